From an optimization exercise on the open Yosys and OpenROAD flow, aimed at small area and a short achievable clock period; shortcuts taken in it are not production practice. Where RTL was checked, it was by simulation tests only, not by an equivalence proof against the original. Order is by start time. A run may have started before the one above it ended, and the first run may already hold edits. The series may have gaps, and a smaller design here may also do less where the tests do not look. Function not checked in runs 4 to 9: the RTL went through the layout flow alone. In runs 8 to 14 the design's own scripts or RTL, not TritonCTS, make the clock network. The clock input has no modelled driver; a real chip could not lean on it and would need a root buffer or a full tree.

===== design/flow/run.sh =====
#!/bin/bash
# synth_recipe.tcl (not shown) runs the flow's synth.tcl, then flattens the netlist and writes it again
# the make line also repeats each setting of config.mk as NAME=value (left out here)
make -C /OpenROAD-flow-scripts/flow DESIGN_CONFIG=/design/flow/config.mk WORK_HOME=/design/flow/orfs CLKGATE_MAP_FILE= SYNTH_SCRIPT=/design/flow/synth_recipe.tcl finish

===== design/flow/config.mk =====
export PLATFORM = sky130hd
export DESIGN_NAME = param_measure
export DESIGN_NICKNAME = param_measure
export VERILOG_FILES = /design/flow/design.v
export SDC_FILE = /design/flow/constraint.sdc
export NUM_CORES = 4
export LEC_CHECK = 0
export CAP_MARGIN = 20
export CORE_MARGIN = 2
export CORE_UTILIZATION = 40
export SLEW_MARGIN = 20

===== design/flow/constraint.sdc =====
create_clock -name core_clock -period 250.0 [get_ports {clk}]
set_input_delay 50.0000 -clock core_clock [delete_from_list [all_inputs] [get_ports {clk}]]
set_output_delay 50.0000 -clock core_clock [all_outputs]
set_load 0.01 [all_outputs]

===== design/flow/design.v =====
module pulse_gen(
    input           rst_n,       
    input  [7:0]    trig_level,
    input           ad_clk,      
    input  [7:0]    ad_data,     
    output          ad_pulse     
);
parameter THR_DATA = 3;
reg          pulse;
reg          pulse_delay;
assign ad_pulse = pulse & pulse_delay;
always @ (posedge ad_clk or negedge rst_n)begin
    if(!rst_n)
        pulse <= 1'b0;
    else begin
        if((trig_level >= THR_DATA) && (ad_data < trig_level - THR_DATA))
            pulse <= 1'b0;
        else if(ad_data > trig_level + THR_DATA)
            pulse <= 1'b1;
    end    
end
always @ (posedge ad_clk or negedge rst_n)begin
    if(!rst_n)
        pulse_delay <= 1'b0;
    else
        pulse_delay <= pulse;
end
endmodule 
module cymometer
   #(parameter    CLK_FS = 26'd50_000_000)  
    (    
        input                 clk_fs ,      
        input                 rst_n  ,      
        input                 clk_fx ,      
        output   reg [19:0]   data_fx       
);
localparam   MAX       =  30;               
localparam   GATE_TIME = 16'd2_000;         
reg                gate        ;            
reg                gate_fs     ;            
reg                gate_fs_r   ;            
reg                gate_fs_d0  ;            
reg                gate_fs_d1  ;           
reg                gate_fx_d0  ;            
reg                gate_fx_d1  ;           
reg    [   58:0]   data_fx_t    ;          
reg    [   15:0]   gate_cnt    ;            
reg    [MAX-1:0]   fs_cnt      ;            
reg    [MAX-1:0]   fs_cnt_temp ;            
reg    [MAX-1:0]   fx_cnt      ;            
reg    [MAX-1:0]   fx_cnt_temp ;            
wire               neg_gate_fs;             
wire               neg_gate_fx;             
reg                clk_fx_d    ;            
wire               fx_en       ;            
assign neg_gate_fs = gate_fs_d1 & (~gate_fs_d0);
assign neg_gate_fx = gate_fx_d1 & (~gate_fx_d0);
assign fx_en       = clk_fx & (~clk_fx_d);
always @(posedge clk_fs or negedge rst_n) begin
    if(!rst_n)
        clk_fx_d <= 1'b0;
    else
        clk_fx_d <= clk_fx;
end
always @(posedge clk_fs or negedge rst_n) begin
    if(!rst_n)
        gate_cnt <= 16'd0; 
    else if(!fx_en)
        gate_cnt <= gate_cnt;
    else if(gate_cnt == GATE_TIME + 5'd20)
        gate_cnt <= 16'd0;
    else
        gate_cnt <= gate_cnt + 1'b1;
end
always @(posedge clk_fs or negedge rst_n) begin
    if(!rst_n)
        gate <= 1'b0;
    else if(!fx_en)
        gate <= gate;
    else if(gate_cnt < 4'd10)
        gate <= 1'b0;     
    else if(gate_cnt < GATE_TIME + 4'd10)
        gate <= 1'b1;
    else if(gate_cnt <= GATE_TIME + 5'd20)
        gate <= 1'b0;
    else 
        gate <= 1'b0;
end
always @(posedge clk_fs or negedge rst_n) begin
    if(!rst_n) begin
        gate_fs_r <= 1'b0;
        gate_fs   <= 1'b0;
    end
    else begin
        gate_fs_r <= gate;
        gate_fs   <= gate_fs_r;
    end
end
always @(posedge clk_fs or negedge rst_n) begin
    if(!rst_n) begin
        gate_fx_d0 <= 1'b0;
        gate_fx_d1 <= 1'b0;
    end
    else if(fx_en) begin
        gate_fx_d0 <= gate;
        gate_fx_d1 <= gate_fx_d0;
    end
end
always @(posedge clk_fs or negedge rst_n) begin
    if(!rst_n) begin
        gate_fs_d0 <= 1'b0;
        gate_fs_d1 <= 1'b0;
    end
    else begin
        gate_fs_d0 <= gate_fs;
        gate_fs_d1 <= gate_fs_d0;
    end
end
always @(posedge clk_fs or negedge rst_n) begin
    if(!rst_n) begin
        fx_cnt_temp <= 32'd0;
        fx_cnt <= 32'd0;
    end
    else if(!fx_en) begin
    end
    else if(gate)
        fx_cnt_temp <= fx_cnt_temp + 1'b1;
    else if(neg_gate_fx) begin
        fx_cnt_temp <= 32'd0;
        fx_cnt   <= fx_cnt_temp;
    end
end 
always @(posedge clk_fs or negedge rst_n) begin
    if(!rst_n) begin
        fs_cnt_temp <= 32'd0;
        fs_cnt <= 32'd0;
    end
    else if(gate_fs)
        fs_cnt_temp <= fs_cnt_temp + 1'b1;
    else if(neg_gate_fs) begin
        fs_cnt_temp <= 32'd0;
        fs_cnt <= fs_cnt_temp;
    end
end
always @(posedge clk_fs or negedge rst_n) begin
    if(!rst_n) begin
        data_fx_t <= 1'b0;
    end
    else if(gate_fs == 1'b0)
        data_fx_t <= CLK_FS * fx_cnt ;
end
always @(posedge clk_fs or negedge rst_n) begin
    if(!rst_n) begin
        data_fx <= 20'd0;
    end
    else if(gate_fs == 1'b0)
        data_fx <= data_fx_t / fs_cnt ;
end
endmodule 
module vpp_measure(   
    input               rst_n,       
    input               ad_clk,      
    input      [7:0]    ad_data,     
    input               ad_pulse,    
    output reg [7:0]    ad_vpp,      
    output reg [7:0]    ad_max,      
    output reg [7:0]    ad_min       
);
reg         vpp_flag;                
reg         vpp_flag_d;              
reg [7:0]   ad_data_max;             
reg [7:0]   ad_data_min;             
wire        vpp_flag_pos;            
wire        vpp_flag_neg;            
reg         ad_pulse_d;              
assign vpp_flag_pos = (~vpp_flag_d) & vpp_flag;
assign vpp_flag_neg = vpp_flag_d & (~vpp_flag);
always @(posedge ad_clk or negedge rst_n) begin
    if(!rst_n)
        ad_pulse_d <= 1'b0;
    else
        ad_pulse_d <= ad_pulse;
end
always @(posedge ad_clk or negedge rst_n) begin
    if(!rst_n)
        vpp_flag <= 1'b0; 
    else if(ad_pulse & (~ad_pulse_d))
        vpp_flag <= ~vpp_flag; 
end
always @(posedge ad_clk or negedge rst_n) begin
    if(!rst_n)
        vpp_flag_d <= 1'b0; 
    else 
        vpp_flag_d <= vpp_flag; 
end
always @(posedge ad_clk or negedge rst_n) begin
    if(!rst_n) begin
        ad_data_max <= 8'd0; 
        ad_data_min <= 8'd0;
    end
    else if(vpp_flag_pos)begin       
        ad_data_max <= ad_data; 
        ad_data_min <= ad_data;
    end
    else if(vpp_flag_d) begin   
        if(ad_data > ad_data_max)
            ad_data_max <= ad_data;  
        if(ad_data < ad_data_min)
            ad_data_min <= ad_data;  
    end    
end
always @(posedge ad_clk or negedge rst_n) begin
    if(!rst_n) begin
        ad_vpp <= 8'd0;
        ad_max <= 8'd0;
        ad_min <= 8'd0;
    end
    else if(vpp_flag_neg) begin
        ad_vpp <= ad_data_max - ad_data_min;
        ad_max <= ad_data_max;
        ad_min <= ad_data_min;
    end
end
endmodule 
module param_measure(
    input               clk ,        
    input               rst_n  ,     
    input      [7:0]    trig_level,  
    input      [7:0]    ad_data,     
    output              ad_pulse,    
    output     [19:0]   ad_freq,     
    output     [7:0]    ad_vpp,      
    output     [7:0]    ad_max,      
    output     [7:0]    ad_min       
);
parameter CLK_FS = 26'd50_000_000;   
pulse_gen u_pulse_gen(
    .rst_n          (rst_n),         
    .trig_level     (trig_level),    
    .ad_clk         (clk),           
    .ad_data        (ad_data),       
    .ad_pulse       (ad_pulse)       
    );
cymometer #(
    .CLK_FS         (CLK_FS)         
) u_cymometer(
    .clk_fs         (clk),
    .rst_n          (rst_n),
    .clk_fx         (ad_pulse),      
    .data_fx        (ad_freq)        
    );
vpp_measure u_vpp_measure(
    .rst_n          (rst_n),
    .ad_clk         (clk),
    .ad_data        (ad_data),
    .ad_pulse       (ad_pulse),
    .ad_vpp         (ad_vpp),
    .ad_max         (ad_max),
    .ad_min         (ad_min)
    );
endmodule 

==> run notes, run 1 <==
The number of slew-limit violations in the final report is 0. The worst clock skew is 0.0597 ns. The share of the Yosys chip area taken by registers is 0.0615. The maximum number of buffers from clock root to sink came out at 3.

The post-synthesis to final-layout area growth came out at 7.68%. The maximum number of pins on one net before global-route repair came out at 91. The layout has 26800 filler cells. The startpoint identified for the worst hold timing path is u_cymometer.gate_fs_r. The floorplan step defined a core boundary enclosing 260000 um2. In this run the mean area of a mapped cell was 7.42 um2.

The end of the worst register-to-register path is u_cymometer.data_fx[0]. In this run the worst setup path terminates at u_cymometer.data_fx[0]. The total number of vias is 108000.

STA classifies the critical path endpoint as a register. Summing all placed instances gives a cell area of 109000 um2. Yosys mapped a number of flops with a built-in enable equal to 0. Hold is met by 0.353 ns. STA puts the critical path data required time at 250.50 ns. TritonCTS built the clock tree. On the worst path, the slowest cell contributes a delay of 0.80 ns.

The die covers 265000 um2. In this run the worst hold path is classified as reg2reg. For this run, design rule violations remaining after detail routing come to 0. The library cell used most frequently in the layout, excluding fill and tap cells, is ha_1. The number of nets at the end of the flow is 15900.

The total area of multi-input combinational cells is 95100 um2. For flop-to-flop paths, the worst setup slack is 14.45 ns. The post-synthesis cell count came out at 14100. The first detailed-routing pass took 9 iterations. The origin of the critical flop-to-flop path is u_cymometer.fs_cnt[0]. The later-pin clock latency in the skew report came out at 0.67 ns.

The die outline width came out at 515 um. Together, buffers and inverters on the worst path number 37. The layout cell share with drive strength beyond 1 came out at 0.0973. The clock period minus worst slack is 235.55 ns.

The upper clock frequency limit came out at 4.25 MHz. Dividing the detail-routed wire length by the instance count gives 21.5 um. The first-pass GRT wire length is 578 mm. The finished cells cover 113000 um2. The cell count of the worst reg-to-reg path is 1118. The measured slew at the worst slew-check pin came out at 1.22 ns. The die is 515 um tall.

For hold timing, the worst endpoint is u_cymometer.gate_fs. Broken down by cell family, the worst path's largest delay share belongs to compound AO/OA/AOI/OAI gates. The weighted congestion at the end of routability-driven global placement came out at 1.01. The initial antenna violation count is 9. The top fanout value on the critical path came out at 68.

The number of buffers added on ports came out at 62. The start-to-end type of the worst setup path is reg2reg. The final count of hold timing violations is 0. The top-level port count came out at 63. Tracing the worst setup path back leads to its startpoint at u_cymometer.fs_cnt[0].

The number of antenna-violating nets in the routed design is 0. Setup violations remaining at the end of the flow were counted as 0. Clock tree synthesis found a total of 257 sinks. The run finished with no timing, DRC or antenna violations. Wires add up to 375 mm.

The count of standard-cell rows came out at 187. The critical path runs through a total of 818 cells. The number of global-route vias before repair is 99200. The sum of net half-perimeters after detailed placement came out at 300 mm. The global-route congestion overflow total came out at 0. The area taken by flip-flops and latches came out at 6430 um2. The overall global routing resource usage is 0.271.

STA puts the critical path data arrival time at 236.06 ns. After the first detailed-routing iteration, the DRC count stood at 10100. In this design, the critical path's most frequently occurring cell is o21a_1. The unique cell type count in the Yosys netlist came out at 153.

Clock-pin slew was measured on the worst setup and hold paths at 0.07 ns. The final clock period utilization by the worst path is 0.942. The area of the mapped netlist is 105000 um2. The detailed-route vias per instance came out at 6.17.

For this design, the slowest cell found on the critical path is o21ai_0. In the layout the commonest cells are ha_1, nor2_1, nand2_1. The worst hold path cell count is 0.

The number of synthesized register bits came out at 257. Clock tree synthesis selected as its root buffer the cell clkbuf_16. Headroom to the max-slew limit came out at 0.180. The initial cell density of the core came out at 0.403. The proportion of register bits with asynchronous set or reset after synthesis is 1.00.

The number of warning messages in the yosys log is 3. STA classifies the critical path startpoint as a register. The level count of the clock H-tree came out at 2. For this run, the leading register cell type out of synthesis is dfrtp_1. Max-cap violations in this run came to 0. The total CTS buffers came out at 36.
## per-stage QoR
stage	TNS [ns]	utilization	worst slack, ns	instances
floorplan	0	-	3.81	14100
global placement	-0.203	0.421	-0.203	17300
detailed placement	-2.40	0.421	-2.35	17300
CTS	0	0.426	0.114	17400
global route	-0.513	0.433	-0.513	17500
finish	0	0.433	14.45	17500
## synthesized netlist by cell type, types with 38 or more instances
cell,count,area share
nor2_1,1320,0.047
nor4_1,95,0.0057
or3_1,110,0.0066
o2111ai_1,43,0.0036
a311oi_1,41,0.0034
inv_1,656,0.024
o21a_1,651,0.047
a211oi_1,102,0.0073
clkbuf_1,290,0.010
or2_2,186,0.011
a21o_1,442,0.032
nor3_1,702,0.034
a211o_1,52,0.0044
o21ai_0,679,0.033
a21oi_1,1064,0.051
buf_1,58,0.0021
mux2_2,347,0.037
and2_1,161,0.0096
a31oi_1,175,0.010
nand2b_1,153,0.0092
a2111oi_0,38,0.0032
nand4_1,218,0.013
and3_1,142,0.0085
ha_1,1560,0.19
o21bai_1,84,0.0060
xnor2_1,625,0.052
nand2_1,1145,0.041
mux2i_1,90,0.0086
and4_1,62,0.0052
dfrtp_1,257,0.062
xor2_1,301,0.025
or4_1,40,0.0029
buf_4,58,0.0042
a21boi_0,39,0.0028
o21ai_1,47,0.0023
fa_1,270,0.052
o211ai_1,108,0.0078
nor2b_1,150,0.0090
nand3_1,352,0.017
o31ai_1,274,0.020
## flip-flops by register name (all words and copies together), names as in the netlist, 8 cells and up
| signal | count |
|---|---|
| u_cymometer.data_fx | 20 |
| u_cymometer.data_fx_t | 49 |
| u_cymometer.fs_cnt | 30 |
| u_cymometer.fs_cnt_temp | 30 |
| u_cymometer.fx_cnt | 30 |
| u_cymometer.fx_cnt_temp | 30 |
| u_cymometer.gate_cnt | 16 |
| u_vpp_measure.ad_data_max | 8 |
| u_vpp_measure.ad_data_min | 8 |
| u_vpp_measure.ad_max | 8 |
| u_vpp_measure.ad_min | 8 |
| u_vpp_measure.ad_vpp | 8 |
## layout make-up
class,instances,area share
repair buffers,365,0.0273
diodes,2,0.0000445
multi-input cells,12700,0.845
clock inverters,17,0.00187
well taps,3402,0.0378
flip-flops and latches,257,0.0572
clock buffers,46,0.00914
inverters,657,0.0221
## routing by layer
layer / global-route usage / vias to the layer above / share of wire / wire length [um]
li1: - / 52500 / - / -
met1: 0.392 / 51000 / 0.47 / 177000
met2: 0.422 / 3686 / 0.43 / 160000
met3: 0.0279 / 611 / 0.069 / 25900
met4: 0.0747 / 2 / 0.032 / 12000
met5: 0 / - / 0.000048 / 18
## cell families (layout without fill, tap and decap cells)
| kind of cell | after synthesis | after routing | share of synthesized area |
|---|---|---|---|
| fa+ha+maj | 1832 | 1832 | 0.239 |
| mux | 470 | 470 | 0.0497 |
| simple gates | 5101 | 5105 | 0.243 |
| compound gates | 4394 | 4399 | 0.285 |
| buf+inv | 1102 | 1085 | 0.0432 |
| other cells | 1 | 5 | 0.0000359 |
| flops | 257 | 257 | 0.0615 |
| xor+xnor | 936 | 936 | 0.0791 |
## what timing repair did
action	in CTS	in global routing
gates cloned	1	8
hold buffers	0	0
pin swaps	1	44
resized for setup	17	284
endpoints found under the setup margin	2	4
setup buffers	0	71
Power of run 1 is not shown: the default activity estimate is doubtful for this run.
==> run 2: changes to the inputs <==
==> design/flow/design.v (replaced) <==
module pulse_gen(
    input           rst_n,
    input  [7:0]    trig_level,
    input           ad_clk,
    input  [7:0]    ad_data,
    output          ad_pulse,
    output          rise         
);
parameter THR_DATA = 3;
reg          pulse;
reg          pulse_delay;    
reg          ad_pulse_d;     
assign ad_pulse = pulse & pulse_delay;
assign rise     = ad_pulse & ~ad_pulse_d;
wire go_low  = ({1'b0, ad_data} + THR_DATA) < {1'b0, trig_level};
wire go_high = {1'b0, ad_data} > ({1'b0, trig_level} + THR_DATA);
always @ (posedge ad_clk or negedge rst_n)begin
    if(!rst_n)
        pulse <= 1'b0;
    else if(go_low)
        pulse <= 1'b0;
    else if(go_high)
        pulse <= 1'b1;
end
always @ (posedge ad_clk) begin
    pulse_delay <= pulse;
    ad_pulse_d  <= ad_pulse;
end
endmodule
module cymometer
   #(parameter    CLK_FS = 26'd50_000_000)
    (
        input                 clk_fs ,
        input                 rst_n  ,
        input                 fx_en  ,      
        output   reg [19:0]   data_fx
);
localparam   MAX       = 30;
localparam   GATE_TIME = 2000;
localparam   PERIODS   = GATE_TIME + 21;            
localparam   EOFS      = 2048 - PERIODS;             
localparam [63:0] DIVIDEND = CLK_FS * 64'd2000;      
localparam   IOFS      = 64 - 37;                    
reg  [10:0]    ecnt;
wire [11:0]    ecnt_inc = ecnt + fx_en;
wire           start    = fx_en & (ecnt == EOFS + 10);           
wire           stop     = fx_en & (ecnt == EOFS + GATE_TIME + 10);  
always @(posedge clk_fs or negedge rst_n) begin
    if(!rst_n)
        ecnt <= EOFS[10:0];
    else
        ecnt <= ecnt_inc[10:0] | (ecnt_inc[11] ? EOFS[10:0] : 11'd0);
end
reg  [5:0]     icnt;
wire           busy = |icnt;
always @(posedge clk_fs or negedge rst_n) begin
    if(!rst_n)
        icnt <= 6'd0;
    else
        icnt <= (icnt + busy) | (stop ? IOFS[5:0] : 6'd0);
end
reg  [MAX-1:0] fs_cnt;
always @(posedge clk_fs) begin
    if(start)
        fs_cnt <= {MAX{1'b0}};
    else
        fs_cnt <= fs_cnt + !busy;
end
reg  [MAX-1:0] rem;
wire           dbit = DIVIDEND[~icnt];
wire [MAX+1:0] diff = {1'b0, rem, dbit} - {2'b00, fs_cnt};
wire           qbit = ~diff[MAX+1];
always @(posedge clk_fs) begin
    if(busy & qbit)
        rem <= diff[MAX-1:0];
    else
        rem <= {rem[MAX-2:0], dbit};
end
always @(posedge clk_fs or negedge rst_n) begin
    if(!rst_n)
        data_fx <= 20'd0;
    else if(busy)
        data_fx <= {data_fx[18:0], qbit};
end
endmodule
module vpp_measure(
    input               rst_n,
    input               ad_clk,
    input      [7:0]    ad_data,
    input               rise,        
    output     [7:0]    ad_vpp,
    output reg [7:0]    ad_max,
    output reg [7:0]    ad_min
);
reg         vpp_flag;
reg         vpp_flag_d;
reg [7:0]   ad_data_max;
reg [7:0]   ad_data_min;
wire        vpp_flag_pos = (~vpp_flag_d) & vpp_flag;
wire        vpp_flag_neg = vpp_flag_d & (~vpp_flag);
always @(posedge ad_clk or negedge rst_n) begin
    if(!rst_n) begin
        vpp_flag   <= 1'b0;
        vpp_flag_d <= 1'b0;
    end
    else begin
        vpp_flag   <= vpp_flag ^ rise;
        vpp_flag_d <= vpp_flag;
    end
end
always @(posedge ad_clk) begin
    if(vpp_flag_pos || ad_data > ad_data_max)
        ad_data_max <= ad_data;
    if(vpp_flag_pos || ad_data < ad_data_min)
        ad_data_min <= ad_data;
end
always @(posedge ad_clk or negedge rst_n) begin
    if(!rst_n) begin
        ad_max <= 8'd0;
        ad_min <= 8'd0;
    end
    else if(vpp_flag_neg) begin
        ad_max <= ad_data_max;
        ad_min <= ad_data_min;
    end
end
assign ad_vpp = ad_max - ad_min;
endmodule
module param_measure(
    input               clk ,
    input               rst_n  ,
    input      [7:0]    trig_level,
    input      [7:0]    ad_data,
    output              ad_pulse,
    output     [19:0]   ad_freq,
    output     [7:0]    ad_vpp,
    output     [7:0]    ad_max,
    output     [7:0]    ad_min
);
parameter CLK_FS = 26'd50_000_000;
wire rise;
pulse_gen u_pulse_gen(
    .rst_n          (rst_n),
    .trig_level     (trig_level),
    .ad_clk         (clk),
    .ad_data        (ad_data),
    .ad_pulse       (ad_pulse),
    .rise           (rise)
    );
cymometer #(
    .CLK_FS         (CLK_FS)
) u_cymometer(
    .clk_fs         (clk),
    .rst_n          (rst_n),
    .fx_en          (rise),
    .data_fx        (ad_freq)
    );
vpp_measure u_vpp_measure(
    .rst_n          (rst_n),
    .ad_clk         (clk),
    .ad_data        (ad_data),
    .rise           (rise),
    .ad_vpp         (ad_vpp),
    .ad_max         (ad_max),
    .ad_min         (ad_min)
    );
endmodule
==> run 2 against run 1 <==
Net effect: first-iteration DRC count decreased by 97%; via count down 94%; worst hold slack better by 0.033 ns; routed wire length shrank 96%; non-clock buffer count down 298; flip-flop and latch count down 123; critical endpoint is now ad_vpp[7]; largest cell class unchanged; highest routed layer is now met4.
==> run notes, run 2 <==
The maximum number of buffers from clock root to sink came out at 2. The number of post-CTS setup repair buffers is 0. The sink count of the clock tree came out at 134. The height of the die is 148 um. The sum of negative setup slack came out at 0 ns.

Leaving out fill and tap cells, the most frequent cell in the layout is ha_1. The total wirelength of the detailed-routed design came out at 16.7 mm. Setup repair after global routing left no endpoint under its margin.

The first-pass GRT wire length came out at 28.5 mm. The number of global-route vias before repair came out at 5910. The setup path with the least slack is of type reg2out. TritonCTS built the clock tree. The count of standard-cell rows came out at 52. The total CTS buffers came out at 17. The cell count of the worst reg-to-reg path is 15. The worst register-to-register path begins at u_cymometer.icnt[0]. The final count of hold timing violations came out at 0.

The worst setup path is launched from a register. The global-route congestion overflow total came out at 0. The proportion of register bits with asynchronous set or reset after synthesis is 0.418. The total die area came out at 21800 um2. The count of flip-flops with a built-in enable after synthesis came out at 16. The library cells used most frequently in the layout, excluding fill and tap cells, are ha_1, inv_1, nand2_1. The layout cell share with drive strength beyond 1 is 0.112. The violation count after the first detailed-route iteration came out at 278. The arrival time at the worst endpoint is 3.08 ns. The final layout contains 1026 nets. The end point of the critical path is ad_vpp[7]. The filler cell count in the final layout is 1947. Buffers placed on the I/O ports in this run total 62. In this run the remaining antenna-violating nets after routing total 0.

The flow ran to the end and the layout has no timing, DRC or antenna violations. The die outline width is 148 um. Of the post-synthesis cell area, the dominant cell type holds 0.157. Pin placement for this block handled 63 I/O pins.

The overall global routing resource usage is 0.162. The number of synthesized register bits is 134. The dominant synthesized flop cell is dfxtp_1. The region available for standard cell placement spans 20200 um2. The detailed-route vias per instance is 4.97. The first-pass iteration count of the detailed router came out at 6. During synthesis, Yosys emitted a total of 3 warnings. Clock tree synthesis selected as its root buffer the cell clkbuf_16. The critical path launch point is u_vpp_measure.ad_min[1]. The measured slew at the worst slew-check pin came out at 0.832 ns.

The upper clock frequency limit came out at 18.8 MHz. The number of buffers inserted for hold repair after clock tree synthesis is 0. In this run the tightest slew margin relative to its limit is 0.445.

Post-CTS repair changed the size of 0 cells. The antenna diode count came out at 0. The later-pin clock latency in the skew report came out at 0.42 ns. The number of slew-limit violations in the final report is 0. The min-delay analysis places its worst path in the category reg2reg. In the post-synthesis netlist, the cell with the most instances is ha_1. The worst path needs 53.08 ns of the cycle, external delays included. The area of the mapped netlist came out at 8270 um2. For this block, the via count after detailed routing is 6019. Along the worst path, the maximum fanout reaches 4. The per-instance average area after synthesis is 9.51 um2. After clock tree synthesis, the clock-pin slew on the worst setup and hold paths is 0.06 ns. By count the netlist is led by ha_1, inv_1, nand2_1, dfxtp_1, nor2_1. The maximum number of pins on one net before global-route repair is 57. The worst register-to-register path ends at u_cymometer.rem[18]. Dividing the detail-routed wire length by the instance count gives 13.8 um.

The post-synthesis to final-layout area growth came out at 17.2%. The worst reg-to-reg setup slack is 245.83 ns. The total of max-cap violations came out at 0. The required time reported for the critical path endpoint is 200.00 ns. The sum of net half-perimeters after detailed placement came out at 12.6 mm. The number of setup violations in the final report is 0. The worst setup path is captured at an output port. The worst clock skew is 0.0115 ns. By area the synthesized netlist is led by dfrtp_1, dfxtp_1, ha_1. The DRC violation count after routing came out at 0. The level count of the clock H-tree came out at 4. The unique cell type count in the Yosys netlist is 70. The initial antenna violation count came to 0. The largest registers in the layout are u_cymometer.fs_cnt: 30 flops, u_cymometer.rem: 30 flops, u_cymometer.data_fx: 20 flops. The initial cell density of the core came out at 0.409. dfrtp_1 takes more of the synthesized area than any other cell.

The congestion estimate from routability-driven global placement came to 0.803. The final clock period utilization by the worst path came out at 0.212. Of the synthesized area, sequential elements account for 0.378. The post-synthesis cell count is 870.
-- run 2: final cells by class --
type | instances | area [um2] | area share
repair buffers | 67 | 653 | 0.0674
clock buffers | 19 | 454 | 0.0469
flip-flops and latches | 134 | 3130 | 0.323
well taps | 270 | 338 | 0.0349
clock inverters | 13 | 141 | 0.0146
multi-input cells | 630 | 4690 | 0.484
inverters | 77 | 289 | 0.0298
-- run 2: worst min path at each step --
stage                           start                        to  slack [ns]  cells after the start
2_1_floorplan  u_vpp_measure.vpp_flag  u_vpp_measure.vpp_flag_d        0.35                      0
3_3_place_gp   u_vpp_measure.vpp_flag  u_vpp_measure.vpp_flag_d        0.36                      0
3_5_place_dp   u_vpp_measure.vpp_flag  u_vpp_measure.vpp_flag_d        0.37                      0
4_1_cts        u_vpp_measure.vpp_flag  u_vpp_measure.vpp_flag_d        0.39                      0
5_1_grt        u_vpp_measure.vpp_flag  u_vpp_measure.vpp_flag_d        0.40                      0
6_report       u_vpp_measure.vpp_flag  u_vpp_measure.vpp_flag_d        0.39                      0
-- run 2: per-layer routing --
layer	part of all wire	up-vias	global-route usage
li1	-	3137	-
met1	0.49	2790	0.216
met2	0.46	73	0.257
met3	0.027	19	0.0367
met4	0.016	0	0.0624
met5	0	-	0
-- run 2: metrics by stage --
stage          std cells  setup slack (ns)  utilization  cell area [um2]  hold slack [ns]
3_3_place_gp        1178            197.33        0.450             9100            0.358
2_1_floorplan        870            198.11            -             8270            0.354
6_report            1210            196.92        0.479             9690            0.386
3_5_place_dp        1178            197.32        0.450             9100            0.367
5_1_grt             1210            196.63        0.479             9690            0.403
4_1_cts             1210            196.86        0.479             9690            0.386
-- run 2: critical path, stage by stage (launching register included) --
cell and delay [ns]:
dfrtp_1 0.41, inv_1 0.07, ha_1 0.26, nor2b_1 0.12, o21ai_0 0.19, a21boi_0 0.15, o21ai_0 0.16, nand2b_1 0.10
a21o_1 0.20, a21oi_1 0.28, xnor2_1 0.16, clkdlybuf4s50_1 0.55
-- run 2: cell families after synthesis --
kind of cell / share of synthesized area
buffers and inverters: 0.0557
XOR/XNOR: 0.0858
flip-flops: 0.378
adder cells (fa/ha/maj): 0.123
AND/OR/NAND/NOR: 0.150
multiplexers: 0.0764
AO/OA/AOI/OAI: 0.131
Power of run 2 is not shown: the default activity estimate is doubtful for this run.
==> run 3: changes to the inputs <==
--- a/design/flow/design.v
+++ b/design/flow/design.v
@@ -12,8 +12,8 @@
 reg          ad_pulse_d;     
 assign ad_pulse = pulse & pulse_delay;
 assign rise     = ad_pulse & ~ad_pulse_d;
-wire go_low  = ({1'b0, ad_data} + THR_DATA) < {1'b0, trig_level};
-wire go_high = {1'b0, ad_data} > ({1'b0, trig_level} + THR_DATA);
+wire [8:0] bw; wire [7:0] dd; assign bw[0]=1'b0; genvar i; generate for(i=0;i<8;i=i+1) begin: g assign dd[i] = ad_data[i]^trig_level[i]^bw[i]; assign bw[i+1] = (~ad_data[i] & trig_level[i]) | (~ad_data[i] & bw[i]) | (trig_level[i] & bw[i]); end endgenerate wire go_low = bw[8] & ~(&dd[7:2] & |dd[1:0]);
+wire go_high = ~bw[8] & |dd[7:2];
 always @ (posedge ad_clk or negedge rst_n)begin
     if(!rst_n)
         pulse <= 1'b0;
@@ -66,15 +66,25 @@
     else
         fs_cnt <= fs_cnt + !busy;
 end
-reg  [MAX-1:0] rem;
+reg  [MAX-1:0] rem_n;
 wire           dbit = DIVIDEND[~icnt];
-wire [MAX+1:0] diff = {1'b0, rem, dbit} - {2'b00, fs_cnt};
-wire           qbit = ~diff[MAX+1];
+wire [MAX:0]   a_n  = {rem_n, ~dbit};        
+wire [MAX:0]   bw;                           
+wire [MAX-1:0] s_n;                          
+assign bw[0] = 1'b0;
+genvar i;
+generate
+    for (i = 0; i < MAX; i = i + 1) begin : g_sub
+        assign s_n[i]   = a_n[i] ^ fs_cnt[i] ^ bw[i];
+        assign bw[i+1]  = (a_n[i] & fs_cnt[i]) | (a_n[i] & bw[i]) | (fs_cnt[i] & bw[i]);
+    end
+endgenerate
+wire           qbit = ~(a_n[MAX] & bw[MAX]);   
 always @(posedge clk_fs) begin
     if(busy & qbit)
-        rem <= diff[MAX-1:0];
+        rem_n <= s_n;
     else
-        rem <= {rem[MAX-2:0], dbit};
+        rem_n <= a_n[MAX-1:0];
 end
 always @(posedge clk_fs or negedge rst_n) begin
     if(!rst_n)
@@ -108,10 +118,20 @@
         vpp_flag_d <= vpp_flag;
     end
 end
+wire [8:0] cg, cl;
+assign cg[0] = 1'b0;
+assign cl[0] = 1'b0;
+genvar i;
+generate
+    for (i = 0; i < 8; i = i + 1) begin : g_cmp
+        assign cg[i+1] = (ad_data[i] & ~ad_data_max[i]) | (ad_data[i] & cg[i]) | (~ad_data_max[i] & cg[i]);
+        assign cl[i+1] = (~ad_data[i] & ad_data_min[i]) | (~ad_data[i] & cl[i]) | (ad_data_min[i] & cl[i]);
+    end
+endgenerate
 always @(posedge ad_clk) begin
-    if(vpp_flag_pos || ad_data > ad_data_max)
+    if(vpp_flag_pos || cg[8])
         ad_data_max <= ad_data;
-    if(vpp_flag_pos || ad_data < ad_data_min)
+    if(vpp_flag_pos || cl[8])
         ad_data_min <= ad_data;
 end
 always @(posedge ad_clk or negedge rst_n) begin
@@ -124,7 +144,14 @@
         ad_min <= ad_data_min;
     end
 end
-assign ad_vpp = ad_max - ad_min;
+wire [8:0] vb;
+assign vb[0] = 1'b0;
+generate
+    for (i = 0; i < 8; i = i + 1) begin : g_sub
+        assign ad_vpp[i] = ad_max[i] ^ ad_min[i] ^ vb[i];
+        assign vb[i+1]   = (~ad_max[i] & ad_min[i]) | (~ad_max[i] & vb[i]) | (ad_min[i] & vb[i]);
+    end
+endgenerate
 endmodule
 module param_measure(
     input               clk ,
==> design/flow/flow/run.sh (new file) <==
#!/bin/bash
# Own layout flow: the standard synthesis and layout, with
#  - every port buffered with buf_1 instead of the default (larger, slower) cell,
#  - the cells that ABC sized up swapped back to their smallest variant after floorplan
#    (repair_design then sizes up only where slew or load need it).
# Each tool's full output goes to a log of its own in this folder (and ORFS's own logs
# under orfs/logs).
set -euo pipefail
W=$PWD
bash standard.sh synth > "$W/log_synth.txt" 2>&1
bash standard.sh \
  "BUFFER_PORTS_ARGS=-buffer_cell sky130_fd_sc_hd__buf_1" \
  "POST_FLOORPLAN_TCL=$W/flow/downsize.tcl" \
  finish > "$W/log_layout.txt" 2>&1
==> design/flow/flow/downsize.tcl (new file) <==
# Swap every cell for the smallest cell of the same function (same name up to the
# drive-strength suffix), ABC having sized cells for a much faster clock than the
# design needs. repair_design later restores drive where slew or load need it.
set db [ord::get_db]
set dont_use {}
if {[info exists ::env(DONT_USE_CELLS)]} { set dont_use $::env(DONT_USE_CELLS) }
proc is_dont_use {name} {
  foreach pat $::dont_use { if {[string match $pat $name]} { return 1 } }
  return 0
}
array set best {}
foreach lib [$db getLibs] {
  foreach m [$lib getMasters] {
    set n [$m getName]
    if {![regexp {^(sky130_fd_sc_hd__[a-z0-9]+)_([0-9]+)$} $n -> base drive]} { continue }
    if {[is_dont_use $n]} { continue }
    set area [expr {[$m getWidth] * [$m getHeight]}]
    if {![info exists best($base)]} { set best($base) [list $m $area $drive]; continue }
    lassign $best($base) bm ba bd
    if {$area < $ba || ($area == $ba && $drive > $bd)} { set best($base) [list $m $area $drive] }
  }
}
set swapped 0
foreach inst [[ord::get_db_block] getInsts] {
  set m [$inst getMaster]
  set n [$m getName]
  if {![regexp {^(sky130_fd_sc_hd__[a-z0-9]+)_([0-9]+)$} $n -> base drive]} { continue }
  if {![info exists best($base)]} { continue }
  set bm [lindex $best($base) 0]
  if {$bm ne $m && [$bm getName] ne $n} {
    if {[$inst swapMaster $bm]} { incr swapped }
  }
}
puts "downsize: swapped $swapped cells to their smallest variant"
==> design/flow/standard.sh (new file) <==
#!/bin/bash
# synth_recipe.tcl (not shown) runs the flow's synth.tcl, then flattens the netlist and writes it again
# the make line also repeats each setting of config.mk as NAME=value (left out here)
make -C /OpenROAD-flow-scripts/flow DESIGN_CONFIG=/design/flow/config.mk WORK_HOME=/design/flow/orfs CLKGATE_MAP_FILE= SYNTH_SCRIPT=/design/flow/synth_recipe.tcl "${@:-finish}"
--- a/design/flow/config.mk
+++ b/design/flow/config.mk
@@ -8,4 +8,5 @@
 export CAP_MARGIN = 20
 export CORE_MARGIN = 2
 export CORE_UTILIZATION = 40
+export CTS_BUF_LIST = sky130_fd_sc_hd__clkbuf_4
 export SLEW_MARGIN = 20
removed: design/flow/run.sh
==> run 3 against run 2 <==
Net effect: area after synthesis shrank 22%; the run now fails in floorplan (2_1_floorplan); synthesized cell count shrank 40%.
==> run notes, run 3 <==
The run stopped with a tool error. The last stage reached is floorplan (2_1_floorplan). The first error in the log reads "Error: floorplan.tcl, 161 can't read ”::dont_use”: no such variable". The commonest cells after synthesis are dfxtp_1, mux2_2, dfrtp_1, fa_1, inv_1. The most area-hungry cell type in the Yosys netlist is dfrtp_1. Yosys mapped a number of flops with a built-in enable equal to 16. The dominant synthesized flop cell is dfxtp_1. The count of standard-cell rows is 46. The initial cell density of the core is 0.407. The proportion of register bits with asynchronous set or reset after synthesis is 0.418. Measured along the y axis, the die boundary spans 131 um.

The number of warning messages in the yosys log came out at 3. The area of the mapped netlist is 6440 um2. The post-synthesis sequential area ratio is 0.486. The unique cell type count in the Yosys netlist came out at 52. The cell count after synthesis came out at 525. Each instance of the synthesized netlist takes up on average 12.3 um2.

The most common cell in the netlist is dfxtp_1. The die outline width is 131 um. In the post-synthesis netlist, the biggest area contributors are dfrtp_1, dfxtp_1, fa_1.

The number of synthesized register bits is 134. The share of synthesized area in the top cell type comes to 0.202.
## run 3: changes by cell type after synthesis, sizes merged, moves of 9 or more
cell    before  now
ha          80   13
a21oi       50    6
fa           1   42
o21ai       49   10
inv         77   40
xnor2       59   24
nand2       68   34
a21o        25    0
nor2        62   37
mux2        43   60
nor2b       18    4
a31oi       13    1
buf         15    6
clkbuf      14    5
## run 3: cell families after synthesis
family,count (synthesis),synth area share
adders and majority gates,57,0.159
DFF,134,0.486
and+or+nand+nor,150,0.127
xor gates and xnor gates,42,0.0572
AOI/OAI and AO/OA,30,0.0303
buffers and inverters,51,0.0319
muxes,61,0.108
==> run 4: changes to the inputs <==
--- a/design/flow/design.v
+++ b/design/flow/design.v
@@ -59,12 +59,20 @@
     else
         icnt <= (icnt + busy) | (stop ? IOFS[5:0] : 6'd0);
 end
+genvar i;
 reg  [MAX-1:0] fs_cnt;
+wire [MAX:0]   fc;
+assign fc[0] = ~busy;
+generate
+    for (i = 0; i < MAX; i = i + 1) begin : g_inc
+        assign fc[i+1] = fc[i] & fs_cnt[i];
+    end
+endgenerate
 always @(posedge clk_fs) begin
     if(start)
         fs_cnt <= {MAX{1'b0}};
     else
-        fs_cnt <= fs_cnt + !busy;
+        fs_cnt <= fs_cnt ^ fc[MAX-1:0];
 end
 reg  [MAX-1:0] rem_n;
 wire           dbit = DIVIDEND[~icnt];
@@ -72,7 +80,6 @@
 wire [MAX:0]   bw;                           
 wire [MAX-1:0] s_n;                          
 assign bw[0] = 1'b0;
-genvar i;
 generate
     for (i = 0; i < MAX; i = i + 1) begin : g_sub
         assign s_n[i]   = a_n[i] ^ fs_cnt[i] ^ bw[i];
--- a/design/flow/flow/downsize.tcl
+++ b/design/flow/flow/downsize.tcl
@@ -2,8 +2,8 @@
 # drive-strength suffix), ABC having sized cells for a much faster clock than the
 # design needs. repair_design later restores drive where slew or load need it.
 set db [ord::get_db]
-set dont_use {}
-if {[info exists ::env(DONT_USE_CELLS)]} { set dont_use $::env(DONT_USE_CELLS) }
+set ::dont_use {}
+if {[info exists ::env(DONT_USE_CELLS)]} { set ::dont_use $::env(DONT_USE_CELLS) }
 proc is_dont_use {name} {
   foreach pat $::dont_use { if {[string match $pat $name]} { return 1 } }
   return 0
--- a/design/flow/config.mk
+++ b/design/flow/config.mk
@@ -8,5 +8,5 @@
 export CAP_MARGIN = 20
 export CORE_MARGIN = 2
 export CORE_UTILIZATION = 40
-export CTS_BUF_LIST = sky130_fd_sc_hd__clkbuf_4
+export CTS_BUF_LIST = sky130_fd_sc_hd__clkbuf_8
 export SLEW_MARGIN = 20
==> run 4 against run 3 <==
Net effect: now clean on timing, DRC and antenna; area after synthesis is 2.0% lower; synthesized cell count fell by 10%.
==> run notes, run 4 <==
The worst reg-to-reg setup slack is 233.96 ns. The number of antenna-violating nets in the routed design is 0. The total wirelength of the detailed-routed design came out at 10.2 mm.

The final core utilization is 0.463. The first global-routing pass estimated 17.8 mm of wire. For this design, the slowest cell found on the critical path is fa_1. The antenna diode count is 0. By instance count, the leading cell after synthesis is dfxtp_1.

The commonest non-fill, non-tap cell in the layout is dfxtp_1. The area of the mapped netlist is 6310 um2. The cell count of the worst reg-to-reg path is 38.

The start-to-end type of the worst setup path is reg2out. The proportion of netlist area held by the largest area contributor came out at 0.206. The sum of net half-perimeters after detailed placement came out at 7.53 mm.

The largest single stage delay on the critical path is 0.41 ns. The number of setup violations in the final report is 0. Yosys printed 3 warnings. The proportion of register bits with asynchronous set or reset after synthesis is 0.418. The dominant cell type by count on the critical path is fa_1.

The critical path crosses 10 cells after its start point. The classification of the worst-slack hold path is reg2reg. Walking the worst path, the cells encountered are inv_2 -> ha_1 -> fa_1 -> fa_1 -> fa_1 -> fa_1 -> fa_1 -> fa_1 -> xnor2_1 -> buf_1.

The top-level port count came out at 63. The filler cell count in the final layout came out at 1457. In the final layout, the registers with the most flip-flops are u_cymometer.fs_cnt: 30 flops, u_cymometer.rem_n: 30 flops, u_cymometer.data_fx: 20 flops.

The worst clock skew came out at 0.00914 ns. Together, buffers and inverters on the worst path number 2. The number of synthesized register bits is 134. The number of post-CTS setup repair buffers is 0. The post-synthesis cell count is 471. Following the worst setup path forward leads to its endpoint at ad_vpp[7]. In the post-synthesis netlist, the biggest area contributors are dfrtp_1, dfxtp_1, fa_1.

The initial utilization of the core area, before any placement, comes to 0.412. The number of placed cells counting well taps is 734. The level count of the clock H-tree is 4. Among cell families on the critical path, the largest total delay comes from adder cells. The post-synthesis to final-layout area growth came out at 12.3%. The DRC violation count after routing came out at 0. After clock tree synthesis, the clock-pin slew on the worst setup and hold paths is 0.07 ns. The floorplan step set the die width to 130 um. The headroom to the max-slew limit is 0.404.

The upper clock frequency limit is 18.6 MHz. The number of buffers inserted for hold repair after clock tree synthesis is 0. Of the synthesized area, sequential elements account for 0.496. The dominant synthesized flop cell is dfxtp_1. TritonCTS built the clock tree. After detailed routing, the average wire length per cell comes to 13.3 um. The final count of hold timing violations came out at 0.

The sink count of the clock tree came out at 134. From bottom edge to top edge, the die measures 130 um. The number of gates resized after CTS was 0. The top cell types in the final layout, fill and taps aside, are dfxtp_1, buf_1, mux2_2. In this run the critical register-to-register path is launched from u_cymometer.icnt[0].

The total number of vias came out at 3589. The final clock period utilization by the worst path came out at 0.215. The end of the worst register-to-register path is u_cymometer.rem_n[16]. The maximum number of buffers from clock root to sink is 2. Excluding fillers, the count of instances in the completed layout stands at 767.

The tree is rooted in a clkbuf_8. The per-instance average area after synthesis came out at 13.4 um2. Routability-driven placement finished with a final weighted congestion of 0.861. Setup repair after global routing left no endpoint under its margin.

The run finished with no timing, DRC or antenna violations. For the final routed database, the setup TNS stands at 0 ns. After floorplanning, the core was sized to cover 15300 um2. After the first detailed-routing iteration, the DRC count stood at 150. After synthesis, the most frequently instantiated cells are dfxtp_1, dfrtp_1, fa_1, inv_1, ha_1. The number of slew-limit violations in the final report was 0. The initial antenna violation count is 0.

The biggest area contributor in the post-synthesis netlist is dfrtp_1. The unique cell type count in the Yosys netlist is 50. The arrival time at the worst endpoint is 3.76 ns.

The count of flip-flops with a built-in enable after synthesis came out at 16. In the global route stage, overall resource usage came out at 0.136. The number of buffers added on ports is 62. Entering global routing, the biggest net connects 57 pins. The detailed-route vias per instance is 4.68.

The number of nets at the end of the flow is 642. The layout cell share with drive strength beyond 1 came out at 0.243. The first detailed-routing pass took 4 iterations.

Clock latency on the worst-skew pair, taken at its later pin, is 0.43 ns. The kind of end point of the critical path is an output port. The measured slew at the worst slew-check pin is 0.893 ns. The worst setup path is launched from a register. The top fanout value on the critical path is 3. The total of max-cap violations is 0.

The count of standard-cell rows is 45. The required time reported for the critical path endpoint came out at 200.00 ns. The critical path launch point is u_vpp_measure.ad_max[0]. The clock period minus worst slack came out at 53.76 ns. The number of global-route vias before repair is 3759. The tightest hold margin came out at 0.434 ns.

The floorplan step defined a die boundary enclosing 16800 um2. The total CTS buffers is 17. The global-route congestion overflow total is 0.
==> run 4: cell count changes after synthesis, moves of 8 or more <==
cell | before | now
xnor2_1 | 24 | 8
ha_1 | 13 | 39
mux2_2 | 59 | 28
mux2_1 | 1 | 29
nor2_1 | 35 | 1
xor2_1 | 18 | 8
nand2_1 | 34 | 15
and2_1 | 3 | 32
nand3_1 | 15 | 7
==> run 4: how the worst min path moves through the flow <==
| stage | from | end | slack, ns | depth (start not counted) |
|---|---|---|---|---|
| after floorplan | u_pulse_gen.pulse | u_pulse_gen.pulse_delay | 0.38 | 0 |
| after global placement | u_vpp_measure.vpp_flag | u_vpp_measure.vpp_flag_d | 0.41 | 0 |
| after detailed placement | u_vpp_measure.vpp_flag | u_vpp_measure.vpp_flag_d | 0.42 | 0 |
| after CTS | u_vpp_measure.vpp_flag | u_vpp_measure.vpp_flag_d | 0.44 | 0 |
| after global routing | u_vpp_measure.vpp_flag | u_vpp_measure.vpp_flag_d | 0.46 | 0 |
| final | u_vpp_measure.vpp_flag | u_vpp_measure.vpp_flag_d | 0.43 | 0 |
==> run 4: worst reg2reg max path, delay by kind of cell (launching register included) <==
family / cells / cell delay (ns)
AOI/OAI and AO/OA: 2 / 0.54
muxes: 1 / 0.30
and+or+nand+nor: 2 / 0.35
adders and majority gates: 31 / 13.88
buffers and inverters: 2 / 0.39
DFF: 1 / 0.44
==> run 4: cell type report <==
cell class	count	area, um2	share of cell area
multi-input cells	283	2910	0.411
well taps	211	264	0.0373
clock inverters	15	123	0.0173
repair buffers	66	272	0.0383
inverters	41	154	0.0217
flip-flops and latches	134	3130	0.442
clock buffers	17	234	0.0330
==> run 4: through the flow <==
stage	instance area (um2)	worst slack, ns
final	7080	196.24
after detailed placement	6710	196.57
after global routing	7080	196.09
after CTS	7070	196.19
after global placement	6710	196.72
after floorplan	6310	196.84
==> run 4: cell families after synthesis <==
group / share of synthesized area
flops: 0.496
simple gates: 0.0926
buf+inv: 0.0385
mux: 0.102
compound gates: 0.0323
xor+xnor: 0.0222
fa+ha+maj: 0.217
==> run 4: routing by layer <==
layer | global-route usage | part of all wire | vias up
met1 | 0.170 | 0.45 | 1784
met2 | 0.221 | 0.50 | 51
met3 | 0.0380 | 0.036 | 13
li1 | - | - | 1741
met5 | 0 | 0 | -
met4 | 0.0595 | 0.016 | 0
Power of run 4 is not shown: the default activity estimate is doubtful for this run.
==> run 5: changes to the inputs <==
--- a/design/flow/config.mk
+++ b/design/flow/config.mk
@@ -8,5 +8,5 @@
 export CAP_MARGIN = 20
 export CORE_MARGIN = 2
 export CORE_UTILIZATION = 40
-export CTS_BUF_LIST = sky130_fd_sc_hd__clkbuf_8
+export CTS_BUF_LIST = sky130_fd_sc_hd__clkbuf_4 sky130_fd_sc_hd__clkbuf_8 sky130_fd_sc_hd__clkbuf_16
 export SLEW_MARGIN = 20
==> run 5 against run 4 <==
Net effect: worst hold slack worse by 0.00098 ns; design area up 2.9%; sequential share of layout area down 1.2 points; critical path type unchanged; highest routed layer unchanged.
==> run notes, run 5 <==
The run finished with no timing, DRC or antenna violations. After synthesis, the share of flip-flops with an asynchronous set or reset is 0.418. The violation count after the first detailed-route iteration is 124. The library cell used most frequently in the layout, excluding fill and tap cells, is dfxtp_1. The final clock period utilization by the worst path came out at 0.215. Summed over all layers, the routed wires come to 10.2 mm.

The number of setup violations in the final report came out at 0. Of all nets on the critical path, the largest fanout is 3. In the final layout, the registers with the most flip-flops are u_cymometer.fs_cnt: 30 flops, u_cymometer.rem_n: 30 flops, u_cymometer.data_fx: 20 flops.

The initial antenna violation count came out at 0. Counting stages on the worst path, the most repeated cell is fa_1. The compound-gate portion of the synthesized area is 0.0323. Setup slack on the worst reg-to-reg path comes out at 233.99 ns. The clock period minus worst slack is 53.73 ns. The number of post-CTS setup repair buffers is 0. The total of max-cap violations is 0. The number of buffers added on ports came out at 62. The area taken by flip-flops and latches came out at 3130 um2. The die outline width is 130 um. The post-CTS clock slew at the launch and capture registers of the worst setup and hold paths is 0.06 ns. The sum of negative setup slack came out at 0 ns.

Synthesis inferred 134 register bits. The core area came out at 15300 um2. For this run, the number of Yosys warnings is 3. The worst setup slack before clock tree synthesis is 196.57 ns.

The final worst-path setup slack came out at 196.27 ns. Yosys attributes the largest share of cell area to dfrtp_1, dfxtp_1, fa_1. The count of standard-cell rows is 45. Counting the buffers created by CTS gives 17.

The number of buffers inserted for hold repair after clock tree synthesis is 0. Of the total synthesized cell area, the portion taken by XOR and XNOR cells is 0.0222. The critical hold path startpoint is u_pulse_gen.pulse.

The dominant synthesized flop cell is dfxtp_1. Synthesis handed over a netlist of 471 instances. The measured slew at the worst slew-check pin came out at 0.913 ns. The overall global routing resource usage is 0.136.

The path with the worst hold slack has its endpoint at u_pulse_gen.pulse_delay. The per-instance average area after synthesis came out at 13.4 um2. The start-to-end type of the worst setup path is reg2out. The filler cell count in the final layout is 1420.

Entering global routing, the biggest net connects 57 pins. The cell chosen for the clock root is clkbuf_16. The largest stage delay on the critical path is 0.40 ns. The unique cell type count in the Yosys netlist came out at 50. The area of the mapped netlist came out at 6310 um2. The maximum number of buffers from clock root to sink came out at 2. The most common cell in the netlist is dfxtp_1. The detailed-route vias per instance is 4.71. The total area of multi-input combinational cells came out at 2910 um2.

The headroom to the max-slew limit is 0.392. The number of standard cells in the layout, taps in and fillers out came out at 767. Among cell families on the critical path, the largest total delay comes from adder cells. The initial cell density of the core is 0.412. The multiplexer share of the synthesized area came out at 0.102.

The global-route congestion overflow total came out at 0. The number of global-route vias before repair came out at 3766. In this run, post-CTS repair resized a total of 0 instances.

The DRC violation count after routing came out at 0. In this run, synthesis inferred 16 flip-flops with an integrated enable. The TritonCTS clock tree is done. The critical path contains buffers and inverters numbering 2 combined. The worst hold path was traced through 0 stages.

The height of the die came out at 130 um. The largest total area in the synthesized netlist belongs to dfrtp_1. The startpoint identified for the worst register-to-register timing path is u_cymometer.icnt[0]. The total number of vias came out at 3612. The number of nets at the end of the flow came out at 642. The top-level port count is 63. In the layout the commonest cells are dfxtp_1, buf_1, mux2_2.

The total die area came out at 16800 um2. Setup repair after global routing left no endpoint under its margin. The antenna diode count is 0. The first-pass GRT wire length came out at 17.8 mm. The final count of hold timing violations is 0.

On the final layout, the worst clock skew is 0.00694 ns. STA classifies the critical path startpoint as a register. STA puts the critical path data arrival time at 3.73 ns. The level count of the clock H-tree is 4. The proportion of netlist area held by the largest area contributor is 0.206. The weighted congestion at the end of routability-driven global placement came out at 0.861.

The cell count of the worst reg-to-reg path came out at 38. The largest individual stage delay along the critical path comes from the cell fa_1. The later-pin clock latency in the skew report came out at 0.41 ns.

After synthesis, the largest family of logic cells by area is adder cells. The sink count of the clock tree came out at 134. The first-pass iteration count of the detailed router is 4. The sum of net half-perimeters after detailed placement came out at 7.53 mm. The worst register-to-register path ends at u_cymometer.rem_n[16]. The upper clock frequency limit came out at 18.6 MHz. The count of nets left with antenna violations once routing finished came out at 0. The number of slew-limit violations in the final report came out at 0. The commonest cells after synthesis are dfxtp_1, dfrtp_1, fa_1, inv_1, ha_1. Including well taps, the total number of placed cells is 734. The post-synthesis to final-layout area growth came out at 15.5%.

The simple-gate portion of the synthesized area is 0.0926. In the final layout, the share of cells above drive strength 1 is 0.248. The required time reported for the critical path endpoint is 200.00 ns. STA classifies the critical path endpoint as an output port. In the final routed layout, each cell accounts on average for 13.4 um. Of the total synthesized cell area, the portion taken by full adders, half adders and majority gates is 0.217. The tightest min-delay check is of the reg2reg type. The signal on the critical path passes through inv_2 -> ha_1 -> fa_1 -> fa_1 -> fa_1 -> fa_1 -> fa_1 -> fa_1 -> xnor2_1 -> buf_1. The post-synthesis sequential area ratio is 0.496.
## run 5: layout make-up
type	instances	area share
inverter	41	0.0211
multi-input combinational	283	0.399
clock inverter	12	0.0153
tap	211	0.0362
sequential	134	0.429
timing repair buffer	66	0.0373
clock buffer	20	0.0615
## run 5: logic make-up (layout without fill, tap and decap cells)
logic type	Yosys count	after routing
buffers and inverters	54	139
adders and majority gates	85	85
muxes	57	57
and+or+nand+nor	94	94
DFF	134	134
xor gates and xnor gates	16	16
AOI/OAI and AO/OA	31	31
## run 5: worst max path at each step
| stage | to | slack (ns) | depth (start not counted) | startpoint |
|---|---|---|---|---|
| 6_report | ad_vpp[7] | 196.27 | 10 | u_vpp_measure.ad_max[0] |
| 5_1_grt | ad_vpp[7] | 196.13 | 10 | u_vpp_measure.ad_max[0] |
| 4_1_cts | ad_vpp[7] | 196.23 | 10 | u_vpp_measure.ad_max[0] |
| 3_5_place_dp | u_pulse_gen.pulse | 196.57 | 15 | ad_data[0] |
| 3_3_place_gp | u_pulse_gen.pulse | 196.72 | 15 | ad_data[0] |
| 2_1_floorplan | ad_vpp[7] | 196.84 | 9 | u_vpp_measure.ad_max[0] |
## run 5: routing by layer
layer / global-route usage / part of all wire / vias up
met5: 0 / 0 / -
met4: 0.0620 / 0.021 / 0
met3: 0.0392 / 0.036 / 16
met2: 0.220 / 0.50 / 59
met1: 0.171 / 0.44 / 1799
li1: - / - / 1738
## run 5: through the flow
| step | hold WS, ns | area (um2) | utilization |
|---|---|---|---|
| after floorplan | 0.381 | 6310 | - |
| after global placement | 0.414 | 6710 | 0.438 |
| after detailed placement | 0.421 | 6710 | 0.438 |
| after CTS | 0.434 | 7270 | 0.475 |
| after global routing | 0.462 | 7290 | 0.476 |
| final | 0.433 | 7290 | 0.476 |
Power of run 5 is not shown: the default activity estimate is doubtful for this run.
==> run 6: changes to the inputs <==
==> design/flow/flow/run.sh (replaced) <==
#!/bin/bash
# Own layout flow: the standard synthesis and layout, with
#  - every port buffered with buf_1 instead of the default (larger, slower) cell,
#  - the cells that ABC sized up swapped back to their smallest variant after floorplan
#    (repair_design then sizes up only where slew or load need it),
#  - a clock tree of larger sink clusters and no dummy loads.
# Each tool's full output goes to a log of its own in this folder (and ORFS's own logs
# under orfs/logs).
set -euo pipefail
W=$PWD
bash standard.sh synth > "$W/log_synth.txt" 2>&1
bash standard.sh \
  "BUFFER_PORTS_ARGS=-buffer_cell sky130_fd_sc_hd__buf_1" \
  "POST_FLOORPLAN_TCL=$W/flow/downsize.tcl" \
  "CTS_ARGS=-sink_clustering_enable -repair_clock_nets -sink_clustering_size 40 -sink_clustering_max_diameter 120 -buf_list sky130_fd_sc_hd__clkbuf_8 -dont_use_dummy_load" \
  finish > "$W/log_layout.txt" 2>&1
--- a/design/flow/config.mk
+++ b/design/flow/config.mk
@@ -8,5 +8,4 @@
 export CAP_MARGIN = 20
 export CORE_MARGIN = 2
 export CORE_UTILIZATION = 40
-export CTS_BUF_LIST = sky130_fd_sc_hd__clkbuf_4 sky130_fd_sc_hd__clkbuf_8 sky130_fd_sc_hd__clkbuf_16
 export SLEW_MARGIN = 20
==> run 6 against run 5 <==
Net effect: still clean on timing, DRC and antenna; worst hold slack improved by 0.0020 ns; final cell count decreased by 2.0%; design area decreased by 4.5%; critical endpoint unchanged.
==> run notes, run 6 <==
The level count of the clock H-tree is 4. Counting flops with an async set or reset pin after synthesis yields a share of 0.418. Setup repair after global routing left no endpoint under its margin. The violation count after the first detailed-route iteration is 135. The per-instance average area after synthesis came out at 13.4 um2. The filler cell count in the final layout is 1454.

The proportion of netlist area held by the largest area contributor is 0.206. dfrtp_1 takes more of the synthesized area than any other cell. The post-synthesis to final-layout area growth came out at 10.3%. The number of post-CTS setup repair buffers came out at 0.

The measured slew at the worst slew-check pin is 0.890 ns. STA classifies the critical path startpoint as a register. Among all cell types in the netlist, the one instantiated most often is dfxtp_1. The TritonCTS clock tree is done. Of all nets on the critical path, the largest fanout is 3. The number of different library cells used by synthesis comes to 50. The number of buffers added on ports came out at 62. The height of the die came out at 130 um. Summing every instance area after synthesis gives 6310 um2.

The number of global-route vias before repair is 3752. The layout cell share with drive strength beyond 1 is 0.237. The kind of end point of the critical path is an output port. 63 I/O pins were placed. The number of clock buffers added by TritonCTS is 17. The final core utilization came out at 0.455.

The global-route congestion overflow total came out at 0. The total die area is 16800 um2. For the final routed database, the setup TNS stands at 0 ns. After the last flow step, the layout net total stands at 642. The initial cell density of the core came out at 0.412. The number of setup violations in the final report is 0. The number of warning messages in the yosys log is 3. The required time reported for the critical path endpoint came out at 200.00 ns. In this run the remaining antenna-violating nets after routing total 0. After synthesis, the cell types taking the most area are dfrtp_1, dfxtp_1, fa_1.

The overall global routing resource usage is 0.135. The routed wirelength normalized by instance count is 13.5 um. Leaving out fill and tap cells, the most frequent cells in the layout are dfxtp_1, buf_1, mux2_2.

In this run the deepest clock path goes through 2 buffers. The count of standard-cell rows is 45. The number of slew-limit violations in the final report came out at 0. After clock tree synthesis, the repair step resized 0 gates. The clock period minus worst slack came out at 53.75 ns.

For the worst-skew pair, the clock arrives at the later sink with an insertion delay of 0.43 ns. The core area is 15300 um2. The number of standard cells in the layout, taps in and fillers out came out at 752. The initial antenna violation count came to 0. Among all flip-flop cells after synthesis, the most frequent one is dfxtp_1.

The final worst-path setup slack is 196.25 ns. For this run, the register share of the synthesized area comes to 0.496. The first-pass iteration count of the detailed router came out at 4. Clock skew on the completed layout was measured at 0.0177 ns. After synthesis, the most frequently instantiated cells are dfxtp_1, dfrtp_1, fa_1, inv_1, ha_1. Counting flops and latches in the post-synthesis netlist gives 134. The arrival time at the worst endpoint is 3.75 ns. The largest registers in the layout are u_cymometer.fs_cnt: 30 flops, u_cymometer.rem_n: 30 flops, u_cymometer.data_fx: 20 flops.

Wires add up to 10.1 mm. The die is 130 um wide. The first-pass GRT wire length is 17.6 mm. The cell chosen for the clock root is clkbuf_8. The post-synthesis cell count is 471. The number of placed cells counting well taps came out at 734.

The wire-length estimate of the detail-placed layout is 7.53 mm. The worst pin sits at a relative slew slack of 0.407. The final count of hold timing violations was 0.

The worst setup slack before clock tree synthesis is 196.57 ns. The classification of the worst-slack hold path is reg2reg. The maximum number of pins on one net before global-route repair came out at 57. The count of flip-flops with a built-in enable after synthesis is 16. The worst setup path is of the reg2out kind. In the finished design, the share of the clock period the worst path needs comes to 0.215. Using the TritonRoute via totals, the vias-per-cell ratio works out to 4.78.

The upper clock frequency limit is 18.6 MHz. The total number of vias came out at 3595. The total of max-cap violations came out at 0. The run finished with no timing, DRC or antenna violations. The congestion estimate from routability-driven global placement came to 0.861. 0 antenna diodes ended up in the layout. The tree built by TritonCTS fans out to 134 sinks. The commonest non-fill, non-tap cell in the layout is dfxtp_1. The post-CTS clock slew at the launch and capture registers of the worst setup and hold paths came out at 0.07 ns. In the routed design, unresolved DRC markers number 0.

The number of buffers inserted for hold repair after clock tree synthesis is 0.
==> run 6: cell counts after synthesis <==
No cell type changed its count.
==> run 6: path summary, 6_finish.rpt <==
check,depth (start not counted),slack [ns],startpoint,endpoint
worst max register to register,38,234.01,u_cymometer.icnt[0],u_cymometer.rem_n[23]
worst max-delay path,10,196.25,u_vpp_measure.ad_max[0],ad_vpp[7]
worst min-delay path,0,0.43,u_vpp_measure.vpp_flag,u_vpp_measure.vpp_flag_d
min in group asynchronous,2,49.71,rst_n,u_pulse_gen.pulse
worst min register to register,0,0.43,u_vpp_measure.vpp_flag,u_vpp_measure.vpp_flag_d
max in group asynchronous,2,199.80,rst_n,u_cymometer.data_fx[1]
==> run 6: worst max-delay path, cell delays in order, from the launching register on <==
cell	delay, ns
dfrtp_1	0.37
inv_2	0.04
ha_1	0.20
fa_1	0.41
fa_1	0.40
fa_1	0.40
fa_1	0.40
fa_1	0.39
fa_1	0.39
xnor2_1	0.16
buf_1	0.17
==> run 6: metal layers <==
layer	vias up	wire length, um	GRT usage
met1	1792	4470	0.166
met4	0	216	0.0670
met3	21	359	0.0359
met2	57	5080	0.221
met5	-	0	0
li1	1725	-	-
==> run 6: kinds of logic (layout without fill, tap and decap cells) <==
kind of cell | after synthesis | in the layout | share of synthesized area
adder cells (fa/ha/maj) | 85 | 85 | 0.217
multiplexers | 57 | 57 | 0.102
AO/OA/AOI/OAI | 31 | 31 | 0.0323
flip-flops | 134 | 134 | 0.496
XOR/XNOR | 16 | 16 | 0.0222
AND/OR/NAND/NOR | 94 | 94 | 0.0926
buffers and inverters | 54 | 124 | 0.0385
==> run 6: cell type report <==
type                            instances  area [um2]  share of cell area
Sequential cell                       134        3130               0.449
Tap cell                              211         264              0.0379
Timing Repair Buffer                   66         272              0.0390
Inverter                               41         154              0.0221
Multi-Input combinational cell        283        2910               0.418
Clock buffer                           17         234              0.0336
==> run 6: stage by stage <==
| step | hold WS, ns | area [um2] |
|---|---|---|
| 2_1_floorplan | 0.381 | 6310 |
| 3_3_place_gp | 0.414 | 6710 |
| 3_5_place_dp | 0.421 | 6710 |
| 4_1_cts | 0.437 | 6950 |
| 5_1_grt | 0.465 | 6960 |
| 6_report | 0.435 | 6960 |
Power of run 6 is not shown: the default activity estimate is doubtful for this run.
==> run 7: changes to the inputs <==
--- a/design/flow/config.mk
+++ b/design/flow/config.mk
@@ -7,5 +7,5 @@
 export LEC_CHECK = 0
 export CAP_MARGIN = 20
 export CORE_MARGIN = 2
-export CORE_UTILIZATION = 40
+export CORE_UTILIZATION = 65
 export SLEW_MARGIN = 20
==> run 7 against run 6 <==
Net effect: still clean; routed wire length shrank 2.2%; die area shrank 37%; non-clock buffer count is the same; fmax is essentially flat; worst hold slack gained 0.010 ns; via count shrank 1.4%; critical path depth is the same; final cell count shrank 11%; core utilization grew 28 points; design area shrank 1.5%; clock skew grew 0.021 ns; largest cell class unchanged.
==> run notes, run 7 <==
The headroom to the max-slew limit is 0.373. After detailed routing, the number of remaining DRC violations is 0. For this run, asynchronously set or reset flops after synthesis account for 0.418. The number of post-CTS setup repair buffers is 0. By area the synthesized netlist is led by dfrtp_1, dfxtp_1, fa_1.

The number of standard cells in the layout, taps in and fillers out is 670. For the worst setup path, the data arrival time is 3.74 ns. The first-pass iteration count of the detailed router is 4.

Leaving out fill and tap cells, the most frequent cells in the layout are dfxtp_1, buf_1, mux2_2. The number of buffers added on ports is 62. Of all nets on the critical path, the largest fanout is 3. The area growth from synthesis to layout is 8.65%.

Clock tree synthesis selected as its root buffer the cell clkbuf_8. The number of warning messages in the yosys log is 3. The initial antenna violation count is 0. The antenna diode count came out at 0. The sort of element at the start of the critical path is a register. Setup violations remaining at the end of the flow were counted as 0.

The weighted congestion at the end of routability-driven global placement came out at 0.828. The number of resized instances in the post-cts repair step is 0. Leaving out fill and tap cells, the most frequent cell in the layout is dfxtp_1.

The maximum number of pins on one net before global-route repair came out at 57. After detailed routing, the number of vias per cell comes to 5.29. After synthesis, the most frequently instantiated cells are dfxtp_1, dfrtp_1, fa_1, inv_1, ha_1. The die outline width came out at 103 um. The level count of the clock H-tree is 4. During I/O placement, the number of pins put on the boundary was 63. The post-synthesis cell count came out at 471.

The biggest area contributor in the post-synthesis netlist is dfrtp_1. The largest registers in the layout are u_cymometer.fs_cnt: 30 flops, u_cymometer.rem_n: 30 flops, u_cymometer.data_fx: 20 flops. The total wirelength of the detailed-routed design is 9.90 mm. The number of antenna-violating nets in the routed design is 0. The core area is 9330 um2. The initialized floorplan defines 35 standard-cell rows. For the pin with the worst max-slew slack, the measured transition is 0.940 ns. The worst clock skew is 0.0386 ns. The final core utilization came out at 0.735. The total of max-cap violations came out at 0. The number of slew-limit violations in the final report is 0. The filler cell count in the final layout is 675. The post-synthesis sequential area ratio is 0.496. The upper clock frequency limit came out at 18.6 MHz. For this configuration, the core starts out at a cell density of 0.676. The critical path is of the reg2out type. The final count of hold timing violations came out at 0. The overall global routing resource usage came out at 0.210.

The first global-routing pass estimated 17.0 mm of wire. The wire-length estimate of the detail-placed layout is 7.19 mm. The number of different library cells used by synthesis comes to 50. The global-route congestion overflow total came out at 0.

The total number of vias is 3546. The tightest hold margin came out at 0.445 ns. The total CTS buffers is 17. STA classifies the critical path endpoint as an output port. The count of flip-flops with a built-in enable after synthesis is 16. A synthesized cell averages 13.4 um2.

The clock passes through at most 2 buffers. The clock period minus worst slack is 53.74 ns. The later-pin clock latency in the skew report is 0.42 ns. The post-CTS clock slew at the launch and capture registers of the worst setup and hold paths is 0.07 ns. The routed wirelength normalized by instance count is 14.8 um. The violation count after the first detailed-route iteration is 70. TritonCTS built the clock tree. The most common cell in the netlist is dfxtp_1. The number of nets at the end of the flow came out at 642.

The share of synthesized area in the top cell type comes to 0.206. The number of placed cells counting well taps came out at 652. The number of global-route vias before repair came out at 3696.

The final clock period utilization by the worst path came out at 0.215. In the final layout, the share of cells above drive strength 1 is 0.237. The flow ran to the end and the layout has no timing, DRC or antenna violations. The dominant synthesized flop cell is dfxtp_1. The required time reported for the critical path endpoint came out at 200.00 ns. The sink count of the clock tree is 134.

The min-delay analysis places its worst path in the category reg2reg. The number of buffers inserted for hold repair after clock tree synthesis came out at 0. The sum of negative setup slack is 0 ns. The total die area is 10500 um2. The height of the die is 103 um. Setup repair after global routing left no endpoint under its margin. The cell area that synthesis handed to floorplanning was 6310 um2. Counting flops and latches in the post-synthesis netlist gives 134.
## run 7: cell counts after synthesis
Identical to the previous run, type by type.
## run 7: area by class of cell
type,count,area [um2],share of cell area
clock buffers,17,234,0.0341
inverters,41,154,0.0224
multi-input cells,283,2910,0.425
flip-flops and latches,134,3130,0.456
well taps,129,161,0.0235
repair buffers,66,268,0.0391
## run 7: through the flow
step	instance area, um2	setup WS, ns
2_1_floorplan	6310	196.84
3_3_place_gp	6610	196.73
3_5_place_dp	6610	196.59
4_1_cts	6840	196.23
5_1_grt	6860	196.12
6_report	6860	196.27
## run 7: cell families (layout without fill, tap and decap cells)
kind of cell,count (synthesis),count (layout),synth area share
XOR/XNOR,16,16,0.0222
flip-flops,134,134,0.496
adder cells (fa/ha/maj),85,85,0.217
AND/OR/NAND/NOR,94,94,0.0926
multiplexers,57,57,0.102
AO/OA/AOI/OAI,31,31,0.0323
buffers and inverters,54,124,0.0385
## run 7: critical path, cell delays in order (launching register included)
cell and delay, ns:
dfrtp_1 0.38, inv_2 0.04, ha_1 0.20, fa_1 0.39
fa_1 0.40, fa_1 0.39, fa_1 0.38, fa_1 0.44
fa_1 0.39, xnor2_1 0.16, buf_1 0.16
## run 7: metal layers
| metal | global-route usage | wire length (um) | share of wire | up-vias |
|---|---|---|---|---|
| met5 | 0 | 0 | 0 | - |
| met2 | 0.358 | 5020 | 0.51 | 56 |
| li1 | - | - | - | 1728 |
| met1 | 0.271 | 4570 | 0.46 | 1758 |
| met3 | 0.0549 | 268 | 0.027 | 4 |
| met4 | 0.0564 | 49 | 0.0049 | 0 |
## run 7: worst paths after layout
kind                                         start                  endpoint  slack [ns]  cells after the start
max                        u_vpp_measure.ad_max[0]                 ad_vpp[7]      196.27                     10
min                         u_vpp_measure.vpp_flag  u_vpp_measure.vpp_flag_d        0.44                      0
max reg2reg                    u_cymometer.icnt[0]     u_cymometer.rem_n[19]      234.04                     37
min reg2reg                 u_vpp_measure.vpp_flag  u_vpp_measure.vpp_flag_d        0.44                      0
max in group asynchronous                    rst_n   u_vpp_measure.ad_min[4]      199.79                      2
min in group asynchronous                    rst_n   u_cymometer.data_fx[18]       49.72                      2
Power of run 7 is not shown: the default activity estimate is doubtful for this run.
==> run 8: changes to the inputs <==
==> design/flow/flow/run.sh (replaced) <==
#!/bin/bash
# Own layout flow: the standard synthesis and layout, with
#  - every port buffered with buf_1 instead of the default (larger, slower) cell,
#  - the cells that ABC sized up swapped back to their smallest variant after floorplan
#    (repair_design then sizes up only where slew or load need it),
#  - a two-level clock tree (clocktree.tcl) in place of TritonCTS's H-tree.
# Each tool's full output goes to a log of its own in this folder (and ORFS's own logs
# under orfs/logs).
set -euo pipefail
W=$PWD
bash standard.sh synth > "$W/log_synth.txt" 2>&1
CLK_LEAVES=$(cat flow/clk_leaves) CLK_LEAF_CELL=$(cat flow/clk_leaf_cell) \
CLK_ROOT_CELL=sky130_fd_sc_hd__clkbuf_8 CLK_NET=clk \
bash standard.sh \
  "BUFFER_PORTS_ARGS=-buffer_cell sky130_fd_sc_hd__buf_1" \
  "POST_FLOORPLAN_TCL=$W/flow/downsize.tcl" \
  "PRE_CTS_TCL=$W/flow/clocktree.tcl" \
  finish > "$W/log_layout.txt" 2>&1
==> design/flow/flow/clk_leaf_cell (new file) <==
sky130_fd_sc_hd__clkbuf_8
==> design/flow/flow/clk_leaves (new file) <==
7
==> design/flow/flow/clocktree.tcl (new file) <==
# PRE_CTS hook: replaces clock_tree_synthesis with a small two-level clock tree.
# The flip-flops are split into CLK_LEAVES groups by placement (k-means); each group is
# driven by one leaf clock buffer at its centre, and the leaf buffers by one root
# buffer fed from the clock port. All flip-flops see the same two buffer stages.
proc clock_tree_synthesis {args} {
  set block [ord::get_db_block]
  set db [ord::get_db]
  set nleaf $::env(CLK_LEAVES)
  set leafm [$db findMaster $::env(CLK_LEAF_CELL)]
  set rootm [$db findMaster $::env(CLK_ROOT_CELL)]
  set clk [$block findNet $::env(CLK_NET)]
  set sinks {}
  foreach it [$clk getITerms] { lappend sinks $it }
  set n [llength $sinks]
  set xs {}; set ys {}
  foreach it $sinks {
    set b [[$it getInst] getBBox]
    lappend xs [expr {([$b xMin] + [$b xMax]) / 2.0}]
    lappend ys [expr {([$b yMin] + [$b yMax]) / 2.0}]
  }
  # k-means, seeded by sorting along x then y
  set order [lsort -real -indices $xs]
  set cx {}; set cy {}
  for {set k 0} {$k < $nleaf} {incr k} {
    set i [lindex $order [expr {int(($k + 0.5) * $n / $nleaf)}]]
    lappend cx [lindex $xs $i]; lappend cy [lindex $ys $i]
  }
  set asg [lrepeat $n 0]
  for {set iter 0} {$iter < 50} {incr iter} {
    for {set i 0} {$i < $n} {incr i} {
      set best 0; set bd 1e30
      for {set k 0} {$k < $nleaf} {incr k} {
        set d [expr {abs([lindex $xs $i] - [lindex $cx $k]) + abs([lindex $ys $i] - [lindex $cy $k])}]
        if {$d < $bd} { set bd $d; set best $k }
      }
      lset asg $i $best
    }
    for {set k 0} {$k < $nleaf} {incr k} {
      set sx 0; set sy 0; set c 0
      for {set i 0} {$i < $n} {incr i} {
        if {[lindex $asg $i] == $k} { set sx [expr {$sx + [lindex $xs $i]}]; set sy [expr {$sy + [lindex $ys $i]}]; incr c }
      }
      if {$c > 0} { lset cx $k [expr {$sx / $c}]; lset cy $k [expr {$sy / $c}] }
    }
  }
  # root buffer at the centre of the leaves
  set rx 0; set ry 0
  for {set k 0} {$k < $nleaf} {incr k} { set rx [expr {$rx + [lindex $cx $k]}]; set ry [expr {$ry + [lindex $cy $k]}] }
  set rx [expr {int($rx / $nleaf)}]; set ry [expr {int($ry / $nleaf)}]
  set root [odb::dbInst_create $block $rootm clkbuf_root]
  set rootnet [odb::dbNet_create $block clknet_root]
  $rootnet setSigType CLOCK
  [$root findITerm A] connect $clk
  [$root findITerm X] connect $rootnet
  $root setLocation $rx $ry
  $root setPlacementStatus PLACED
  for {set k 0} {$k < $nleaf} {incr k} {
    set leaf [odb::dbInst_create $block $leafm clkbuf_leaf_$k]
    set net [odb::dbNet_create $block clknet_leaf_$k]
    $net setSigType CLOCK
    [$leaf findITerm A] connect $rootnet
    [$leaf findITerm X] connect $net
    $leaf setLocation [expr {int([lindex $cx $k])}] [expr {int([lindex $cy $k])}]
    $leaf setPlacementStatus PLACED
    set c 0
    for {set i 0} {$i < $n} {incr i} {
      if {[lindex $asg $i] == $k} {
        set it [lindex $sinks $i]
        $it disconnect
        $it connect $net
        incr c
      }
    }
    puts "clocktree: leaf $k drives $c flip-flops"
  }
  set_propagated_clock [all_clocks]
  puts "clocktree: $n sinks, $nleaf leaf buffers"
}
==> run 8 against run 7 <==
Net effect: area after synthesis unchanged; routed wire length decreased by 3.5%; flip-flop and latch count unchanged; final cell count decreased by 1.3%; die area stayed put; critical path type unchanged; critical endpoint unchanged.
==> run notes, run 8 <==
Tracing the worst setup path back leads to its startpoint at u_vpp_measure.ad_max[0]. Fill cells in the final layout number 692. In this run the most critical hold path is launched from u_pulse_gen.pulse.

After floorplanning, the core was sized to cover 9330 um2. Broken down by cell family, the worst path's largest delay share belongs to adder cells. The number of slew-limit violations in the final report came to 0. The post-synthesis sequential area ratio came out at 0.496. The measured slew at the worst slew-check pin came out at 0.958 ns. Ranked by instance count, the synthesized netlist is headed by dfxtp_1, dfrtp_1, fa_1, inv_1, ha_1. In the final routed layout, each cell accounts on average for 14.5 um. The violation count after the first detailed-route iteration came out at 129. In this run the core area contains 35 standard-cell rows. Summing over every cut layer, the via total after detailed routing is 3530.

The headroom to the max-slew limit is 0.362. At the end of routability-driven placement, the weighted congestion stood at 0.828. The proportion of netlist area held by the largest area contributor is 0.206. The number of global-route vias before repair is 3569. The critical path is of the reg2out type. The largest registers in the layout are u_cymometer.fs_cnt: 30 flops, u_cymometer.rem_n: 30 flops, u_cymometer.data_fx: 20 flops. Input and output buffers added on the ports amount to 62. The commonest non-fill, non-tap cell in the layout is dfxtp_1. Traced cell by cell, the critical path runs through inv_2 -> ha_1 -> fa_1 -> fa_1 -> fa_1 -> fa_1 -> fa_1 -> fa_1 -> xnor2_1 -> buf_1. In the synthesized netlist the async set-or-reset flop fraction comes to 0.418. The arrival time at the worst endpoint came out at 3.71 ns.

Once detail routing completed, the nets flagged for antenna violations numbered 0. Before antenna repair, the detailed router went through 4 iterations. The synthesized design spends more area on one cell type than any other, namely dfrtp_1. The path class of the tightest hold or removal check is reg2reg.

The unique cell type count in the Yosys netlist is 50. The maximum number of pins on one net before global-route repair is 57. The sort of element at the start of the critical path is a register. The clock period minus worst slack came out at 53.71 ns. The final count of hold timing violations came out at 0. Of all nets on the critical path, the largest fanout is 3. The final clock period utilization by the worst path is 0.215. The number of warning messages in the yosys log is 3. Detailed placement finished with a half-perimeter wire length of 7.19 mm.

The initial cell density of the core came out at 0.676. The per-instance average area after synthesis is 13.4 um2. The sum of negative setup slack came out at 0 ns. The post-synthesis cell count is 471. The initial antenna violation count is 0. The die outline width came out at 103 um.

Measured along the y axis, the die boundary spans 103 um. The number of buffers and inverters on the critical path is 2. The number of nets at the end of the flow came out at 633. The later-pin clock latency in the skew report came out at 0.38 ns. The origin of the critical flop-to-flop path is u_cymometer.icnt[0].

Data on the critical path is required at its endpoint by 200.00 ns. The DRC violation count after routing came out at 0. The first-pass GRT wire length is 16.5 mm. Setup repair after global routing left no endpoint under its margin. After detailed routing, the total wire length is 9.56 mm. The worst clock skew is 0.0334 ns.

The die covers 10500 um2. The detailed-route vias per instance is 5.34. The number of resized instances in the post-cts repair step came out at 0. The slowest stage of the critical path is the fa_1 cell. The upper clock frequency limit came out at 18.6 MHz. Across every metal layer, demand over resource in global routing totals 0.192.

The run finished with no timing, DRC or antenna violations. The worst setup path is captured at an output port. Ranked by total cell area, the synthesized netlist is headed by dfrtp_1, dfxtp_1, fa_1. The post-CTS clock slew at the launch and capture registers of the worst setup and hold paths is 0.11 ns.

Summing all flip-flop and latch instances after layout gives 3130 um2. The number of setup violations in the final report is 0. The largest stage delay on the critical path is 0.43 ns. In the final layout, the multi-input gates occupy 2910 um2. In this design, the critical path's most frequently occurring cell is fa_1. For this run, the leading register cell type out of synthesis is dfxtp_1. The final worst-path setup slack came out at 196.29 ns.

In the final layout, the share of cells above drive strength 1 is 0.224. The top-level port count is 63. Yosys mapped a number of flops with a built-in enable equal to 16. The area of the mapped netlist is 6310 um2. The antenna diode count is 0.

The post-synthesis to final-layout area growth came out at 6.68%. The worst setup slack before clock tree synthesis is 196.59 ns. The number of hold buffers added after CTS was 0.

Leaving out fill and tap cells, the most frequent cells in the layout are dfxtp_1, buf_1, mux2_2. After global routing the overflow that remains totals 0. The most common cell in the netlist is dfxtp_1. Max-cap violations in this run came to 0.

The number of synthesized register bits came out at 134. The number of post-CTS setup repair buffers came out at 0.
run 8: cell counts after synthesis:
Identical to the previous run, type by type.
run 8: final timing paths:
| check | endpoint | slack (ns) | cells past startpoint |
|---|---|---|---|
| max | ad_vpp[7] | 196.29 | 10 |
| min | u_pulse_gen.pulse_delay | 0.44 | 0 |
| max reg2reg | u_cymometer.rem_n[16] | 234.01 | 37 |
| min reg2reg | u_pulse_gen.pulse_delay | 0.44 | 0 |
| max in group asynchronous | u_vpp_measure.ad_max[1] | 199.78 | 2 |
| min in group asynchronous | u_cymometer.data_fx[18] | 49.73 | 2 |
run 8: area by class of cell:
| class | instances | area share |
|---|---|---|
| buffer | 8 | 0.0164 |
| inverter | 41 | 0.0229 |
| timing repair buffer | 66 | 0.0398 |
| tap | 129 | 0.0240 |
| multi-input combinational | 283 | 0.432 |
| sequential | 134 | 0.465 |
run 8: metal layers:
metal | wire, um | vias to the layer above | global-route usage
met3 | 343 | 11 | 0.0183
met4 | 108 | 0 | 0.0226
li1 | - | 1705 | -
met1 | 4310 | 1748 | 0.263
met5 | 0 | - | 0
met2 | 4800 | 66 | 0.347
run 8: cells by family after synthesis:
kind of cell / after synthesis / share of synthesized area
muxes: 57 / 0.102
xor gates and xnor gates: 16 / 0.0222
DFF: 134 / 0.496
and+or+nand+nor: 94 / 0.0926
adders and majority gates: 85 / 0.217
AOI/OAI and AO/OA: 31 / 0.0323
buffers and inverters: 54 / 0.0385
run 8: metrics by stage:
stage | area, um2 | hold slack, ns | utilization | instances
after floorplan | 6310 | 0.381 | - | 471
after global placement | 6610 | 0.412 | 0.709 | 652
after detailed placement | 6610 | 0.426 | 0.709 | 652
after CTS | 6720 | 0.441 | 0.720 | 660
after global routing | 6730 | 0.468 | 0.722 | 661
final | 6730 | 0.437 | 0.722 | 661
run 8: worst reg2reg max path, delay by kind of cell (launching register included):
kind	cells	cell delay (ns)
adder cells (fa/ha/maj)	31	14.00
AND/OR/NAND/NOR	3	0.45
flip-flops	1	0.44
AO/OA/AOI/OAI	1	0.40
buffers and inverters	1	0.33
multiplexers	1	0.29
Power of run 8 is not shown: the default activity estimate is doubtful for this run.
==> run 9: changes to the inputs <==
==> design/flow/flow/clk_leaves (replaced) <==
9
==> run 9 against run 8 <==
Net effect: still clean; first-iteration DRC count down 39%; flip-flop and latch count unchanged; worst hold slack lost 0.0066 ns; global-route usage up 0.085 points; register-to-register slack better by 0.04 ns; synthesized cell count is the same.
==> run notes, run 9 <==
The total number of vias came out at 3528. For met2 alone, demand over resource in global routing was 0.347. The min-delay analysis places its worst path in the category reg2reg.

The cell that appears most often on the critical path is fa_1. For hold timing, the worst endpoint is u_pulse_gen.pulse_delay. The final count of hold timing violations came to 0. In this run, synthesis produced a sequential element count of 134. At the worst endpoint, the required time is 200.00 ns. STA classifies the critical path startpoint as a register. The final clock period utilization by the worst path came out at 0.215. After synthesis, the cell types taking the most area are dfrtp_1, dfxtp_1, fa_1.

Entering global routing, the biggest net connects 57 pins. The worst pin sits at a relative slew slack of 0.356. After detailed routing, the average wire length per cell comes to 14.5 um.

The cell count of the worst reg-to-reg path is 37. The largest registers in the layout are u_cymometer.fs_cnt: 30 flops, u_cymometer.rem_n: 30 flops, u_cymometer.data_fx: 20 flops. The flow ran to the end and the layout has no timing, DRC or antenna violations. The number of standard cells in the layout, taps in and fillers out is 663.

The number of antenna-violating nets in the routed design is 0. For met3 alone, demand over resource in global routing was 0.0203. Traced cell by cell, the critical path runs through inv_2 -> ha_1 -> fa_1 -> fa_1 -> fa_1 -> fa_1 -> fa_1 -> fa_1 -> xnor2_1 -> buf_1. The worst hold path begins at u_pulse_gen.pulse. Timing would allow up to 18.6 MHz. The number of global-route vias before repair is 3594. The slowest stage of the critical path is the fa_1 cell. The compound-gate portion of the synthesized area is 0.0323. After global routing, the most crowded layer is met2. The floorplan has 35 rows.

The overall global routing resource usage came out at 0.193. In this run the critical register-to-register path is launched from u_cymometer.icnt[0]. The library cell used most frequently in the layout, excluding fill and tap cells, is dfxtp_1. The first-pass GRT wire length came out at 16.6 mm. The worst reg-to-reg setup slack is 234.05 ns. The number of slew-limit violations in the final report was 0. After routing, the total negative slack on setup checks comes to 0 ns. The per-instance average area after synthesis is 13.4 um2. The worst hold path cell count came out at 0.

The antenna diode count came out at 0. The number of post-CTS setup repair buffers is 0. The dominant synthesized flop cell is dfxtp_1. STA classifies the critical path endpoint as an output port. The cell count after synthesis came out at 471. The sum of net half-perimeters after detailed placement is 7.19 mm. The core area came out at 9330 um2. After synthesis, the share of cell area in mux cells is 0.102.

The DRC violation count after routing came out at 0. The first-pass iteration count of the detailed router came out at 4. The die is 103 um tall.

The total of max-cap violations came out at 0. Of the total synthesized cell area, the portion taken by XOR and XNOR cells is 0.0222. The post-CTS clock slew at the launch and capture registers of the worst setup and hold paths is 0.09 ns. The worst setup slack before clock tree synthesis came out at 196.59 ns. The detailed router finished its first iteration with 79 violations. Setup repair after global routing left no endpoint under its margin. The area of the mapped netlist is 6310 um2. Leaving out fill and tap cells, the most frequent cells in the layout are dfxtp_1, buf_1, mux2_2. During I/O placement, the number of pins put on the boundary was 63. The total die area is 10500 um2.

The number of buffers inserted for hold repair after clock tree synthesis is 0. At the pin with the least slew margin, the transition time is 0.965 ns. After detailed routing, the total wire length is 9.60 mm. The unique cell type count in the Yosys netlist is 50. Of the total synthesized cell area, the portion taken by full adders, half adders and majority gates is 0.217. By instance count, the leading cell after synthesis is dfxtp_1. The die outline width is 103 um. After layout, the worst setup slack is 196.30 ns. The largest family of logic cells by synthesized area is adder cells. Of all nets on the critical path, the largest fanout is 3. The largest stage delay on the critical path is 0.43 ns. The number of warning messages in the yosys log is 3.

The initial antenna violation count was 0. The number of resized instances in the post-cts repair step came out at 0. The number of nets at the end of the flow is 635. Routability-driven placement finished with a final weighted congestion of 0.828.

The number of setup violations in the final report came out at 0. Of all cell types, the one taking the most synthesized area is dfrtp_1. The proportion of register bits with asynchronous set or reset after synthesis is 0.418. The count of flip-flops with a built-in enable after synthesis came out at 16. Compared with the post-synthesis result, the final layout area differs by 7.12%. For this run, global-route usage on met1 was measured as 0.263.

The proportion of netlist area held by the largest area contributor came out at 0.206. The end of the worst register-to-register path is u_cymometer.rem_n[27]. The global-route congestion overflow total came out at 0.

The start-to-end type of the worst setup path is reg2out. The layout cell share with drive strength beyond 1 came out at 0.227. The commonest cells after synthesis are dfxtp_1, dfrtp_1, fa_1, inv_1, ha_1. The number of placed cells counting well taps came out at 652. Port buffering added 62 buffers. At the later pin of the worst-skew pair, clock insertion delay measures 0.39 ns. The worst clock skew came out at 0.0209 ns.

The initial cell density of the core is 0.676. Of the total synthesized cell area, the portion taken by AND, OR, NAND and NOR gates is 0.0926. The detailed-route vias per instance came out at 5.32. The arrival time at the worst endpoint came out at 3.70 ns. The routed design could run at a clock period as short as 53.71 ns. The post-synthesis sequential area ratio is 0.496.
## run 9: cell counts after synthesis
No cell type changed its count.
## run 9: per-layer routing
layer | share of wire | wire, um
met2 | 0.50 | 4770
met1 | 0.45 | 4340
met4 | 0.013 | 126
met3 | 0.038 | 368
met5 | 0 | 0
## run 9: area by class of cell
type / instances / area, um2
plain buffers: 10 / 138
flip-flops and latches: 134 / 3130
inverters: 41 / 154
fillers: 692 / 2570
repair buffers: 66 / 268
well taps: 129 / 161
multi-input cells: 283 / 2910
## run 9: cells by family after synthesis
kind of cell | after synthesis
and+or+nand+nor | 94
DFF | 134
xor gates and xnor gates | 16
AOI/OAI and AO/OA | 31
muxes | 57
adders and majority gates | 85
buffers and inverters | 54
## run 9: worst max-delay path by stage
stage,start,end,slack [ns]
after global routing,u_vpp_measure.ad_max[0],ad_vpp[7],196.16
after global placement,ad_data[0],u_pulse_gen.pulse,196.73
final,u_vpp_measure.ad_max[0],ad_vpp[7],196.30
after floorplan,u_vpp_measure.ad_max[0],ad_vpp[7],196.84
after detailed placement,ad_data[0],u_pulse_gen.pulse,196.59
after CTS,u_vpp_measure.ad_max[0],ad_vpp[7],196.26
## run 9: per-stage QoR
stage	hold slack [ns]	instance area, um2	util
2_1_floorplan	0.381	6310	-
3_3_place_gp	0.412	6610	0.709
3_5_place_dp	0.426	6610	0.709
4_1_cts	0.428	6750	0.723
5_1_grt	0.457	6760	0.725
6_report	0.431	6760	0.725
## run 9: critical path, delay by kind of cell (launching register included)
family     cells  cell delay, ns
fa+ha+maj      7            2.58
buf+inv        2            0.20
xor+xnor       1            0.16
flops          1            0.38
Power of run 9 is not shown: the default activity estimate is doubtful for this run.
==> run 10: changes to the inputs <==
--- a/design/flow/design.v
+++ b/design/flow/design.v
@@ -12,8 +12,18 @@
 reg          ad_pulse_d;     
 assign ad_pulse = pulse & pulse_delay;
 assign rise     = ad_pulse & ~ad_pulse_d;
-wire [8:0] bw; wire [7:0] dd; assign bw[0]=1'b0; genvar i; generate for(i=0;i<8;i=i+1) begin: g assign dd[i] = ad_data[i]^trig_level[i]^bw[i]; assign bw[i+1] = (~ad_data[i] & trig_level[i]) | (~ad_data[i] & bw[i]) | (trig_level[i] & bw[i]); end endgenerate wire go_low = bw[8] & ~(&dd[7:2] & |dd[1:0]);
-wire go_high = ~bw[8] & |dd[7:2];
+wire [8:0] dc;
+wire [7:0] dd;
+assign dc[0] = 1'b1;
+genvar i;
+generate
+    for (i = 0; i < 8; i = i + 1) begin : g_sub
+        assign dd[i]   = ad_data[i] ^ ~trig_level[i] ^ dc[i];
+        assign dc[i+1] = (ad_data[i] & ~trig_level[i]) | (ad_data[i] & dc[i]) | (~trig_level[i] & dc[i]);
+    end
+endgenerate
+wire go_high = dc[8] & |dd[7:2];
+wire go_low  = ~dc[8] & ~(&dd[7:2] & |dd[1:0]);
 always @ (posedge ad_clk or negedge rst_n)begin
     if(!rst_n)
         pulse <= 1'b0;
@@ -151,12 +161,12 @@
         ad_min <= ad_data_min;
     end
 end
-wire [8:0] vb;
-assign vb[0] = 1'b0;
+wire [8:0] vc;
+assign vc[0] = 1'b1;
 generate
     for (i = 0; i < 8; i = i + 1) begin : g_sub
-        assign ad_vpp[i] = ad_max[i] ^ ad_min[i] ^ vb[i];
-        assign vb[i+1]   = (~ad_max[i] & ad_min[i]) | (~ad_max[i] & vb[i]) | (ad_min[i] & vb[i]);
+        assign ad_vpp[i] = ad_max[i] ^ ~ad_min[i] ^ vc[i];
+        assign vc[i+1]   = (ad_max[i] & ~ad_min[i]) | (ad_max[i] & vc[i]) | (~ad_min[i] & vc[i]);
     end
 endgenerate
 endmodule
==> design/flow/flow/clk_leaves (replaced) <==
8
==> run 10 against run 9 <==
Net effect: via count up 0.11%; clock skew rose by 0.0084 ns; fmax is 0.42% lower; global-route usage shrank 0.43 points; register-to-register slack better by 0.04 ns; final cell count shrank 0.15%; synthesized cell count stayed put; sequential share of layout area hardly changed; still clean on timing, DRC and antenna; critical path type unchanged.
==> run notes, run 10 <==
The origin of the critical flop-to-flop path is u_cymometer.icnt[0]. The met1 usage came out at 0.271. The detailed-route vias per instance is 5.34. The post-synthesis cell count came out at 471. For met3 alone, demand over resource in global routing was 0.0210. After detailed routing, the number of remaining DRC violations is 0. The core region is 9330 um2.

In this run the post-CTS setup repair buffer count came out at 0. The dominant synthesized flop cell is dfxtp_1. The sum of negative setup slack is 0 ns.

The critical path starts at u_vpp_measure.ad_max[0]. The layout cell share with drive strength beyond 1 is 0.227. The first detailed-routing pass took 4 iterations.

The first-pass GRT wire length is 16.2 mm. The share of synthesized area in the top cell type comes to 0.206. The unique cell type count in the Yosys netlist is 50. Of all cell types, the one taking the most synthesized area is dfrtp_1. The number of setup violations in the final report came out at 0. The floorplan has 35 rows. The top fanout value on the critical path is 3. The post-synthesis sequential area ratio came out at 0.495.

The maximum number of pins on one net before global-route repair came out at 57. In this run the remaining antenna-violating nets after routing total 0. Leaving out fill and tap cells, the most frequent cell in the layout is dfxtp_1.

The total wirelength of the detailed-routed design is 9.47 mm. The required time reported for the critical path endpoint came out at 200.00 ns. The worst setup path is of the reg2out kind. Leaving out fill and tap cells, the most frequent cells in the layout are dfxtp_1, buf_1, mux2_2.

In the final layout, the registers with the most flip-flops are u_cymometer.fs_cnt: 30 flops, u_cymometer.rem_n: 30 flops, u_cymometer.data_fx: 20 flops. The cell count of the worst reg-to-reg path is 37. In this run, synthesis produced a sequential element count of 134.

The Yosys step of the flow raised 3 warnings. By count the netlist is led by dfxtp_1, dfrtp_1, mux2_2, fa_1, inv_1. The proportion of register bits with asynchronous set or reset after synthesis is 0.418.

The flow ran to the end and the layout has no timing, DRC or antenna violations. The final clock period utilization by the worst path is 0.216. The floorplan step defined a die boundary enclosing 10500 um2. Derived from the worst setup path, the maximum achievable clock frequency is 18.5 MHz. The arrival time at the worst endpoint is 3.93 ns.

Hold timing on the final database bottoms out at a slack of 0.463 ns. The later-pin clock latency in the skew report came out at 0.40 ns. The number of global-route vias before repair came to 3536. In this run the most critical hold path is launched from u_pulse_gen.pulse. The mapped netlist covers 6320 um2. Counting instances, the worst hold path has a depth of 0. The routed wirelength normalized by instance count is 14.3 um. The sum of net half-perimeters after detailed placement came out at 7.03 mm. The path class of the tightest hold or removal check is reg2reg. The headroom to the max-slew limit came out at 0.271. The measured slew at the worst slew-check pin came out at 1.09 ns. The count of flip-flops with a built-in enable after synthesis came out at 16. The global-route congestion overflow total is 0. The clock period minus worst slack is 53.93 ns. The worst clock skew is 0.0293 ns. The total number of vias is 3532. The weighted congestion at the end of routability-driven global placement came out at 0.813.

For this block, the initial DRC count from the detailed router was 81. The final count of hold timing violations is 0. After synthesis, the cell types taking the most area are dfrtp_1, dfxtp_1, fa_1. The post-CTS clock slew at the launch and capture registers of the worst setup and hold paths came out at 0.11 ns.

For this run, the total global-route usage over all layers was measured as 0.189. The global routing usage on met2 is 0.324. The initial antenna violation count was 0. The most common cell in the netlist is dfxtp_1. In this run the most used layer during global routing was met2. The post-synthesis to final-layout area growth is 6.89%. Setup repair after global routing left no endpoint under its margin. The top-level port count is 63. The final core utilization is 0.724.

The initial cell density of the core came out at 0.678. Once the clock tree was built, the resizer swapped 0 gates to a different size. The number of slew-limit violations in the final report came out at 0. Across the run, the number of max-cap violations was 0. The number of buffers inserted for hold repair after clock tree synthesis came out at 0. The die outline width came out at 103 um.

Averaged over all synthesized cells, the footprint is 13.4 um2. The height of the die came out at 103 um. STA classifies the critical path endpoint as an output port. The antenna diode count is 0. The sort of element at the start of the critical path is a register. The number of buffers added on ports is 62. In the final design database the tool counted 634 nets.
[run 10: changes by cell type after synthesis, moves of 6 or more]
cell     change
mux2_1      -29
mux2_2      +19
mux2_4      +10
nand2_1      +6
o22ai_1      -6
[run 10: kinds of logic after synthesis]
| kind of cell | share of synthesized area |
|---|---|
| AO/OA/AOI/OAI | 0.0329 |
| XOR/XNOR | 0.0222 |
| adder cells (fa/ha/maj) | 0.217 |
| buffers and inverters | 0.0341 |
| flip-flops | 0.495 |
| multiplexers | 0.113 |
| AND/OR/NAND/NOR | 0.0867 |
[run 10: worst paths after layout]
check	end	slack, ns
hold / removal	u_pulse_gen.pulse_delay	0.46
setup / recovery	ad_vpp[7]	196.07
max in group asynchronous	u_cymometer.icnt[4]	199.81
setup reg to reg	u_cymometer.rem_n[15]	234.09
hold reg to reg	u_pulse_gen.pulse_delay	0.46
min in group asynchronous	u_vpp_measure.ad_max[0]	49.74
[run 10: per-layer routing]
layer | up-vias | routed length [um]
li1 | 1725 | -
met1 | 1737 | 4410
met2 | 62 | 4570
met3 | 8 | 388
met4 | 0 | 105
met5 | - | 0
[run 10: critical path, stage by stage, from the launching register on]
cell and delay (ns):
dfrtp_1 0.39, inv_2 0.04, ha_1 0.23, fa_1 0.40, fa_1 0.40, fa_1 0.41, fa_1 0.39, fa_1 0.39
fa_1 0.39, xnor2_1 0.18, xnor2_1 0.14, buf_1 0.17
[run 10: per-stage QoR]
| step | area (um2) | setup slack (ns) | cells |
|---|---|---|---|
| after floorplan | 6320 | 196.72 | 471 |
| after global placement | 6630 | 196.58 | 653 |
| after detailed placement | 6630 | 196.49 | 653 |
| after CTS | 6750 | 196.04 | 662 |
| after global routing | 6760 | 195.91 | 662 |
| final | 6760 | 196.07 | 662 |
[run 10: area by class of cell]
cell class	count	area (um2)
fill	696	2570
inverter	40	150
timing repair buffer	65	256
buffer	9	124
tap	129	161
multi-input combinational	285	2940
sequential	134	3130
Power of run 10 is not shown: the default activity estimate is doubtful for this run.
==> run 11: changes to the inputs <==
--- a/design/flow/design.v
+++ b/design/flow/design.v
@@ -121,6 +121,7 @@
 );
 reg         vpp_flag;
 reg         vpp_flag_d;
+reg         vpp_b4;                  
 reg [7:0]   ad_data_max;
 reg [7:0]   ad_data_min;
 wire        vpp_flag_pos = (~vpp_flag_d) & vpp_flag;
@@ -155,18 +156,26 @@
     if(!rst_n) begin
         ad_max <= 8'd0;
         ad_min <= 8'd0;
+        vpp_b4 <= 1'b0;
     end
     else if(vpp_flag_neg) begin
         ad_max <= ad_data_max;
         ad_min <= ad_data_min;
-    end
-end
-wire [8:0] vc;
+        vpp_b4 <= rb[4];
+    end
+end
+wire [4:0] rb;                   
+assign rb[0] = 1'b0;
+wire [8:0] vc;                   
 assign vc[0] = 1'b1;
 generate
+    for (i = 0; i < 4; i = i + 1) begin : g_rb
+        assign rb[i+1] = (~ad_data_max[i] & ad_data_min[i]) | (~ad_data_max[i] & rb[i]) | (ad_data_min[i] & rb[i]);
+    end
     for (i = 0; i < 8; i = i + 1) begin : g_sub
-        assign ad_vpp[i] = ad_max[i] ^ ~ad_min[i] ^ vc[i];
-        assign vc[i+1]   = (ad_max[i] & ~ad_min[i]) | (ad_max[i] & vc[i]) | (~ad_min[i] & vc[i]);
+        wire c = (i == 4) ? ~vpp_b4 : vc[i];
+        assign ad_vpp[i] = ad_max[i] ^ ~ad_min[i] ^ c;
+        assign vc[i+1]   = (ad_max[i] & ~ad_min[i]) | (ad_max[i] & c) | (~ad_min[i] & c);
     end
 endgenerate
 endmodule
==> design/flow/flow/clk_leaves (replaced) <==
10
==> run 11 against run 10 <==
Net effect: clock skew is 0.012 ns higher; die area is 1.0% higher; final cell count is 4.7% higher; global-route usage is 0.45 points higher; register-to-register slack better by 0.04 ns; core utilization is 1.2 points lower; design area is 1.6% higher; critical path type is now in2reg; highest routed layer unchanged.
==> run notes, run 11 <==
The flow ran to the end and the layout has no timing, DRC or antenna violations. The proportion of netlist area held by the largest area contributor came out at 0.208. After detailed routing, the total wire length is 9.92 mm. The number of antenna-violating nets in the routed design came out at 0. The path with the worst hold slack has its endpoint at u_pulse_gen.pulse_delay. The number of slew-limit violations in the final report came out at 0. Setup repair after global routing left no endpoint under its margin. In this run the critical register-to-register path is launched from u_cymometer.icnt[0]. The number of resized instances in the post-cts repair step is 0.

The worst register-to-register path ends at u_cymometer.rem_n[10]. The sum of negative setup slack came out at 0 ns. The headroom to the max-slew limit came out at 0.397.

In this run the core area contains 36 standard-cell rows. The count of flip-flops with a built-in enable after synthesis came out at 16. The area growth from synthesis to layout is 7.50%. The maximum number of pins on one net before global-route repair came out at 58. The most common cell in the netlist is dfxtp_1. The post-synthesis cell count came out at 495. In the final layout, the registers with the most flip-flops are u_cymometer.fs_cnt: 30 flops, u_cymometer.rem_n: 30 flops, u_cymometer.data_fx: 20 flops. The upper clock frequency limit came out at 18.9 MHz. The initial cell density of the core is 0.663. The number of global-route vias before repair is 3634. Of the cells placed in the final design, the portion with a size suffix greater than 1 is 0.200. Grouping stages by cell kind, the critical path spends the most delay in adder cells. The detailed-route vias per instance is 5.28.

The sum of net half-perimeters after detailed placement is 7.35 mm. The library cell used most frequently in the layout, excluding fill and tap cells, is dfxtp_1. STA classifies the critical path endpoint as a register. Between clock sinks in the finished design, the worst skew comes to 0.0411 ns. The initial antenna violation count was 0. Of all nets on the critical path, the largest fanout is 6. The synthesized design contains 135 register bits. The antenna diode count came out at 0. The worst hold path cell count came out at 0. The proportion of register bits with asynchronous set or reset after synthesis is 0.422. The DRC violation count after routing came out at 0. The overall global routing resource usage is 0.193.

Among the stages of the critical path, the cell type that occurs most often is fa_1. The post-CTS clock slew at the launch and capture registers of the worst setup and hold paths is 0.08 ns. The total die area is 10600 um2. The later-pin clock latency in the skew report is 0.41 ns.

Ranked by total cell area, the synthesized netlist is headed by dfrtp_1, dfxtp_1, fa_1. STA classifies the critical path startpoint as an input pin. The area of the mapped netlist came out at 6390 um2. The first-pass GRT wire length is 16.7 mm. Setup violations remaining at the end of the flow were counted as 0.

The slowest stage of the critical path is the fa_1 cell. The arrival time at the worst endpoint is 53.34 ns. Of the available clock period, the critical path in the final layout requires 0.212. The unique cell type count in the Yosys netlist came out at 50. The top-level port count came out at 63.

The number of nets at the end of the flow is 660. The global-route congestion overflow total came out at 0. The clock period minus worst slack came out at 53.03 ns. The signal on the critical path passes through buf_1 -> inv_2 -> ha_1 -> fa_1 -> fa_1 -> inv_2 -> fa_1 -> fa_1 -> fa_1 -> fa_1 -> fa_1 -> nand4b_1 -> a21oi_1 -> a41oi_1 -> a21oi_1. The startpoint identified for the worst hold timing path is u_pulse_gen.pulse. By count the netlist is led by dfxtp_1, dfrtp_1, fa_1. After detailed routing, the average wire length per cell comes to 14.3 um.

The die outline width is 103 um. The largest single stage delay on the critical path is 0.52 ns. The worst hold path belongs to the class reg2reg. For the pin with the worst max-slew slack, the measured transition is 0.901 ns. Once the clock tree was built, the setup fixing pass inserted 0 buffers. For this design, the CTS-stage hold fixing added 0 buffers.

Across all layers, the routed design uses 3661 vias. The library cells used most frequently in the layout, excluding fill and tap cells, are dfxtp_1, buf_1, dfrtp_1. The first-pass iteration count of the detailed router came out at 4. The per-instance average area after synthesis is 12.9 um2. By startpoint and endpoint, the worst setup path is classified as in2reg. The biggest area contributor in the post-synthesis netlist is dfrtp_1.

For this run, the register share of the synthesized area comes to 0.494. The violation count after the first detailed-route iteration came out at 118. The final count of hold timing violations came out at 0. The total of max-cap violations came out at 0. The dominant synthesized flop cell is dfxtp_1. The cell count of the worst reg-to-reg path is 37. The core area came out at 9640 um2. The required time reported for the critical path endpoint came out at 250.32 ns.

The weighted congestion at the end of routability-driven global placement is 0.820. The number of warning messages in the yosys log came out at 3. The worst reg-to-reg setup slack is 234.13 ns. The critical path contains buffers and inverters numbering 3 combined. The number of buffers added on ports came out at 62. The height of the die came out at 103 um.
[run 11: cell count changes after synthesis, moves of 3 or more]
cell / delta
or2_2: -3
mux2_2: -8
nor2b_1: +3
o21ai_0: +6
nand2_1: +18
[run 11: cell families after synthesis]
group                      synth area share
DFF                                   0.494
and+or+nand+nor                      0.0997
adders and majority gates             0.213
buffers and inverters                0.0331
muxes                                0.0974
AOI/OAI and AO/OA                    0.0388
xor gates and xnor gates             0.0247
[run 11: worst register-to-register path, delay by kind of cell, from the launching register on]
kind | cells | cell delay (ns)
multiplexers | 2 | 0.60
flip-flops | 1 | 0.43
adder cells (fa/ha/maj) | 31 | 14.01
buffers and inverters | 1 | 0.36
AO/OA/AOI/OAI | 3 | 0.42
[run 11: how the worst max path moves through the flow]
| stage | slack, ns | start | cells past startpoint | end |
|---|---|---|---|---|
| after detailed placement | 196.57 | ad_data[0] | 15 | u_pulse_gen.pulse |
| after floorplan | 196.96 | ad_data[0] | 14 | u_pulse_gen.pulse |
| after global placement | 196.72 | ad_data[0] | 15 | u_pulse_gen.pulse |
| after global routing | 196.80 | ad_data[0] | 15 | u_pulse_gen.pulse |
| after CTS | 196.99 | ad_data[0] | 15 | u_pulse_gen.pulse |
| final | 196.98 | ad_data[0] | 15 | u_pulse_gen.pulse |
[run 11: metal layers]
metal / vias to the layer above / global-route usage / share of wire
met3: 18 / 0.0203 / 0.038
met4: 0 / 0.0334 / 0.021
li1: 1805 / - / -
met1: 1777 / 0.276 / 0.47
met5: - / 0 / 0
met2: 61 / 0.329 / 0.47
[run 11: area by class of cell]
type                    count  area (um2)
repair buffers             67         272
well taps                 133         166
multi-input cells         309        2980
fillers                   743        2770
flip-flops and latches    135        3150
plain buffers              11         151
inverters                  38         143
[run 11: metrics by stage]
stage	setup WS, ns	instances	instance area, um2	hold WS [ns]	utilization
finish	196.98	693	6870	0.441	0.712
global route	196.80	693	6870	0.467	0.712
CTS	196.99	693	6870	0.440	0.712
detailed placement	196.57	682	6720	0.418	0.697
global placement	196.72	682	6710	0.423	0.696
floorplan	196.96	495	6390	0.381	-
Power of run 11 is not shown: the default activity estimate is doubtful for this run.
==> run 12: changes to the inputs <==
==> design/flow/flow/clk_leaves (replaced) <==
8
--- a/design/flow/flow/clocktree.tcl
+++ b/design/flow/flow/clocktree.tcl
@@ -43,6 +43,28 @@
       if {$c > 0} { lset cx $k [expr {$sx / $c}]; lset cy $k [expr {$sy / $c}] }
     }
   }
+  # final assignment with at most ceil(n/nleaf)+1 flip-flops per leaf: nearest pairs first
+  set cap [expr {($n + $nleaf - 1) / $nleaf + 1}]
+  set pairs {}
+  for {set i 0} {$i < $n} {incr i} {
+    for {set k 0} {$k < $nleaf} {incr k} {
+      lappend pairs [list [expr {abs([lindex $xs $i] - [lindex $cx $k]) + abs([lindex $ys $i] - [lindex $cy $k])}] $i $k]
+    }
+  }
+  set used [lrepeat $nleaf 0]
+  set done [lrepeat $n 0]
+  foreach p [lsort -real -index 0 $pairs] {
+    lassign $p d i k
+    if {[lindex $done $i] || [lindex $used $k] >= $cap} { continue }
+    lset asg $i $k; lset done $i 1; lset used $k [expr {[lindex $used $k] + 1}]
+  }
+  for {set k 0} {$k < $nleaf} {incr k} {
+    set sx 0; set sy 0; set c 0
+    for {set i 0} {$i < $n} {incr i} {
+      if {[lindex $asg $i] == $k} { set sx [expr {$sx + [lindex $xs $i]}]; set sy [expr {$sy + [lindex $ys $i]}]; incr c }
+    }
+    if {$c > 0} { lset cx $k [expr {$sx / $c}]; lset cy $k [expr {$sy / $c}] }
+  }
   # root buffer at the centre of the leaves
   set rx 0; set ry 0
   for {set k 0} {$k < $nleaf} {incr k} { set rx [expr {$rx + [lindex $cx $k]}]; set ry [expr {$ry + [lindex $cy $k]}] }
==> run 12 against run 11 <==
Net effect: still clean; register-to-register slack lost 0.02 ns; worst hold slack gained 0.0090 ns; die area is the same; final cell count shrank 0.29%; via count is essentially flat.
==> run notes, run 12 <==
Yosys attributes the largest share of cell area to dfrtp_1, dfxtp_1, fa_1. The first-pass iteration count of the detailed router is 4. Headroom to the max-slew limit came out at 0.391.

The largest family of logic cells by synthesized area is adder cells. The top-level port count came out at 63. The later-pin clock latency in the skew report came out at 0.39 ns.

The sum of negative setup slack is 0 ns. The overall global routing resource usage is 0.196. The compound-gate portion of the synthesized area came out at 0.0388. The path class of the tightest hold or removal check is reg2reg. At the end of the flow, the number of nets in the layout was 658. Of the post-synthesis cell area, the part taken by muxes is 0.0974.

The xor and xnor fraction of the mapped netlist area came out at 0.0247. The commonest non-fill, non-tap cell in the layout is dfxtp_1. At the pin with the least slew margin, the transition time is 0.910 ns.

The final count of hold timing violations came out at 0. The most common cell in the synthesized netlist is dfxtp_1. The first global-routing pass estimated 16.9 mm of wire.

The number of antenna diodes in the final layout is 0. The total number of vias is 3663. The total die area came out at 10600 um2.

Setup repair after global routing left no endpoint under its margin. The core area came out at 9640 um2. The largest registers in the layout are u_cymometer.fs_cnt: 30 flops, u_cymometer.rem_n: 30 flops, u_cymometer.data_fx: 20 flops. The die is 103 um tall. The dominant synthesized flop cell is dfxtp_1. The top fanout value on the critical path is 6.

The largest stage delay on the critical path came out at 0.52 ns. The layer flagged by global routing as most heavily used is met2. The post-synthesis cell count is 495. The simple-gate portion of the synthesized area is 0.0997.

The slowest stage of the critical path belongs to the cell fa_1. The count of flip-flops with a built-in enable after synthesis came out at 16. The initial antenna violation count came to 0.

The number of slew-limit violations in the final report is 0. The unique cell type count in the Yosys netlist is 50. Once the clock tree was built, the setup fixing pass inserted 0 buffers.

The number of antenna-violating nets in the routed design is 0. The die outline width is 103 um. The area of the mapped netlist came out at 6390 um2. Using the TritonRoute via totals, the vias-per-cell ratio works out to 5.30.

The total area of multi-input combinational cells is 2980 um2. The post-synthesis sequential area ratio is 0.494. The top cell types in the final layout, fill and taps aside, are dfxtp_1, buf_1, dfrtp_1. For the worst setup path, the data required time is 250.32 ns. For this run, global-route usage on met3 was measured as 0.0169. The sum of net half-perimeters after detailed placement is 7.35 mm. The final clock period utilization by the worst path came out at 0.212. The post-CTS clock slew at the launch and capture registers of the worst setup and hold paths came out at 0.10 ns.

The number of buffers added on ports came out at 62. The number of warning messages in the yosys log came out at 3. The total wirelength of the detailed-routed design is 9.97 mm.

The floorplan has 36 rows. The maximum number of pins on one net before global-route repair came out at 58. For this run the aggregate overflow at the end of global routing stands at 0.

The total of max-cap violations is 0. In the routed design, unresolved DRC markers number 0. The weighted congestion at the end of routability-driven global placement came out at 0.820. Traced cell by cell, the critical path runs through buf_1 -> inv_2 -> ha_1 -> fa_1 -> fa_1 -> inv_2 -> fa_1 -> fa_1 -> fa_1 -> fa_1 -> fa_1 -> nand4b_1 -> a21oi_1 -> a41oi_1 -> a21oi_1. The arrival time at the worst endpoint came out at 53.35 ns. The area taken by flip-flops and latches came out at 3150 um2. Buffers inserted to repair hold after CTS numbered 0.

The routed wirelength normalized by instance count is 14.4 um. The global routing usage on met2 is 0.336. The run finished with no timing, DRC or antenna violations. Gates resized during post-CTS repair numbered 0.

The number of global-route vias before repair came to 3677. The post-synthesis to final-layout area growth is 7.07%. The sort of element at the start of the critical path is an input pin. Dividing the synthesized area by the synthesized cell count gives 12.9 um2.

The initial cell density of the core is 0.663. After synthesis, the share of flip-flops with an asynchronous set or reset is 0.422. For flop-to-flop paths, the worst setup slack is 234.11 ns. Counting flops and latches in the post-synthesis netlist gives 135. The filler cell count in the final layout is 740.

By count the netlist is led by dfxtp_1, dfrtp_1, fa_1. The dominant cell type by count on the critical path is fa_1. Of the cells placed in the final design, the portion with a size suffix greater than 1 is 0.197. The kind of end point of the critical path is a register.

The worst clock skew came out at 0.0352 ns. The met1 usage is 0.279. The clock period minus worst slack is 53.03 ns. The adder-cell share of the synthesized area came out at 0.213.

The setup path with the least slack is of type in2reg. dfrtp_1 takes more of the synthesized area than any other cell. The violation count after the first detailed-route iteration came out at 113. The proportion of netlist area held by the largest area contributor came out at 0.208.

The upper clock frequency limit came out at 18.9 MHz. The number of setup violations in the final report is 0.
==> run 12: cell counts after synthesis <==
Identical to the previous run, type by type.
==> run 12: through the flow <==
step,utilization,cells,hold WS (ns),worst slack (ns),instance area (um2)
after floorplan,-,495,0.381,196.96,6390
after global placement,0.696,682,0.423,196.72,6710
after detailed placement,0.697,682,0.418,196.57,6720
after CTS,0.710,691,0.446,197.00,6840
after global routing,0.710,691,0.473,196.79,6840
final,0.710,691,0.450,196.97,6840
==> run 12: cell families (layout without fill, tap and decap cells) <==
kind of cell | after synthesis | count (layout)
compound gates | 38 | 38
xor+xnor | 18 | 18
fa+ha+maj | 85 | 85
buf+inv | 51 | 114
flops | 135 | 135
mux | 51 | 51
simple gates | 117 | 117
==> run 12: worst paths after layout <==
kind / cells after the start / startpoint / end
worst min register to register: 0 / u_pulse_gen.pulse / u_pulse_gen.pulse_delay
max in group asynchronous: 2 / rst_n / u_cymometer.ecnt[2]
min in group asynchronous: 2 / rst_n / u_cymometer.data_fx[13]
worst min-delay path: 0 / u_pulse_gen.pulse / u_pulse_gen.pulse_delay
worst max-delay path: 15 / ad_data[0] / u_pulse_gen.pulse
worst max register to register: 39 / u_cymometer.icnt[1] / u_cymometer.rem_n[6]
==> run 12: routing by layer <==
metal	up-vias	share of wire	wire length, um
met5	-	0	0
met2	53	0.49	4850
li1	1799	-	-
met3	17	0.031	314
met4	0	0.023	229
met1	1794	0.46	4570
==> run 12: cell type report <==
cell class                      count  share of cell area
Inverter                           38              0.0209
Tap cell                          133              0.0243
Sequential cell                   135               0.461
Timing Repair Buffer               67              0.0397
Buffer                              9              0.0181
Multi-Input combinational cell    309               0.436
==> run 12: critical path: cells and delay by family <==
family          cells  cell delay, ns
buf+inv             3            0.25
compound gates      3            0.40
fa+ha+maj           8            2.60
simple gates        1            0.10
Power of run 12 is not shown: the default activity estimate is doubtful for this run.
==> run 13: changes to the inputs <==
--- a/design/flow/design.v
+++ b/design/flow/design.v
@@ -124,7 +124,6 @@
 reg         vpp_b4;                  
 reg [7:0]   ad_data_max;
 reg [7:0]   ad_data_min;
-wire        vpp_flag_pos = (~vpp_flag_d) & vpp_flag;
 wire        vpp_flag_neg = vpp_flag_d & (~vpp_flag);
 always @(posedge ad_clk or negedge rst_n) begin
     if(!rst_n) begin
@@ -147,9 +146,9 @@
     end
 endgenerate
 always @(posedge ad_clk) begin
-    if(vpp_flag_pos || cg[8])
+    if(~vpp_flag_d || cg[8])
         ad_data_max <= ad_data;
-    if(vpp_flag_pos || cl[8])
+    if(~vpp_flag_d || cl[8])
         ad_data_min <= ad_data;
 end
 always @(posedge ad_clk or negedge rst_n) begin
--- a/design/flow/flow/run.sh
+++ b/design/flow/flow/run.sh
@@ -10,7 +10,7 @@
 W=$PWD
 bash standard.sh synth > "$W/log_synth.txt" 2>&1
 CLK_LEAVES=$(cat flow/clk_leaves) CLK_LEAF_CELL=$(cat flow/clk_leaf_cell) \
-CLK_ROOT_CELL=sky130_fd_sc_hd__clkbuf_8 CLK_NET=clk \
+CLK_ROOT_CELL=sky130_fd_sc_hd__clkbuf_16 CLK_NET=clk \
 bash standard.sh \
   "BUFFER_PORTS_ARGS=-buffer_cell sky130_fd_sc_hd__buf_1" \
   "POST_FLOORPLAN_TCL=$W/flow/downsize.tcl" \
==> run 13 against run 12 <==
Net effect: routed wire length decreased by 2.7%; synthesized cell count decreased by 4.2%; flip-flop and latch count unchanged; largest cell class unchanged; critical path depth unchanged; register-to-register slack got worse by 0.20 ns; worst hold slack got worse by 0.019 ns; global-route usage decreased by 1.5 points; sequential share of layout area increased by 0.33 points; die area increased by 1.4%; still clean.
==> run notes, run 13 <==
The sort of element at the start of the critical path is an input pin. Setup violations remaining at the end of the flow were counted as 0. The simple-gate portion of the synthesized area came out at 0.0807. The number of buffers added on ports is 62. By area the synthesized netlist is led by dfrtp_1, dfxtp_1, fa_1. The post-synthesis cell count is 474.

Pin placement for this block handled 63 I/O pins. The post-synthesis to final-layout area growth came out at 4.79%. The dominant synthesized flop cell is dfxtp_1. The total die area came out at 10800 um2. The detailed-route vias per instance came out at 5.28.

Across the run, the number of max-cap violations was 0. The filler cell count in the final layout is 758. The DRC violation count after routing is 0.

The initial antenna violation count came to 0. The number of resized instances in the post-cts repair step came out at 0. The total number of vias came out at 3519.

The sum of net half-perimeters after detailed placement is 7.13 mm. The worst clock skew is 0.0150 ns. Of the total synthesized cell area, the portion taken by full adders, half adders and majority gates is 0.210. After synthesis, the largest family of logic cells by area is adder cells. In this run the cell area of the synthesized design comes to 6480 um2. The area taken by flip-flops and latches is 3150 um2. The proportion of register bits with asynchronous set or reset after synthesis came out at 0.422.

The measured slew at the worst slew-check pin came out at 0.989 ns. In the synthesized netlist, the cells that appear most often are dfxtp_1, dfrtp_1, fa_1, ha_1, inv_1. The headroom to the max-slew limit came out at 0.341. The number of slew-limit violations in the final report is 0. The maximum number of pins on one net before global-route repair is 58.

The critical hold path startpoint is u_vpp_measure.vpp_flag. For this design, the CTS-stage hold fixing added 0 buffers. The number of post-CTS setup repair buffers is 0. In this run the worst setup path begins at ad_data[0]. In this run the mean area of a mapped cell was 13.7 um2.

The total area of multi-input combinational cells came out at 2940 um2. The overall global routing resource usage came out at 0.181. In this run the worst hold path is classified as reg2reg. The routed wirelength normalized by instance count came out at 14.6 um. The die is 104 um wide.

The upper clock frequency limit is 18.9 MHz. The post-CTS clock slew at the launch and capture registers of the worst setup and hold paths came out at 0.10 ns. The proportion of netlist area held by the largest area contributor is 0.205. The top fanout value on the critical path came out at 5. In this run, synthesis produced a sequential element count of 135. The run finished with no timing, DRC or antenna violations. The multiplexer share of the synthesized area is 0.123. The initial cell density of the core is 0.666.

By startpoint and endpoint, the worst setup path is classified as in2reg. The final count of hold timing violations came out at 0. The layout cell share with drive strength beyond 1 is 0.218.

Setup repair after global routing left no endpoint under its margin. At the end of routability-driven placement, the weighted congestion stood at 0.760. Data on the critical path is required at its endpoint by 250.27 ns. During synthesis, Yosys emitted a total of 3 warnings. The count of standard-cell rows is 36. The number of antenna-violating nets in the routed design came out at 0. The compound-gate portion of the synthesized area is 0.0357.

The number of global-route vias before repair came out at 3510. 0 antenna diodes ended up in the layout. The later-pin clock latency in the skew report is 0.35 ns. The xor and xnor fraction of the mapped netlist area is 0.0243. STA classifies the critical path endpoint as a register.

The violation count after the first detailed-route iteration came out at 91. The library cells used most frequently in the layout, excluding fill and tap cells, are dfxtp_1, buf_1, mux2_2. In the final layout, the registers with the most flip-flops are u_cymometer.fs_cnt: 30 flops, u_cymometer.rem_n: 30 flops, u_cymometer.data_fx: 20 flops.

The most common cell in the netlist is dfxtp_1. Leaving out fill and tap cells, the most frequent cell in the layout is dfxtp_1. The first TritonRoute pass finished after 4 iterations. The worst register-to-register path begins at u_cymometer.icnt[0].

The share of the Yosys chip area taken by registers is 0.487. The first global-routing pass estimated 16.5 mm of wire. The arrival time at the worst endpoint came out at 53.31 ns.

The total wirelength of the detailed-routed design is 9.70 mm. The count of flip-flops with a built-in enable after synthesis came out at 16. Summed over all failing endpoints, the final setup total negative slack is 0 ns. The clock period minus worst slack is 53.03 ns. The most area-hungry cell type in the Yosys netlist is dfrtp_1. The unique cell type count in the Yosys netlist came out at 49. The die is 104 um tall. The core area came out at 9730 um2.

Summed over all layers, the global routing overflow is 0. The number of nets at the end of the flow is 633. The final clock period utilization by the worst path is 0.212.
run 13: changes by cell type after synthesis, sizes merged, moves of 2 or more:
| cell | previous run | this run |
|---|---|---|
| a221oi | 3 | 0 |
| buf | 6 | 9 |
| clkbuf | 7 | 5 |
| mux2 | 49 | 59 |
| nand2 | 39 | 17 |
| nand3b | 1 | 3 |
| nor2b | 9 | 3 |
| nor3b | 0 | 2 |
| o21ai | 16 | 9 |
| o22ai | 2 | 4 |
run 13: cells by family after synthesis:
kind of cell             count (synthesis)
XOR/XNOR                                18
adder cells (fa/ha/maj)                 85
multiplexers                            60
AND/OR/NAND/NOR                         91
buffers and inverters                   52
flip-flops                             135
AO/OA/AOI/OAI                           33
run 13: metrics by stage:
step	hold slack (ns)	instances	util	setup slack, ns	cell area [um2]
floorplan	0.384	474	-	196.96	6480
global placement	0.399	657	0.684	196.74	6660
detailed placement	0.415	657	0.684	196.61	6660
CTS	0.439	666	0.698	196.98	6790
global route	0.451	666	0.698	196.81	6790
finish	0.430	666	0.698	196.97	6790
run 13: final timing paths:
path	end	slack, ns	cells past startpoint
hold / removal	u_vpp_measure.vpp_flag_d	0.43	0
max in group asynchronous	u_pulse_gen.pulse	199.75	2
hold reg to reg	u_vpp_measure.vpp_flag_d	0.43	0
min in group asynchronous	u_cymometer.data_fx[8]	49.77	2
setup reg to reg	u_cymometer.rem_n[10]	233.91	38
setup / recovery	u_pulse_gen.pulse	196.97	15
run 13: per-layer routing:
metal / track usage / vias to the layer above / part of all wire / routed length (um)
met5: 0 / - / 0 / 0
met4: 0.0299 / 0 / 0.019 / 189
met3: 0.0151 / 15 / 0.033 / 318
met2: 0.322 / 59 / 0.50 / 4800
met1: 0.250 / 1715 / 0.45 / 4390
li1: - / 1730 / - / -
run 13: worst max-delay path, stage by stage:
cell      delay, ns
buf_1          0.12
inv_2          0.06
ha_1           0.15
fa_1           0.18
fa_1           0.18
inv_2          0.04
fa_1           0.37
fa_1           0.40
fa_1           0.40
fa_1           0.40
fa_1           0.52
nand4b_1       0.10
a21oi_1        0.14
a41oi_1        0.13
a21oi_1        0.12
run 13: area by class of cell:
class                      instances  share of cell area
inverter                          38              0.0210
multi-input combinational        287               0.434
sequential                       135               0.464
timing repair buffer              64              0.0367
buffer                             9              0.0199
tap                              133              0.0245
Power of run 13 is not shown: the default activity estimate is doubtful for this run.
==> run 14: changes to the inputs <==
--- a/design/flow/config.mk
+++ b/design/flow/config.mk
@@ -7,5 +7,5 @@
 export LEC_CHECK = 0
 export CAP_MARGIN = 20
 export CORE_MARGIN = 2
-export CORE_UTILIZATION = 65
+export CORE_UTILIZATION = 80
 export SLEW_MARGIN = 20
==> run 14 against run 13 <==
Net effect: final cell count decreased by 4.7%; sequential share of layout area rose by 0.27 points; critical path depth stayed put; routed wire length rose by 9.2%; via count is 2.7% higher; register-to-register slack worse by 0.18 ns; clock skew is 0.00051 ns lower; global-route usage increased by 7.7 points; largest cell class unchanged.
==> run notes, run 14 <==
During synthesis, Yosys emitted a total of 3 warnings. The number of setup violations in the final report came out at 0. Of the total synthesized cell area, the portion taken by full adders, half adders and majority gates is 0.210.

The violation count after the first detailed-route iteration came out at 125. The number of slew-limit violations in the final report came out at 0. For flop-to-flop paths, the worst setup slack is 233.73 ns.

The upper clock frequency limit is 18.8 MHz. The compound-gate portion of the synthesized area is 0.0357. The filler cell count in the final layout came out at 407.

The start-to-end type of the worst setup path is in2reg. The per-instance average area after synthesis is 13.7 um2. The top fanout value on the critical path came out at 5. The antenna diode count is 0.

The post-synthesis to final-layout area growth came out at 4.19%. The detail route stage leaves a number of antenna-violating nets equal to 0. The synthesized design spends more area on one cell type than any other, namely dfrtp_1. The top-level port count is 63. Leaving out fill and tap cells, the most frequent cell in the layout is dfxtp_1. The total of max-cap violations is 0.

The count of standard-cell rows is 32. The unique cell type count in the Yosys netlist is 49. In the synthesized netlist the async set-or-reset flop fraction comes to 0.422. The final clock period utilization by the worst path came out at 0.212. The number of buffers added on ports came out at 62.

The path class of the tightest hold or removal check is reg2reg. For this run, global-route usage on met2 was measured as 0.486. Data on the critical path is required at its endpoint by 250.27 ns.

The number of nets at the end of the flow is 633. The sum of net half-perimeters after detailed placement came out at 8.04 mm. The sort of element at the start of the critical path is an input pin. The detailed-route vias per instance is 5.69. By count the netlist is led by dfxtp_1, dfrtp_1, fa_1, ha_1, inv_1. Synthesis produced 474 cells. The share of synthesized area in the top cell type comes to 0.205.

The first-pass GRT wire length is 18.2 mm. After synthesis, the largest family of logic cells by area is adder cells. Global routing finished with a remaining overflow of 0. The tightest hold margin came out at 0.426 ns. met2 is the most crowded layer.

Headroom to the max-slew limit came out at 0.334. The die is 94 um tall. By area the synthesized netlist is led by dfrtp_1, dfxtp_1, fa_1.

In the final layout, the registers with the most flip-flops are u_cymometer.fs_cnt: 30 flops, u_cymometer.rem_n: 30 flops, u_cymometer.data_fx: 20 flops. The area of the mapped netlist came out at 6480 um2. In this run the most critical hold path is launched from u_vpp_measure.vpp_flag. The cell count of the worst reg-to-reg path is 38.

The number of resized instances in the post-cts repair step is 0. After clock tree synthesis, the clock-pin slew on the worst setup and hold paths is 0.10 ns. For the pin with the worst max-slew slack, the measured transition is 0.999 ns. In the routed design, unresolved DRC markers number 0. The worst hold path cell count came out at 0. The count of flip-flops with a built-in enable after synthesis is 16. Entering global routing, the biggest net connects 58 pins. The final count of hold timing violations came out at 0.

The multiplexer share of the synthesized area is 0.123. The number of synthesized register bits came out at 135. The worst setup path is captured at a register. The die is 94 um wide. The flow ran to the end and the layout has no timing, DRC or antenna violations. The initial utilization of the core area, before any placement, comes to 0.830. The end of the worst register-to-register path is u_cymometer.rem_n[24]. The number of global-route vias before repair is 3934.

For the worst-skew pair, the clock arrives at the later sink with an insertion delay of 0.34 ns. The xor and xnor fraction of the mapped netlist area is 0.0243. The clock period minus worst slack came out at 53.07 ns. For hold timing, the worst endpoint is u_vpp_measure.vpp_flag_d. The overall global routing resource usage is 0.258. The first detailed-routing pass ran for 4 iterations.

The simple-gate portion of the synthesized area is 0.0807. The startpoint identified for the worst register-to-register timing path is u_cymometer.icnt[0]. The floorplan step defined a die boundary enclosing 8840 um2. Measured on the finished design, the core utilization comes to 0.865. The number of post-CTS setup repair buffers is 0. The met1 usage came out at 0.326. The core area is 7810 um2. The final route contains 3614 vias. After detailed routing, the average wire length per cell comes to 16.7 um. The routed design has 10.6 mm of wire.

The global-route met3 utilization is 0.0273. Summed over all failing endpoints, the final setup total negative slack is 0 ns. The most common cell in the netlist is dfxtp_1. The worst clock skew is 0.0145 ns.

The dominant synthesized flop cell is dfxtp_1. After clock tree synthesis, the flow added hold-fix buffers numbering 0. STA puts the critical path data arrival time at 53.34 ns. For this run, the register share of the synthesized area comes to 0.487.

Of the cells placed in the final design, the portion with a size suffix greater than 1 is 0.218. The initial antenna violation count is 0. Setup repair after global routing left no endpoint under its margin. Routability-driven placement finished with a final weighted congestion of 0.830. In the layout the commonest cells are dfxtp_1, buf_1, mux2_2.
-- run 14: cell counts after synthesis --
Identical to the previous run, type by type.
-- run 14: routing by layer --
layer  routed length (um)  part of all wire  vias up
met5                    0                 0        -
met1                 4280              0.40     1805
met3                  376             0.036       16
li1                     -                 -     1721
met2                 5750              0.54       72
met4                  189             0.018        0
-- run 14: how the worst max path moves through the flow --
stage / from / to / slack [ns] / cells after the start
2_1_floorplan: ad_data[0] / u_pulse_gen.pulse / 196.96 / 14
3_3_place_gp: ad_data[0] / u_pulse_gen.pulse / 196.74 / 15
3_5_place_dp: ad_data[0] / u_pulse_gen.pulse / 196.59 / 15
4_1_cts: ad_data[0] / u_pulse_gen.pulse / 196.97 / 15
5_1_grt: ad_data[0] / u_pulse_gen.pulse / 196.73 / 15
6_report: ad_data[0] / u_pulse_gen.pulse / 196.93 / 15
-- run 14: cell type report --
class,instances,area [um2],area share
Buffer,9,135,0.0200
Timing Repair Buffer,64,249,0.0369
Sequential cell,135,3150,0.467
Inverter,38,143,0.0211
Multi-Input combinational cell,287,2940,0.436
Tap cell,102,128,0.0189
-- run 14: cell families (layout without fill, tap and decap cells) --
kind of cell	after synthesis	count (layout)
compound gates	33	33
xor+xnor	18	18
fa+ha+maj	85	85
buf+inv	52	111
flops	135	135
mux	60	60
simple gates	91	91
-- run 14: per-stage QoR --
stage                     setup slack (ns)  instances  instance area [um2]
after global placement              196.74        626                 6620
after floorplan                     196.96        474                 6480
after global routing                196.73        635                 6750
final                               196.93        635                 6750
after CTS                           196.97        635                 6750
after detailed placement            196.59        626                 6620
-- run 14: worst max-delay path: stages --
cell and delay (ns):
buf_1 0.12, inv_2 0.06, ha_1 0.15, fa_1 0.18, fa_1 0.18, inv_2 0.04
fa_1 0.37, fa_1 0.40, fa_1 0.39, fa_1 0.39, fa_1 0.53, nand4b_1 0.11
a21oi_1 0.15, a41oi_1 0.14, a21oi_1 0.12
Power of run 14 is not shown: the default activity estimate is doubtful for this run.

-- afterwards: timing with drivers on the ports --
The flow's constraints put no driver on any port. The routed layouts listed below were extracted and timed again, unchanged, in two steps. Step 1 assumes that a clkbuf_16 drives the clock port and a buf_2 every other input. Step 2 also shifts input and output timing later by t, the mid clock arrival at the registers, as if the neighbouring blocks saw the same clock. Three values: ideal, step 1, step 2; two values: the first two.
run	t, ns	slack for setup (ns)	slew at the worst register clock pin (ns)
run 1	0.736	14.446 / 14.446 / 14.446	0.07 / 0.07
run 2	0.464	196.918 / 196.868 / 197.332	0.06 / 0.06
run 4	0.463	196.243 / 196.208 / 196.588	0.08 / 0.08
run 5	0.448	196.271 / 196.233 / 196.586	0.06 / 0.06
run 6	0.458	196.249 / 196.213 / 196.598	0.07 / 0.07
run 7	0.433	196.265 / 196.234 / 196.577	0.09 / 0.09
run 8	0.395	196.294 / 196.265 / 196.574	0.12 / 0.12
run 9	0.411	196.295 / 196.266 / 196.565	0.10 / 0.10
run 10	0.413	196.070 / 196.037 / 196.451	0.12 / 0.12
run 11	0.421	196.975 / 196.984 / 196.563	0.11 / 0.11
run 12	0.412	196.972 / 196.981 / 196.568	0.12 / 0.12
run 13	0.382	196.967 / 196.984 / 196.602	0.12 / 0.12
run 14	0.372	196.932 / 196.945 / 196.572	0.11 / 0.11
After both steps setup and hold are still met in every run listed. The setup slack of run 11, which loses most, moves by +0.009 ns with the drivers and by -0.412 ns with both steps.
